This design comes from an exercise in tuning for small area on the open sky130 flow, not from production work.
At most, simulation tests tie the RTL to the original design; equivalence was not proved.
Runs are listed by start time; runs that overlapped did not see each other's results, and the first one shown may already differ from the original design.
Not every run is shown, and edits may drop behaviour that the tests do not exercise.
No functional check of the RTL was part of run 2.
No driver is modelled on the clock port, so clocking that relies on it looks cheaper here than on a real chip.

==> flow/design.v <==
module PanelDisplay (
input logic clk,
input logic rst,
input logic button_up,
input logic button_dn,
input logic button_r,
input logic button_l,
input logic switch,
output logic [5:0] P1_Score,
output logic [5:0] P2_Score,
output logic hsync,
output logic vsync,
output logic move_enable,
output logic [3:0] red,
output logic [3:0] green,
output logic [3:0] blue);
reg [5:0]counter1;
reg [5:0]counter2;
assign P1_Score=counter1;
assign P2_Score=counter2;
parameter hpixels = 800;  
parameter vlines = 600;  
parameter hpulse = 120;  
parameter vpulse = 6;  
parameter hbp = 64; 	
parameter hfp = 56; 	
parameter vbp = 23;
parameter vfp = 37;
reg [10:0]hc;
reg [9:0]vc;
assign hsync = (hc < 920) ? 1:0; 
assign vsync = (vc < 660) ? 1:0;
wire valid_move_p1, valid_move_p2;
wire p1_up, p1_dn, p2_up, p2_dn;
assign valid_move_p1= button_up ^ button_l;
assign valid_move_p2= button_dn ^ button_r;
reg[10:0]p1h;
reg[9:0]p1v;
reg[10:0]p2h;
reg[9:0]p2v;
always_ff @(posedge clk) begin
if (rst) begin
p1h<=264;
p1v<=278;
end  if (valid_move_p1 && move_enable && switch) begin
     if(p1v>=189 && p1v<368) begin
	   if(p1_up==1) 
	     p1v<=p1v+10;
	  else if(p1_dn==1) 
	    p1v<=p1v-10;
      end else if(p1v<189 && p1_up==1) 
	   p1v<=219;
       else if(p1v>=368 && p1_dn==1)
		p1v<=367;
	end
end
always_ff @(posedge clk) begin
if (rst) begin
    p2h<=648;
    p2v<=278;
end  
else if (valid_move_p2 && move_enable==1 && switch ) begin
    if(p2v>=189 && p2v<368) begin
	   if(p2_up==1) 
	        p2v<=p2v+10;
	   else if(p2_dn==1) 
	        p2v<=p2v-10;	
	end
	else if(p2v<189 && p2_up==1) 
	   p2v<=190;
    else if(p2v>=368 && p2_dn==1)
	   p2v<=367;
	end
end
logic [1:0] p1_up_reg;
always_ff @(posedge clk) begin
 if (rst)
 p1_up_reg <= 2'b00;
 else begin
 p1_up_reg[1] <= p1_up_reg[0];
 p1_up_reg[0] <= button_up;
 end
 end
 assign p1_up= p1_up_reg[1];
logic [1:0] p1_dn_reg;
always_ff @(posedge clk) begin
 if (rst)
 p1_dn_reg <= 2'b00;
 else begin
 p1_dn_reg[1] <= p1_dn_reg[0];
 p1_dn_reg[0] <= button_l;
 end
 end
 assign p1_dn= p1_dn_reg[1];
logic [1:0] p2_up_reg;
always_ff @(posedge clk) begin
 if (rst)
 p2_up_reg <= 2'b00;
 else begin
 p2_up_reg[1] <= p2_up_reg[0];
 p2_up_reg[0] <= button_r;
 end
 end
 assign p2_up= p2_up_reg[1];
logic [1:0] p2_dn_reg;
always_ff @(posedge clk) begin
 if (rst)
 p2_dn_reg <= 2'b00;
 else begin
 p2_dn_reg[1] <= p2_dn_reg[0];
 p2_dn_reg[0] <= button_dn;
 end
 end
 assign p2_dn= p2_dn_reg[1];
logic pxlClk;
always_ff @(posedge clk) begin
 if (rst)
 pxlClk <= 1'b1;
 else
 pxlClk <= ~pxlClk;
end
logic [1:0] s_reg;
always_ff @(posedge clk) begin
 if (rst)
 s_reg <= 2'b11;
 else begin
 s_reg[1] <= s_reg[0];
 s_reg[0] <= vsync;
 end
 end
 assign move_enable = s_reg[1] & ~s_reg[0];
 always_ff @(posedge clk) begin
 if (rst) begin
 hc <=0;
 vc <=0;
 end
 else if (pxlClk) begin
	if (hc < 1040 )
	   hc <= hc + 1; 
	else begin
	hc<=0;
	if(vc<666)
		vc<=vc+1;
	else
		vc<=0;
	end
   end 
end
reg move_r;
reg move_u;
reg[10:0]hsq;
reg[9:0]vsq;
always_ff @(posedge clk) begin
 if (rst) begin
 hsq <=454;
 vsq <=313;
 move_r <= 0;
 move_u <= 1;
counter1<=0;
counter2<=0;
 end else if (vsync==0 && move_enable==1 && switch) begin
 	if (hsq < 628 && hsq > 264 && vsq < 458 && vsq >= 187) begin 
   		 if (move_r == 1) 
       			 hsq <= hsq + 5;
		 else 
			hsq<= hsq-5;
   		end
   		 if (move_u == 1) 
      			  vsq <= vsq - 5;
    		 else  
      			  vsq <= vsq + 5;
 	end
    else if (hsq+20>=p2h && move_r == 1) begin
      	if(vsq+20>=p2v && vsq<=p2v+90)begin
	hsq <= hsq - 5;
        move_r <= 0;
	end else begin
	 hsq <=454;
 	 vsq <=313;
	 counter1<=counter1+1;
end
    end else if (hsq<=p1h &&  move_r == 0) begin
       	if(vsq+20>=p1v && vsq<=p1v+90) begin
	 hsq <= hsq + 5;
         move_r <= 1;
	 end else begin
	  hsq <=454;
 	 vsq <=313;
	 counter2<=counter2+1;
	end
    end else if (vsq >= 438 && move_u == 0) begin
        vsq <= vsq - 5;    
        move_u <= 1;
    end else if (vsq < 188 && move_u == 1) begin
        vsq <= vsq + 5;
        move_u <= 0;
    end
end
always_ff @(posedge clk) begin
if (rst) begin
  	red = 4'b0000;
	green = 4'b0000;
    	blue = 4'b0000;
end
if (pxlClk ) begin 
	if (hc > (hpixels + hbp) || hc < hbp || vc > (vlines + vbp) || vc< vbp)begin
	    red = 4'b0000;
    	    green = 4'b0000;
            blue = 4'b0000;
  	end
	else if (vc <=149+vbp || vc >= 450+vbp ) begin
	    	red = 4'b0000;
    		green = 4'b0000;
		blue = 4'b0000;	
        end
	else if ((vc >= 150+vbp && vc <= 164+vbp)||(vc >= 435+vbp && vc <= 449+vbp)) begin
     		if ( hc <= 263 || (hc >= 664 && hc<= 1039)) begin
       			red = 4'b0000;
       			green = 4'b0000;
	   		blue = 4'b0000;       
	        end 
     		else begin
      	 		red = 4'b1111;
      	 		green = 4'b1111;
	  		blue = 4'b1111;                           
       		end
        end
 	else if (vc>= 165+vbp && vc<= 434+vbp) begin
		 if(hc>=hsq && hc<hsq+20 &&  vc>=vsq && vc<vsq+20 ) begin
      	 			red = 4'b1111;
      	 			green = 4'b1111;
	  		 	blue = 4'b1111;		
			end
			else if(hc>=p1h && hc<p1h+15 && vc>=p1v && vc<p1v+90) begin
				red = 4'b1111;
      	 			green = 4'b1111;
	  		 	blue = 4'b1111;		
				end
			else if(hc>=p2h && hc<p2h+15 && vc>=p2v && vc<p2v+90) begin
      	 			red = 4'b1111;
      	 			green = 4'b1111;
	  		 	blue = 4'b1111;
			end	
			else begin
      	 			red = 4'b0000;
      	 			green = 4'b0000;
	  		 	blue = 4'b0000;
			end	
end    
end
end
endmodule
==> flow/run.sh <==
#!/bin/bash
# synth_recipe.tcl (not shown) runs the flow's synth.tcl, then flattens the netlist and writes it again
# the make line also repeats each setting of config.mk as NAME=value (left out here)
make -C /OpenROAD-flow-scripts/flow DESIGN_CONFIG=/design/flow/config.mk WORK_HOME=/design/flow/orfs CLKGATE_MAP_FILE= SYNTH_SCRIPT=/design/flow/synth_recipe.tcl finish
==> flow/config.mk <==
export PLATFORM = sky130hd
export DESIGN_NAME = PanelDisplay
export DESIGN_NICKNAME = PanelDisplay
export VERILOG_FILES = /design/flow/design.v
export SDC_FILE = /design/flow/constraint.sdc
export NUM_CORES = 4
export LEC_CHECK = 0
export CAP_MARGIN = 20
export CORE_MARGIN = 2
export CORE_UTILIZATION = 40
export SLEW_MARGIN = 20
==> flow/constraint.sdc <==
create_clock -name core_clock -period 10.0 [get_ports {clk}]
set_input_delay 2.0000 -clock core_clock [delete_from_list [all_inputs] [get_ports {clk}]]
set_output_delay 2.0000 -clock core_clock [all_outputs]
set_load 0.01 [all_outputs]
==> flow_summary_export.csv, run 1 <==
group,metric,value,unit
status,run_status,"finished clean",
synthesis,post_synth_top_flop,"sky130_fd_sc_hd__dfxtp_1",
die,row_count,56,
die,die_width,158,um
worst_setup_path,crit_family,"buffers and inverters",
timing,fin_worst_skew,0.00986,ns
timing,setup_violations,0,
detailed_routing,drt_first_pass_iters,6,
grt,grt_remaining_overflow,0,
job,max_cap_viol_count,0,
worst_hold_path,hold-path-cell-count,1,
timing,tightest_slew,0.969,ns
detailed_routing,drt.antenna.violating_nets,0,
detailed_routing,drt_drc_violations_left,0,
timing,slew_violations,0,
grt,global_route_wire_length_before_repair,44.1,mm
timing,setup_total_negative_slack,0,ns
placement,port_buffers,33,
placement,dp_hpwl,19.6,mm
worst_setup_path,critical_path_cell_count,4,
worst_setup_path,critical_path.reg2reg.startpoint,"p2v[1]",
layout,layout-area-overhead-vs-synth,8.52,%
worst_setup_path,r2r_end,"vsq[3]",
timing,hold_viol,0,
die,floorplan.io_pins,34,
worst_setup_path,slowest_stage_cell_on_the_critical_path,"sky130_fd_sc_hd__dfxtp_1",
synthesis,async_reset_ff_share,0,%
worst_setup_path,critPathKind,"flip-flop to output port",
layout,number_of_antenna_cells_inserted,0,
layout,reg.largest.list,"hc: 11 flops, hsq: 11 flops",
clock_tree,clkSlewWorstSetupHoldPaths,0.08,ns
worst_setup_path,critical_path_peak_fanout,15,
synthesis,mappedNetlistNets,1368,
worst_hold_path,hold_class,"flip-flop to flip-flop",
clock_tree,clkSinkCount,99,
worst_setup_path,cp.required,8.00,ns
layout,layout-drive-gt1-share,4.53,%
layout,finalNetCount,1355,
detailed_routing,drt-initial-drc-count,1115,
synthesis,synth_cells,1223,
layout,highest_count_cells_in_the_layout_ignoring_fill_and_taps,"137 x sky130_fd_sc_hd__ha_1, 123 x sky130_fd_sc_hd__nor2_1, 98 x sky130_fd_sc_hd__dfxtp_1, 91 x sky130_fd_sc_hd__nand2_1, 89 x sky130_fd_sc_hd__a21oi_1",
grt,antenna_violations_before_repair,0,
clock_tree,worst_skew_pair.late_latency,0.37,ns
synthesis,yosysUniqueCellTypes,87,
clock_tree,post_cts.resized_instances,0,
clock_tree,clock_tree.root_cell,"sky130_fd_sc_hd__clkbuf_16",
grt,gr-usage-all-layers,22.2,%
detailed_routing,routed_via_density,5.84,
synthesis,number_of_synthesized_flops_with_an_enable_pin,1,
synthesis,sequential_fraction_of_the_synthesis_area,21.1,%
grt,grt_start_max_net_pins,39,
detailed_routing,vias,8965,
synthesis,yosys_register_bits,99,
die,core,0.0233,mm2
synthesis,syn_area_per_cell,7.73,um2
worst_hold_path,start_point_of_the_worst_min_delay_path,"p2_dn_reg[0]",
clock_tree,cts_htree_levels,3,
timing,max_slew_margin,35.4,%
detailed_routing,wire_per_inst,17.4,um
worst_setup_path,arrival,2.26,ns
worst_setup_path,timing.critical_path.buf_inv,2,
clock_tree,cts_inserted_buffers,9,
layout,layout.core_utilization,44.0,%
timing,rsz0062_at_grt,"false",
clock_tree,postCtsSetupBuffers,0,
clock_tree,clockBufferDepth,2,
placement,place.gp.congestion,0.889,
die,design.die.area,0.0249,mm2
die,floorplan.initialDensity,40.5,%
worst_setup_path,critPathMaxStageDelay,0.56,ns
clock_tree,cts_tree,"built",
worst_setup_path,critPathCaptureType,"output port",
timing,timing.final.crit_period,4.26,ns
synthesis,synthesis.area,0.00946,mm2
worst_setup_path,critical_path.startpoint_type,"flip-flop",
timing,finalCritPeriodShare,42.6,%
detailed_routing,routed_wirelength,26.7,mm
worst_setup_path,ff2ff_setup_slack,5.79,ns
grt,vias_in_the_first_global_route,8370,
worst_setup_path,worst-r2r-cell-count,14,
layout,fill_cells,2431,
timing,max_clock_freq,235,MHz
worst_hold_path,min_delay_worst_endpoint,"p2_dn_reg[1]",
layout,mostFrequentLayoutCell,"sky130_fd_sc_hd__ha_1",
synthesis,synth.yosys.warnings,1,
worst_setup_path,critical_path.cell_chain,"or3_1, o221a_2, inv_2, clkdlybuf4s50_1",
clock_tree,post_cts_hold_buffer_count,0,
die,floorplan.die.height,158,um
metrics by stage:
step / setup WS (ns) / std cells / hold WS, ns / area [um2]
2_1_floorplan: 6.42 / 1223 / 0.414 / 9460
3_3_place_gp: 5.50 / 1518 / 0.416 / 9960
3_5_place_dp: 5.48 / 1518 / 0.425 / 9960
4_1_cts: 5.74 / 1534 / 0.448 / 10300
5_1_grt: 5.41 / 1534 / 0.454 / 10300
6_report: 5.74 / 1534 / 0.442 / 10300
worst max-delay path by stage:
stage	from	endpoint	slack [ns]
2_1_floorplan	switch	vsq[6]	6.42
6_report	vc[6]	vsync	5.74
5_1_grt	p2v[1]	vsq[3]	5.41
3_3_place_gp	switch	hsq[7]	5.50
4_1_cts	vc[6]	vsync	5.74
3_5_place_dp	switch	hsq[7]	5.48
cells in the mapped netlist (10+ instances only):
library cell | count | area [um2]
sky130_fd_sc_hd__and2_1 | 10 | 62.6
sky130_fd_sc_hd__nor4_1 | 10 | 62.6
sky130_fd_sc_hd__nor2b_1 | 15 | 93.8
sky130_fd_sc_hd__inv_1 | 69 | 259
sky130_fd_sc_hd__nand4_1 | 20 | 125
sky130_fd_sc_hd__a21o_1 | 40 | 300
sky130_fd_sc_hd__a31oi_1 | 24 | 150
sky130_fd_sc_hd__nor3_1 | 21 | 105
sky130_fd_sc_hd__nand2_1 | 91 | 342
sky130_fd_sc_hd__xnor2_1 | 50 | 438
sky130_fd_sc_hd__dfxtp_1 | 98 | 1960
sky130_fd_sc_hd__nor2_1 | 123 | 462
sky130_fd_sc_hd__ha_1 | 137 | 1710
sky130_fd_sc_hd__a211oi_1 | 18 | 135
sky130_fd_sc_hd__o22ai_1 | 12 | 75.1
sky130_fd_sc_hd__o21a_1 | 13 | 97.6
sky130_fd_sc_hd__xor2_1 | 23 | 201
sky130_fd_sc_hd__and3_1 | 11 | 68.8
sky130_fd_sc_hd__clkbuf_1 | 47 | 176
sky130_fd_sc_hd__o211ai_1 | 14 | 105
sky130_fd_sc_hd__a21oi_1 | 89 | 445
sky130_fd_sc_hd__buf_2 | 13 | 65.1
sky130_fd_sc_hd__nand2b_1 | 15 | 93.8
sky130_fd_sc_hd__o21ai_0 | 67 | 335
sky130_fd_sc_hd__nand3_1 | 39 | 195
per-layer routing:
metal | global-route usage [%] | wire length (um) | up-vias
met5 | 0 | 0 | -
met4 | 6.71 | 596 | 0
met3 | 2.98 | 1400 | 40
met2 | 34.9 | 11800 | 265
met1 | 31.4 | 12900 | 4218
li1 | - | - | 4442
final cells by class:
class                   instances  area [um2]  share of cell area, %
inverters                      74         278                   2.71
multi-input cells             984        6900                   67.2
clock inverters                 7        78.8                  0.768
well taps                     319         399                   3.89
repair buffers                 42         393                   3.83
clock buffers                   9         225                   2.19
flip-flops and latches         99        1990                   19.4
logic make-up (layout without fill, tap and decap cells):
group                      after synthesis  count (layout)  synth area share (%)
buffers and inverters                  140             132                  6.01
DFF                                     99              99                  21.1
and+or+nand+nor                        389             389                  19.9
xor gates and xnor gates                73              73                  6.76
AOI/OAI and AO/OA                      376             376                  27.1
muxes                                    6               6                 0.648
adders and majority gates              140             140                  18.6
Power of run 1 is not shown: the default activity estimate is doubtful for this run.
==> run 2: changes to the inputs <==
==> flow/design.v (replaced) <==
module PanelDisplay (
input logic clk,
input logic rst,
input logic button_up,
input logic button_dn,
input logic button_r,
input logic button_l,
input logic switch,
output logic [5:0] P1_Score,
output logic [5:0] P2_Score,
output logic hsync,
output logic vsync,
output logic move_enable,
output logic [3:0] red,
output logic [3:0] green,
output logic [3:0] blue);
reg [5:0] counter1, counter2;
assign P1_Score = counter1;
assign P2_Score = counter2;
reg [10:0] hc;
reg [9:0]  vc;
reg        pxl;
assign hsync = (hc < 920);
assign vsync = (vc < 660);
reg [1:0] sup, sl, sr, sdn;
always_ff @(posedge clk) begin
  sup <= {sup[0], button_up};
  sl  <= {sl[0],  button_l};
  sr  <= {sr[0],  button_r};
  sdn <= {sdn[0], button_dn};
end
reg [1:0] s_reg;
always_ff @(posedge clk) begin
  if (rst) s_reg <= 2'b11;
  else     s_reg <= {s_reg[0], vsync};
end
assign move_enable = s_reg[1] & ~s_reg[0];
wire mv = move_enable & switch;
always_ff @(posedge clk) begin
  if (rst) begin
    pxl <= 1'b1; hc <= 0; vc <= 0;
  end else begin
    pxl <= ~pxl;
    if (pxl) begin
      if (hc != 1040) hc <= hc + 1;
      else begin
        hc <= 0;
        if (vc != 666) vc <= vc + 1; else vc <= 0;
      end
    end
  end
end
reg [8:0] p1v, p2v;
always_ff @(posedge clk) begin
  if (rst) p1v <= 278;
  else if ((button_up ^ button_l) && mv) begin
    if (p1v >= 189 && p1v < 368) begin
      if (sup[1]) p1v <= p1v + 10;
      else if (sl[1]) p1v <= p1v - 10;
    end else if (p1v < 189 && sup[1]) p1v <= 219;
    else if (p1v >= 368 && sl[1]) p1v <= 367;
  end
end
always_ff @(posedge clk) begin
  if (rst) p2v <= 278;
  else if ((button_dn ^ button_r) && mv) begin
    if (p2v >= 189 && p2v < 368) begin
      if (sr[1]) p2v <= p2v + 10;
      else if (sdn[1]) p2v <= p2v - 10;
    end else if (p2v < 189 && sr[1]) p2v <= 190;
    else if (p2v >= 368 && sdn[1]) p2v <= 367;
  end
end
reg [9:0] hsq;
reg [8:0] vsq;
reg move_r, move_u;
always_ff @(posedge clk) begin
  if (rst) begin
    hsq <= 454; vsq <= 313; move_r <= 0; move_u <= 1;
    counter1 <= 0; counter2 <= 0;
  end else if (mv) begin
    hsq <= move_r ? hsq + 5 : hsq - 5;
    vsq <= move_u ? vsq - 5 : vsq + 5;
  end else if (hsq >= 628 && move_r) begin
    if (vsq + 20 >= p2v && vsq <= p2v + 90) begin
      hsq <= hsq - 5; move_r <= 0;
    end else begin
      hsq <= 454; vsq <= 313; counter1 <= counter1 + 1;
    end
  end else if (hsq <= 264 && !move_r) begin
    if (vsq + 20 >= p1v && vsq <= p1v + 90) begin
      hsq <= hsq + 5; move_r <= 1;
    end else begin
      hsq <= 454; vsq <= 313; counter2 <= counter2 + 1;
    end
  end else if (vsq >= 438 && !move_u) begin
    vsq <= vsq - 5; move_u <= 1;
  end else if (vsq < 188 && move_u) begin
    vsq <= vsq + 5; move_u <= 0;
  end
end
reg pix;
always_ff @(posedge clk) begin
  if (pxl) begin
    if (hc > 864 || hc < 64 || vc <= 172 || vc >= 473) pix <= 1'b0;
    else if (vc <= 187 || vc >= 458) pix <= (hc >= 264 && hc <= 663);
    else pix <= (hc >= hsq && hc < hsq + 20 && vc >= vsq && vc < vsq + 20)
             || (hc >= 264 && hc < 279 && vc >= p1v && vc < p1v + 90)
             || (hc >= 648 && hc < 663 && vc >= p2v && vc < p2v + 90);
  end
end
assign red = {4{pix}};
assign green = {4{pix}};
assign blue = {4{pix}};
endmodule
==> flow_summary_export.csv, run 2 <==
group,metric,value,unit
clock_tree,clock_tree.root_cell,"sky130_fd_sc_hd__clkbuf_16",
grt,grt_start_max_net_pins,52,
synthesis,yosysTopAreaCell,"sky130_fd_sc_hd__ha_1",
layout,layout-drive-gt1-share,4.03,%
timing,timing.final.crit_period,4.31,ns
clock_tree,cts_htree_levels,3,
job,max_cap_viol_count,0,
grt,gr-usage-all-layers,20.6,%
grt,vias_in_the_first_global_route,7103,
status,run_status,"finished clean",
worst_setup_path,cp.required,10.24,ns
worst_setup_path,arrival,4.54,ns
clock_tree,post_cts_hold_buffer_count,0,
clock_tree,cts_tree,"built",
grt,grt_remaining_overflow,0,
timing,rsz0062_at_grt,"false",
clock_tree,cts_inserted_buffers,9,
synthesis,yosys_register_bits,84,
clock_tree,clkSinkCount,84,
synthesis,mappedNetlistNets,1192,
timing,finalCritPeriodShare,43.1,%
worst_setup_path,critPathCaptureType,"flip-flop",
synthesis,yosysUniqueCellTypes,77,
synthesis,syn_area_per_cell,7.90,um2
layout,layout-area-overhead-vs-synth,8.56,%
worst_setup_path,critical_path_peak_fanout,18,
die,floorplan.die.height,148,um
die,design.die.area,0.0219,mm2
layout,mostFrequentLayoutCell,"sky130_fd_sc_hd__ha_1",
grt,antenna_violations_before_repair,0,
synthesis,sequential_fraction_of_the_synthesis_area,20.4,%
timing,max_clock_freq,232,MHz
synthesis,post_synth_main_area_contributors,"sky130_fd_sc_hd__ha_1 20%, sky130_fd_sc_hd__dfxtp_1 20%, sky130_fd_sc_hd__xnor2_1 6.1%",
layout,largest_register_ffs,11,
worst_hold_path,hold_class,"flip-flop to flip-flop",
placement,dp_hpwl,16.5,mm
timing,fin_worst_skew,0.0149,ns
layout,highest_count_cells_in_the_layout_ignoring_fill_and_taps,"134 x sky130_fd_sc_hd__ha_1, 105 x sky130_fd_sc_hd__nor2_1, 83 x sky130_fd_sc_hd__dfxtp_1, 71 x sky130_fd_sc_hd__a21oi_1, 67 x sky130_fd_sc_hd__inv_1",
synthesis,post_synth_top_flop,"sky130_fd_sc_hd__dfxtp_1",
synthesis,synthesis.area,0.00829,mm2
synthesis,netlist.area_leader.share,20.2,%
timing,slew_violations,0,
timing,tightest_slew,1.02,ns
detailed_routing,drt-initial-drc-count,500,
clock_tree,clockBufferDepth,2,
worst_setup_path,critical_path.startpoint_type,"input pin",
worst_setup_path,critPathKind,"input pin to flip-flop",
placement,port_buffers,33,
grt,global_route_wire_length_before_repair,36.8,mm
layout,regMostFlops,"hc",
detailed_routing,routed_via_density,5.68,
layout,fill_cells,2067,
timing,hold_viol,0,
synthesis,async_reset_ff_share,0,%
timing,max_slew_margin,31.7,%
timing,setup_total_negative_slack,0,ns
detailed_routing,drt_drc_violations_left,0,
die,die_width,148,um
layout,number_of_antenna_cells_inserted,0,
clock_tree,worst_skew_pair.late_latency,0.36,ns
die,floorplan.initialDensity,40.8,%
synthesis,number_of_synthesized_flops_with_an_enable_pin,1,
die,floorplan.io_pins,34,
clock_tree,post_cts.resized_instances,0,
synthesis,synth.yosys.warnings,1,
clock_tree,postCtsSetupBuffers,0,
clock_tree,clkSlewWorstSetupHoldPaths,0.08,ns
detailed_routing,drt.antenna.violating_nets,0,
detailed_routing,wire_per_inst,16.9,um
die,row_count,52,
die,core,0.0203,mm2
detailed_routing,drt_first_pass_iters,4,
synthesis,yosysMostFrequentCell,"sky130_fd_sc_hd__ha_1",
detailed_routing,routed_wirelength,22.2,mm
detailed_routing,vias,7454,
timing,setup_violations,0,
placement,place.gp.congestion,0.924,
synthesis,post_synth_most_frequent_cells,"134 x sky130_fd_sc_hd__ha_1, 105 x sky130_fd_sc_hd__nor2_1, 83 x sky130_fd_sc_hd__dfxtp_1, 71 x sky130_fd_sc_hd__a21oi_1, 67 x sky130_fd_sc_hd__inv_1",
synthesis,synth_cells,1049,
layout,finalNetCount,1180,
layout,reg.largest.list,"hc: 11 flops, hsq: 10 flops, vc: 10 flops",
run 2: per-layer routing:
layer	part of all wire, %	track usage, %	wire length (um)
met2	46	33.4	10300
met1	48	28.5	10700
met5	0	0	0
met3	3.8	2.50	834
met4	1.7	6.57	387
run 2: cell type report:
class,instances,area (um2),area share (%)
timing repair buffer,36,348,3.86
sequential,84,1690,18.8
multi-input combinational,836,6050,67.3
tap,270,338,3.75
clock inverter,7,80.1,0.890
clock buffer,9,225,2.50
inverter,70,263,2.92
run 2: metrics by stage:
| step | setup WS (ns) | utilization [%] | cell area, um2 | hold slack, ns | std cells |
|---|---|---|---|---|---|
| 6_report | 5.69 | 44.3 | 9000 | 0.328 | 1312 |
| 5_1_grt | 5.36 | 44.3 | 9000 | 0.335 | 1312 |
| 4_1_cts | 5.63 | 44.3 | 9000 | 0.327 | 1312 |
| 3_5_place_dp | 5.27 | 42.8 | 8690 | 0.312 | 1296 |
| 3_3_place_gp | 5.35 | 42.8 | 8690 | 0.312 | 1296 |
| 2_1_floorplan | 6.45 | - | 8290 | 0.310 | 1049 |
run 2: worst paths after layout:
kind | from | to | slack [ns] | cells after the start
setup / recovery | switch | hsq[7] | 5.69 | 8
hold / removal | sup[0] | sup[1] | 0.33 | 0
setup reg to reg | vsq[3] | vsq[8] | 5.93 | 10
hold reg to reg | sup[0] | sup[1] | 0.33 | 0
run 2: worst max-delay path, cell delays in order:
cell and delay, ns:
sky130_fd_sc_hd__clkdlybuf4s50_1 0.47, sky130_fd_sc_hd__nand2_1 0.43, sky130_fd_sc_hd__nand4_1 0.52, sky130_fd_sc_hd__o21ai_0 0.30
sky130_fd_sc_hd__or3_1 0.41, sky130_fd_sc_hd__a21oi_1 0.18, sky130_fd_sc_hd__xnor2_1 0.14, sky130_fd_sc_hd__o21ai_0 0.09
run 2: kinds of logic after synthesis:
group / count (synthesis) / synth area share (%)
AND/OR/NAND/NOR: 315 / 18.6
AO/OA/AOI/OAI: 299 / 24.4
adder cells (fa/ha/maj): 139 / 21.1
buffers and inverters: 129 / 6.57
flip-flops: 84 / 20.4
XOR/XNOR: 74 / 7.82
multiplexers: 9 / 1.15
Power of run 2 is not shown: the default activity estimate is doubtful for this run.
==> run 3: changes to the inputs <==
==> flow/design.v (replaced) <==
module PanelDisplay (
input logic clk,
input logic rst,
input logic button_up,
input logic button_dn,
input logic button_r,
input logic button_l,
input logic switch,
output logic [5:0] P1_Score,
output logic [5:0] P2_Score,
output logic hsync,
output logic vsync,
output logic move_enable,
output logic [3:0] red,
output logic [3:0] green,
output logic [3:0] blue);
reg [4:0] L;    
reg [6:0] A;    
reg [3:0] U;    
reg [6:0] T;    
wire [3:0] B = L[4:1];
wire Lend = L[4] & L[1] & L[0];             
wire hend = A[6] & A[5] & A[3] & L[0];      
wire Uend = U[3] & U[0];                    
wire vend = T[6] & T[1] & U[2] & U[1];      
always_ff @(posedge clk) begin
  L <= rst ? 5'd1 : (Lend | hend) ? 5'd0 : L + 5'd1;
  A <= (rst | hend) ? 7'd0 : A + {6'd0, Lend};
  U <= (rst | (hend & (Uend | vend))) ? 4'd0 : U + {3'd0, hend};
  T <= (rst | (hend & vend)) ? 7'd0 : T + {6'd0, hend & Uend};
end
assign hsync = ~(A[6] & (A[5] | (A[4] & A[3] & A[2])));      
assign vsync = ~(T[6] & T[1]);                               
assign move_enable = T[6] & T[1] & (U[2:0] == 3'd0) & (A == 7'd0) & (L == 5'd1);
wire mv = move_enable & switch;
reg cu1, cd1, cu2, cd2;
always_ff @(posedge clk)
  if (hend) {cu1, cd1, cu2, cd2} <= {button_up, button_l, button_r, button_dn};
reg [5:0] a;  reg hb;      
reg [4:0] s;  reg hv;      
reg move_r, move_u;
reg [4:0] t1; reg u18, u19;    
reg [4:0] t2; reg v28, v27;    
reg [5:0] counter1, counter2;
assign P1_Score = counter1;
assign P2_Score = counter2;
wire sel = T[6];
wire [4:0] Tin = sel ? s : T[4:0];
wire [3:0] Uin = sel ? {hv, 1'b0, ~hv, ~hv} : U;
wire lt7 = ~Uin[3] & ~(Uin[2] & Uin[1] & Uin[0]);
wire lt8 = ~Uin[3];
wire lt9 = ~(Uin[3] & Uin[0]);
wire eq8 = Uin[3] & ~Uin[0];
wire c1 = u18 ? lt8 : u19 ? lt9 : lt7;
wire c2 = v28 ? lt8 : v27 ? lt7 : 1'b0;
wire [4:0] d1 = Tin - t1 - {4'd0, c1};
wire [4:0] d2 = Tin - t2 - {4'd0, c2};
wire in1 = d1 <= 5'd8;
wire in2 = d2 <= 5'd8;
wire hit1 = in1 | (d1 >= 5'd30) | (d1 == 5'd9 & eq8 & u18);
wire hit2 = in2 | (d2 >= 5'd30) | (d2 == 5'd9 & eq8 & v28);
wire coll = move_r ? (a == 6'd62 & hb) : (a == 6'd26 & ~hb);
wire hit  = move_r ? hit2 : hit1;
wire miss = coll & ~hit;
wire wall = ~coll & (move_u ? (s == 5'd18 & ~hv) : (s == 5'd11 & hv));
wire hstep = mv | (coll & hit);
wire hplus = move_r ^ coll;
wire vstep = mv | wall;
wire vplus = ~(move_u ^ wall);
always_ff @(posedge clk) begin
  if (rst | miss) begin
    a <= 6'd45; hb <= 1'b0; s <= 5'd31; hv <= 1'b0;
  end else begin
    if (hstep) begin
      hb <= ~hb;
      if (hb == hplus) a <= hplus ? a + 6'd1 : a - 6'd1;
    end
    if (vstep) begin
      hv <= ~hv;
      if (hv == vplus) s <= vplus ? s + 5'd1 : s - 5'd1;
    end
  end
  if (rst) begin
    move_r <= 1'b0; move_u <= 1'b1;
  end else begin
    if (coll & hit) move_r <= ~move_r;
    if (wall) move_u <= ~move_u;
  end
  if (rst) counter1 <= 6'd0;
  else if (miss & move_r) counter1 <= counter1 + 6'd1;
  if (rst) counter2 <= 6'd0;
  else if (miss & ~move_r) counter2 <= counter2 + 6'd1;
end
wire lo1 = (t1 == 5'd17) | (t1 == 5'd18 & ~u19);         
wire hi1 = (t1 == 5'd5) | (t1 == 5'd4 & (u18 | u19));    
always_ff @(posedge clk) begin
  if (rst) begin
    t1 <= 5'd27; u18 <= 1'b1; u19 <= 1'b0;            
  end else if ((button_up ^ button_l) & mv) begin
    if (~lo1 & ~hi1) begin
      if (cu1) t1 <= t1 + 5'd1;
      else if (cd1) t1 <= t1 - 5'd1;
    end else if (lo1 & cu1) begin
      t1 <= 5'd21; u18 <= 1'b0; u19 <= 1'b1;           
    end else if (hi1 & cd1) begin
      t1 <= 5'd4; u18 <= 1'b0; u19 <= 1'b0;            
    end
  end
end
wire lo2 = (t2 == 5'd18);                                
wire hi2 = (t2 == 5'd5) | (t2 == 5'd4 & v28);            
always_ff @(posedge clk) begin
  if (rst) begin
    t2 <= 5'd27; v28 <= 1'b1; v27 <= 1'b0;            
  end else if ((button_dn ^ button_r) & mv) begin
    if (~lo2 & ~hi2) begin
      if (cu2) t2 <= t2 + 5'd1;
      else if (cd2) t2 <= t2 - 5'd1;
    end else if (lo2 & cu2) begin
      t2 <= 5'd19; v28 <= 1'b0; v27 <= 1'b0;           
    end else if (hi2 & cd2) begin
      t2 <= 5'd4; v28 <= 1'b0; v27 <= 1'b1;            
    end
  end
end
wire rowm = ~T[6] & (T[5] ^ T[4]);                       
wire ch  = hb | (~B[3] & ~(B[2] & (B[1] | B[0])));       
wire [6:0] dh = A - {1'b0, a} - {6'd0, ch};
wire cv  = hv ? ~U[3] : (~U[3] & ~U[2] & ~(U[1] & U[0]));  
wire [4:0] dv = T[4:0] - s - {4'd0, cv};
wire ball = (dh[6:1] == 6'd0) & (dv[4:1] == 4'd0) & rowm;
wire a26 = (A == 7'd26) & (B >= 4'd5);
wire pc1 = a26 | (A == 7'd27);                                   
wire pc2 = ((A == 7'd64) & (B == 4'd9)) | (A == 7'd65) | ((A == 7'd66) & (B <= 4'd3));  
wire cb  = a26 | ((A >= 7'd27) & (A <= 7'd65)) | ((A == 7'd66) & (B <= 4'd4));          
wire rb  = ((T == 7'd17) & (U >= 4'd3)) | ((T == 7'd18) & (U <= 4'd7)) | ((T == 7'd45) & (U >= 4'd8))
         | (T == 7'd46) | ((T == 7'd47) & (U <= 4'd2));
wire pix = ball | (rb & cb) | (rowm & ((pc1 & in1) | (pc2 & in2)));
assign red = {4{pix}};
assign green = {4{pix}};
assign blue = {4{pix}};
endmodule
==> flow_summary_export.csv, run 3 <==
group,metric,value,unit
status,run_status,"finished clean",
worst_hold_path,hold-path-cell-count,1,
clock_tree,post_cts.resized_instances,0,
synthesis,yosys_register_bits,68,
clock_tree,cts_htree_levels,3,
timing,setup_total_negative_slack,0,ns
synthesis,synthesis.area,0.00536,mm2
grt,grt_start_max_net_pins,27,
layout,layout-area-overhead-vs-synth,12.5,%
worst_setup_path,critical_path_peak_fanout,16,
synthesis,synthMuxAreaShare,3.88,%
worst_setup_path,r2r_end,"counter2[4]",
worst_setup_path,critPathMaxStageDelay,0.69,ns
clock_tree,cts_inserted_buffers,9,
layout,highest_count_cells_in_the_layout_ignoring_fill_and_taps,"64 x sky130_fd_sc_hd__dfxtp_1, 56 x sky130_fd_sc_hd__nor2_1, 52 x sky130_fd_sc_hd__inv_1, 46 x sky130_fd_sc_hd__ha_1, 40 x sky130_fd_sc_hd__nand2_1",
timing,finalCritPeriodShare,66.1,%
worst_setup_path,critical_path.reg2reg.startpoint,"T[6]",
timing,timing.final.crit_period,6.61,ns
worst_setup_path,critPathKind,"flip-flop to output port",
job,max_cap_viol_count,0,
synthesis,number_of_synthesized_flops_with_an_enable_pin,4,
worst_setup_path,slowest_stage_cell_on_the_critical_path,"sky130_fd_sc_hd__dfxtp_1",
timing,slew_violations,0,
die,design.die.area,0.0143,mm2
synthesis,synth_compound_area_share,16.4,%
grt,vias_in_the_first_global_route,4111,
worst_setup_path,critPathCaptureType,"output port",
detailed_routing,drt.antenna.violating_nets,0,
clock_tree,clock_tree.root_cell,"sky130_fd_sc_hd__clkbuf_16",
synthesis,post_synth_most_frequent_cells,"64 x sky130_fd_sc_hd__dfxtp_1, 56 x sky130_fd_sc_hd__nor2_1, 52 x sky130_fd_sc_hd__inv_1, 46 x sky130_fd_sc_hd__ha_1, 40 x sky130_fd_sc_hd__nand2_1",
layout,layout-drive-gt1-share,6.13,%
timing,setup_violations,0,
worst_setup_path,critical_path.startpoint_type,"flip-flop",
die,floorplan.io_pins,34,
timing,fin_worst_skew,0.00655,ns
detailed_routing,drt_drc_violations_left,0,
synthesis,post_synth_main_area_contributors,"sky130_fd_sc_hd__dfxtp_1 24%, sky130_fd_sc_hd__ha_1 11%, sky130_fd_sc_hd__xnor2_1 6.4%",
timing,max_clock_freq,151,MHz
die,core,0.0131,mm2
clock_tree,post_cts_hold_buffer_count,0,
clock_tree,worst_skew_pair.late_latency,0.34,ns
grt,gr-usage-all-layers,17.6,%
detailed_routing,vias,4437,
worst_hold_path,min_delay_worst_endpoint,"L[0]",
detailed_routing,wire_per_inst,14.8,um
timing,tightest_slew,0.819,ns
layout,fill_cells,1292,
worst_setup_path,cp.required,8.00,ns
detailed_routing,drt_first_pass_iters,7,
layout,number_of_antenna_cells_inserted,0,
timing,rsz0062_at_grt,"false",
synthesis,async_reset_ff_share,0,%
worst_hold_path,start_point_of_the_worst_min_delay_path,"L[0]",
synthesis,yosys.area_share.simple,21.1,%
clock_tree,clkSinkCount,68,
layout,finish.instance_area,0.00602,mm2
detailed_routing,drt-initial-drc-count,212,
clock_tree,clkSlewWorstSetupHoldPaths,0.06,ns
grt,grt_remaining_overflow,0,
clock_tree,clockBufferDepth,2,
placement,placed_area,0.00573,mm2
die,floorplan.initialDensity,40.8,%
die,row_count,42,
die,die_width,120,um
clock_tree,cts_tree,"built",
synthesis,syn_area_per_cell,8.46,um2
timing,max_slew_margin,45.4,%
placement,dp_hpwl,9.37,mm
placement,port_buffers,33,
layout,mostFrequentLayoutCell,"sky130_fd_sc_hd__dfxtp_1",
synthesis,synthAdderAreaFrac,15.2,%
synthesis,synth_xor_area_share,9.72,%
worst_setup_path,worst-r2r-cell-count,14,
synthesis,synth.yosys.warnings,1,
synthesis,yosysTopAreaCell,"sky130_fd_sc_hd__dfxtp_1",
synthesis,sequential_fraction_of_the_synthesis_area,26.2,%
synthesis,netlist.area_leader.share,23.9,%
synthesis,mappedNetlistNets,698,
grt,antenna_violations_before_repair,0,
worst_setup_path,ff2ff_setup_slack,5.66,ns
layout,reg.largest.list,"A: 7 flops, T: 7 flops",
synthesis,synth_top_family_by_area,"simple AND/OR/NAND/NOR gates",
placement,place.gp.congestion,0.889,
synthesis,yosysUniqueCellTypes,74,
worst_setup_path,timing.critical_path.buf_inv,2,
synthesis,yosysMostFrequentCell,"sky130_fd_sc_hd__dfxtp_1",
die,floorplan.die.height,120,um
worst_setup_path,crit_family,"compound AO/OA/AOI/OAI gates",
worst_setup_path,critical_path.cell_chain,"inv_1, a21oi_1, nand2_1, fa_1, fa_1, nand2b_1, a21oi_1, xnor2_2, nand3_1, o2bb2ai_1, a31oi_1, o31ai_2, clkdlybuf4s50_1",
clock_tree,postCtsSetupBuffers,0,
synthesis,synth_cells,633,
worst_setup_path,arrival,4.61,ns
timing,hold_viol,0,
detailed_routing,routed_wirelength,12.2,mm
synthesis,post_synth_top_flop,"sky130_fd_sc_hd__dfxtp_1",
grt,global_route_wire_length_before_repair,20.2,mm
detailed_routing,routed_via_density,5.36,
worst_hold_path,hold_class,"flip-flop to flip-flop",
layout,finalNetCount,712,
==> run 3: changes by cell type in the layout (fill, tap and decap cells not counted), moves of 15 or more <==
cell / previous run / this run
sky130_fd_sc_hd__ha_1: 134 / 46
sky130_fd_sc_hd__nor2_1: 105 / 56
sky130_fd_sc_hd__a21oi_1: 71 / 31
sky130_fd_sc_hd__o21ai_0: 62 / 30
sky130_fd_sc_hd__dfxtp_1: 83 / 64
sky130_fd_sc_hd__xnor2_1: 58 / 39
sky130_fd_sc_hd__nand2_1: 56 / 40
sky130_fd_sc_hd__inv_1: 67 / 52
==> run 3: final cells by class <==
cell class / count / area (um2) / area share (%)
clock inverters: 7 / 67.6 / 1.12
well taps: 176 / 220 / 3.66
multi-input cells: 478 / 3560 / 59.1
repair buffers: 34 / 338 / 5.61
clock buffers: 9 / 225 / 3.74
flip-flops and latches: 68 / 1400 / 23.3
inverters: 56 / 211 / 3.51
==> run 3: how the worst max path moves through the flow <==
stage               from  endpoint  slack, ns  depth (start not counted)
floorplan           T[6]   blue[0]       4.44                         15
global placement    T[6]    red[2]       3.58                         13
detailed placement  T[6]    red[0]       3.37                         13
CTS                 T[6]    red[0]       2.99                         13
global route        T[6]    red[0]       2.96                         13
finish              T[6]    red[0]       3.39                         13
==> run 3: layer usage <==
metal  up-vias  global-route usage, %  share of wire [%]
met5         -                      0                  0
met4         0                   5.00                1.2
met3        12                   3.75                3.8
met2        89                   29.0                 47
met1      2111                   23.3                 48
li1       2225                      -                  -
==> run 3: worst register-to-register path, delay by kind of cell, from the launching register on <==
| family | cells | cell delay, ns |
|---|---|---|
| mux | 1 | 0.34 |
| xor+xnor | 1 | 0.16 |
| compound gates | 4 | 1.23 |
| simple gates | 4 | 0.91 |
| fa+ha+maj | 2 | 0.66 |
| flops | 1 | 0.69 |
| buf+inv | 2 | 0.23 |
==> run 3: stage by stage <==
| stage | cells | hold WS [ns] | utilization, % | setup WS (ns) |
|---|---|---|---|---|
| after CTS | 828 | 0.458 | 45.8 | 2.99 |
| final | 828 | 0.458 | 45.8 | 3.39 |
| after detailed placement | 812 | 0.444 | 43.6 | 3.37 |
| after global routing | 828 | 0.493 | 45.8 | 2.96 |
| after global placement | 812 | 0.451 | 43.6 | 3.58 |
| after floorplan | 633 | 0.407 | - | 4.44 |
==> run 3: kinds of logic after synthesis <==
| group | after synthesis |
|---|---|
| xor gates and xnor gates | 57 |
| adders and majority gates | 58 |
| muxes | 18 |
| buffers and inverters | 87 |
| AOI/OAI and AO/OA | 129 |
| and+or+nand+nor | 216 |
| DFF | 68 |
Power of run 3 is not shown: the default activity estimate is doubtful for this run.
==> run 4: changes to the inputs <==
--- a/flow/design.v
+++ b/flow/design.v
@@ -14,6 +14,26 @@
 output logic [3:0] red,
 output logic [3:0] green,
 output logic [3:0] blue);
+function automatic [7:0] radd(input [7:0] x, input [7:0] y, input ci);
+  reg c; integer i;
+  begin
+    c = ci;
+    for (i = 0; i < 8; i = i + 1) begin
+      radd[i] = x[i] ^ y[i] ^ c;
+      c = (x[i] & y[i]) | (c & (x[i] ^ y[i]));
+    end
+  end
+endfunction
+function automatic [7:0] incdec(input [7:0] x, input en, input dn);
+  reg c; integer i;
+  begin
+    c = en;
+    for (i = 0; i < 8; i = i + 1) begin
+      incdec[i] = x[i] ^ c;
+      c = c & (x[i] ^ dn);
+    end
+  end
+endfunction
 reg [4:0] L;    
 reg [6:0] A;    
 reg [3:0] U;    
@@ -24,10 +44,10 @@
 wire Uend = U[3] & U[0];                    
 wire vend = T[6] & T[1] & U[2] & U[1];      
 always_ff @(posedge clk) begin
-  L <= rst ? 5'd1 : (Lend | hend) ? 5'd0 : L + 5'd1;
-  A <= (rst | hend) ? 7'd0 : A + {6'd0, Lend};
-  U <= (rst | (hend & (Uend | vend))) ? 4'd0 : U + {3'd0, hend};
-  T <= (rst | (hend & vend)) ? 7'd0 : T + {6'd0, hend & Uend};
+  L <= rst ? 5'd1 : (Lend | hend) ? 5'd0 : incdec({3'd0, L}, 1'b1, 1'b0);
+  A <= (rst | hend) ? 7'd0 : incdec({1'b0, A}, Lend, 1'b0);
+  U <= (rst | (hend & (Uend | vend))) ? 4'd0 : incdec({4'd0, U}, hend, 1'b0);
+  T <= (rst | (hend & vend)) ? 7'd0 : incdec({1'b0, T}, hend & Uend, 1'b0);
 end
 assign hsync = ~(A[6] & (A[5] | (A[4] & A[3] & A[2])));      
 assign vsync = ~(T[6] & T[1]);                               
@@ -53,8 +73,10 @@
 wire eq8 = Uin[3] & ~Uin[0];
 wire c1 = u18 ? lt8 : u19 ? lt9 : lt7;
 wire c2 = v28 ? lt8 : v27 ? lt7 : 1'b0;
-wire [4:0] d1 = Tin - t1 - {4'd0, c1};
-wire [4:0] d2 = Tin - t2 - {4'd0, c2};
+wire [7:0] d1x = radd({3'd0, Tin}, {3'd0, ~t1}, ~c1);
+wire [4:0] d1 = d1x[4:0];
+wire [7:0] d2x = radd({3'd0, Tin}, {3'd0, ~t2}, ~c2);
+wire [4:0] d2 = d2x[4:0];
 wire in1 = d1 <= 5'd8;
 wire in2 = d2 <= 5'd8;
 wire hit1 = in1 | (d1 >= 5'd30) | (d1 == 5'd9 & eq8 & u18);
@@ -73,11 +95,11 @@
   end else begin
     if (hstep) begin
       hb <= ~hb;
-      if (hb == hplus) a <= hplus ? a + 6'd1 : a - 6'd1;
+      a <= incdec({2'd0, a}, hb == hplus, ~hplus);
     end
     if (vstep) begin
       hv <= ~hv;
-      if (hv == vplus) s <= vplus ? s + 5'd1 : s - 5'd1;
+      s <= incdec({3'd0, s}, hv == vplus, ~vplus);
     end
   end
   if (rst) begin
@@ -87,9 +109,9 @@
     if (wall) move_u <= ~move_u;
   end
   if (rst) counter1 <= 6'd0;
-  else if (miss & move_r) counter1 <= counter1 + 6'd1;
+  else counter1 <= incdec({2'd0, counter1}, miss & move_r, 1'b0);
   if (rst) counter2 <= 6'd0;
-  else if (miss & ~move_r) counter2 <= counter2 + 6'd1;
+  else counter2 <= incdec({2'd0, counter2}, miss & ~move_r, 1'b0);
 end
 wire lo1 = (t1 == 5'd17) | (t1 == 5'd18 & ~u19);         
 wire hi1 = (t1 == 5'd5) | (t1 == 5'd4 & (u18 | u19));    
@@ -98,8 +120,7 @@
     t1 <= 5'd27; u18 <= 1'b1; u19 <= 1'b0;            
   end else if ((button_up ^ button_l) & mv) begin
     if (~lo1 & ~hi1) begin
-      if (cu1) t1 <= t1 + 5'd1;
-      else if (cd1) t1 <= t1 - 5'd1;
+      t1 <= incdec({3'd0, t1}, cu1 | cd1, ~cu1);
     end else if (lo1 & cu1) begin
       t1 <= 5'd21; u18 <= 1'b0; u19 <= 1'b1;           
     end else if (hi1 & cd1) begin
@@ -114,8 +135,7 @@
     t2 <= 5'd27; v28 <= 1'b1; v27 <= 1'b0;            
   end else if ((button_dn ^ button_r) & mv) begin
     if (~lo2 & ~hi2) begin
-      if (cu2) t2 <= t2 + 5'd1;
-      else if (cd2) t2 <= t2 - 5'd1;
+      t2 <= incdec({3'd0, t2}, cu2 | cd2, ~cu2);
     end else if (lo2 & cu2) begin
       t2 <= 5'd19; v28 <= 1'b0; v27 <= 1'b0;           
     end else if (hi2 & cd2) begin
@@ -125,9 +145,11 @@
 end
 wire rowm = ~T[6] & (T[5] ^ T[4]);                       
 wire ch  = hb | (~B[3] & ~(B[2] & (B[1] | B[0])));       
-wire [6:0] dh = A - {1'b0, a} - {6'd0, ch};
+wire [7:0] dhx = radd({1'b0, A}, {2'b11, ~a}, ~ch);
+wire [6:0] dh = dhx[6:0];
 wire cv  = hv ? ~U[3] : (~U[3] & ~U[2] & ~(U[1] & U[0]));  
-wire [4:0] dv = T[4:0] - s - {4'd0, cv};
+wire [7:0] dvx = radd({3'd0, T[4:0]}, {3'd0, ~s}, ~cv);
+wire [4:0] dv = dvx[4:0];
 wire ball = (dh[6:1] == 6'd0) & (dv[4:1] == 4'd0) & rowm;
 wire a26 = (A == 7'd26) & (B >= 4'd5);
 wire pc1 = a26 | (A == 7'd27);                                   
--- a/flow/config.mk
+++ b/flow/config.mk
@@ -8,4 +8,6 @@
 export CAP_MARGIN = 20
 export CORE_MARGIN = 2
 export CORE_UTILIZATION = 40
+export CTS_BUF_LIST = sky130_fd_sc_hd__clkbuf_4
+export CTS_CLUSTER_SIZE = 40
 export SLEW_MARGIN = 20
==> flow_summary_export.csv, run 4 <==
group,metric,value,unit
placement,dp_hpwl,8.64,mm
worst_hold_path,hold_class,"flip-flop to flip-flop",
timing,finalCritPeriodShare,71.8,%
timing,timing.final.crit_period,7.18,ns
die,floorplan.die.height,113,um
placement,port_buffers,33,
timing,fin_worst_skew,0.0156,ns
grt,antenna_violations_before_repair,0,
worst_setup_path,critPathCaptureType,"output port",
timing,setup_violations,0,
clock_tree,worst_skew_pair.late_latency,0.47,ns
clock_tree,clock_tree.root_cell,"sky130_fd_sc_hd__clkbuf_4",
die,floorplan.io_pins,34,
worst_setup_path,critical_path_peak_fanout,20,
synthesis,yosys_register_bits,68,
grt,grt_start_max_net_pins,37,
worst_setup_path,worst-r2r-cell-count,19,
synthesis,yosysTopAreaCell,"sky130_fd_sc_hd__dfxtp_1",
die,floorplan.initialDensity,41.3,%
detailed_routing,drt_drc_violations_left,0,
clock_tree,cts_htree_levels,3,
worst_setup_path,critical_path.reg2reg.startpoint,"T[6]",
synthesis,yosysMostFrequentCell,"sky130_fd_sc_hd__dfxtp_1",
synthesis,yosysUniqueCellTypes,74,
timing,rsz0062_at_grt,"false",
job,max_cap_viol_count,0,
synthesis,number_of_synthesized_flops_with_an_enable_pin,4,
layout,fill_cells,1119,
timing,tightest_slew,0.966,ns
placement,dpl_worst_slack,3.34,ns
detailed_routing,routed_wirelength,11.5,mm
clock_tree,post_cts_hold_buffer_count,0,
die,design.die.area,0.0127,mm2
timing,setup_total_negative_slack,0,ns
detailed_routing,wire_per_inst,16.7,um
detailed_routing,drt-initial-drc-count,218,
clock_tree,clkSlewWorstSetupHoldPaths,0.12,ns
clock_tree,clkSinkCount,68,
worst_setup_path,cp.required,8.00,ns
worst_hold_path,start_point_of_the_worst_min_delay_path,"L[0]",
detailed_routing,drt.antenna.violating_nets,0,
synthesis,synth.yosys.warnings,1,
layout,mostFrequentLayoutCell,"sky130_fd_sc_hd__dfxtp_1",
layout,finalNetCount,598,
worst_setup_path,arrival,5.18,ns
timing,hold_viol,0,
worst_setup_path,critical_path.startpoint_type,"flip-flop",
grt,grt_remaining_overflow,0,
synthesis,post_synth_most_frequent_cells,"64 x sky130_fd_sc_hd__dfxtp_1, 33 x sky130_fd_sc_hd__ha_1, 32 x sky130_fd_sc_hd__nand2_1, 30 x sky130_fd_sc_hd__inv_1",
timing,slew_violations,0,
clock_tree,clockBufferDepth,2,
grt,gr-usage-all-layers,19.1,%
clock_tree,cts_inserted_buffers,9,
timing,timing.final.ws_setup,2.82,ns
die,core,0.0115,mm2
synthesis,mappedNetlistNets,592,
synthesis,synth_cells,536,
timing,max_clock_freq,139,MHz
clock_tree,post_cts.resized_instances,0,
worst_hold_path,hold-path-cell-count,1,
detailed_routing,routed_via_density,5.78,
detailed_routing,drt_first_pass_iters,5,
synthesis,post_synth_main_area_contributors,"sky130_fd_sc_hd__dfxtp_1 27%, sky130_fd_sc_hd__ha_1 8.7%, sky130_fd_sc_hd__fa_1 6.8%",
synthesis,post_synth_top_flop,"sky130_fd_sc_hd__dfxtp_1",
detailed_routing,vias,3984,
synthesis,netlist.area_leader.share,27.0,%
die,row_count,39,
worst_setup_path,critPathKind,"flip-flop to output port",
die,die_width,113,um
status,run_status,"finished clean",
placement,place.gp.congestion,0.893,
synthesis,syn_area_per_cell,8.84,um2
clock_tree,cts_tree,"built",
layout,layout-drive-gt1-share,4.40,%
grt,global_route_wire_length_before_repair,19.3,mm
synthesis,async_reset_ff_share,0,%
layout,number_of_antenna_cells_inserted,0,
clock_tree,postCtsSetupBuffers,0,
timing,max_slew_margin,34.7,%
grt,vias_in_the_first_global_route,3818,
layout,reg.largest.list,"A: 7 flops, T: 7 flops",
synthesis,sequential_fraction_of_the_synthesis_area,29.6,%
layout,layout-area-overhead-vs-synth,9.19,%
synthesis,synthesis.area,0.00474,mm2
layout,highest_count_cells_in_the_layout_ignoring_fill_and_taps,"64 x sky130_fd_sc_hd__dfxtp_1, 33 x sky130_fd_sc_hd__ha_1, 33 x sky130_fd_sc_hd__clkdlybuf4s50_1, 32 x sky130_fd_sc_hd__nand2_1, 30 x sky130_fd_sc_hd__inv_1",
worst_setup_path,critPathLaunch,"T[6]",
[run 4: changes by cell type after synthesis, moves of 8 or more]
| cell | before | now |
|---|---|---|
| sky130_fd_sc_hd__a21oi_1 | 31 | 18 |
| sky130_fd_sc_hd__and2_1 | 8 | 22 |
| sky130_fd_sc_hd__ha_1 | 46 | 33 |
| sky130_fd_sc_hd__inv_1 | 52 | 30 |
| sky130_fd_sc_hd__nand2_1 | 40 | 32 |
| sky130_fd_sc_hd__nor2_1 | 56 | 25 |
| sky130_fd_sc_hd__nor2b_1 | 6 | 14 |
| sky130_fd_sc_hd__nor3_1 | 27 | 13 |
| sky130_fd_sc_hd__xnor2_1 | 39 | 11 |
[run 4: worst paths after layout]
kind | to | slack (ns)
min | L[0] | 0.48
min reg2reg | L[0] | 0.48
max reg2reg | counter2[4] | 4.99
max | red[3] | 2.82
[run 4: cells by family (layout without fill, tap and decap cells)]
family          count (synthesis)  after routing  synth area share, %
fa+ha+maj                      49             49                 15.5
mux                             5              5                 1.06
simple gates                  206            206                 25.7
flops                          68             68                 29.6
compound gates                114            114                 17.1
buf+inv                        71             81                 6.89
xor+xnor                       23             23                 4.25
[run 4: per-layer routing]
layer	part of all wire (%)	vias up	track usage, %
li1	-	1955	-
met2	44	127	28.8
met4	2.4	0	8.13
met1	48	1881	26.4
met5	0	-	0
met3	5.9	21	4.39
[run 4: stage by stage]
step | hold WS, ns | area [um2] | std cells | util, %
floorplan | 0.395 | 4740 | 536 | -
global placement | 0.441 | 5050 | 674 | 44.0
detailed placement | 0.448 | 5050 | 674 | 44.0
CTS | 0.484 | 5170 | 689 | 45.1
global route | 0.499 | 5170 | 689 | 45.1
finish | 0.485 | 5170 | 689 | 45.1
[run 4: layout make-up]
class,instances,area (um2),share of cell area (%)
clock inverters,4,42.5,0.822
repair buffers,34,338,6.53
clock buffers,11,82.6,1.60
multi-input cells,397,3010,58.2
flip-flops and latches,68,1400,27.1
well taps,143,179,3.46
inverters,32,120,2.32
[run 4: critical path, stage by stage, from the launching register on]
cell	delay, ns
sky130_fd_sc_hd__dfxtp_1	0.76
sky130_fd_sc_hd__nand4b_1	0.23
sky130_fd_sc_hd__a21oi_1	0.08
sky130_fd_sc_hd__a211oi_1	0.24
sky130_fd_sc_hd__fa_1	0.22
sky130_fd_sc_hd__inv_1	0.05
sky130_fd_sc_hd__fa_1	0.38
sky130_fd_sc_hd__fa_1	0.39
sky130_fd_sc_hd__fa_1	0.38
sky130_fd_sc_hd__xnor2_1	0.15
sky130_fd_sc_hd__xnor2_1	0.18
sky130_fd_sc_hd__a221o_1	0.30
sky130_fd_sc_hd__a311o_1	0.27
sky130_fd_sc_hd__o21ai_1	0.39
sky130_fd_sc_hd__clkdlybuf4s50_1	0.68
Power of run 4 is not shown: the default activity estimate is doubtful for this run.
==> run 5: changes to the inputs <==
==> flow/flow/run.sh (new file) <==
#!/bin/bash
# Standard ORFS flow; only the port buffers use the smallest buffer cell.
cp standard.sh standard_sh_copy.log
export BUFFER_PORTS_ARGS="-buffer_cell sky130_fd_sc_hd__buf_1"
bash standard.sh > standard.log 2>&1
==> flow/standard.sh (new file) <==
#!/bin/bash
# synth_recipe.tcl (not shown) runs the flow's synth.tcl, then flattens the netlist and writes it again
# the make line also repeats each setting of config.mk as NAME=value (left out here)
make -C /OpenROAD-flow-scripts/flow DESIGN_CONFIG=/design/flow/config.mk WORK_HOME=/design/flow/orfs CLKGATE_MAP_FILE= SYNTH_SCRIPT=/design/flow/synth_recipe.tcl "${@:-finish}"
removed: flow/run.sh
==> flow_summary_export.csv, run 5 <==
group,metric,value,unit
timing,max_clock_freq,150,MHz
worst_hold_path,hold_class,"flip-flop to flip-flop",
timing,timing.final.crit_period,6.69,ns
timing,hold_viol,0,
detailed_routing,routed_wirelength,11.4,mm
synthesis,syn_area_per_cell,8.84,um2
worst_setup_path,timing.critical_path.buf_inv,2,
layout,layout-area-overhead-vs-synth,4.70,%
detailed_routing,routed_via_density,5.79,
detailed_routing,vias,3985,
synthesis,mappedNetlistNets,592,
grt,gr-usage-all-layers,18.7,%
clock_tree,cts_tree,"built",
clock_tree,clock_tree.root_cell,"sky130_fd_sc_hd__clkbuf_4",
placement,dpl_worst_slack,3.84,ns
synthesis,yosysMostFrequentCell,"sky130_fd_sc_hd__dfxtp_1",
placement,dp_hpwl,8.56,mm
timing,setup_total_negative_slack,0,ns
worst_setup_path,critical_path_peak_fanout,20,
worst_setup_path,critPathCaptureType,"output port",
timing,finalCritPeriodShare,66.9,%
layout,number_of_antenna_cells_inserted,0,
worst_setup_path,critical_path.startpoint_type,"flip-flop",
worst_hold_path,hold-path-cell-count,1,
worst_setup_path,cp.required,8.00,ns
worst_setup_path,critPathKind,"flip-flop to output port",
clock_tree,worst_skew_pair.late_latency,0.44,ns
grt,grt_remaining_overflow,0,
worst_setup_path,critPathLaunch,"T[6]",
status,run_status,"finished clean",
worst_setup_path,worst-r2r-cell-count,17,
worst_setup_path,critical_path.most_common_cell,"sky130_fd_sc_hd__fa_1",
synthesis,post_synth_top_flop,"sky130_fd_sc_hd__dfxtp_1",
clock_tree,clockBufferDepth,2,
layout,mostFrequentLayoutCell,"sky130_fd_sc_hd__dfxtp_1",
worst_setup_path,arrival,4.69,ns
grt,grt_start_max_net_pins,37,
layout,reg.largest.list,"A: 7 flops, T: 7 flops",
die,row_count,39,
worst_setup_path,critPathMaxStageDelay,0.75,ns
detailed_routing,wire_per_inst,16.5,um
synthesis,number_of_synthesized_flops_with_an_enable_pin,4,
timing,max_slew_margin,30.5,%
synthesis,post_synth_main_area_contributors,"sky130_fd_sc_hd__dfxtp_1 27%, sky130_fd_sc_hd__ha_1 8.7%, sky130_fd_sc_hd__fa_1 6.8%",
synthesis,synthesis.area,0.00474,mm2
clock_tree,postCtsSetupBuffers,0,
die,floorplan.initialDensity,41.3,%
worst_setup_path,slowest_stage_cell_on_the_critical_path,"sky130_fd_sc_hd__dfxtp_1",
clock_tree,post_cts_hold_buffer_count,0,
placement,port_buffers,33,
timing,slew_violations,0,
layout,fill_cells,1147,
layout,finalNetCount,597,
worst_hold_path,start_point_of_the_worst_min_delay_path,"L[0]",
synthesis,sequential_fraction_of_the_synthesis_area,29.6,%
worst_setup_path,critical_path.reg2reg.startpoint,"T[6]",
synthesis,netlist.area_leader.share,27.0,%
die,die_width,113,um
synthesis,post_synth_most_frequent_cells,"64 x sky130_fd_sc_hd__dfxtp_1, 33 x sky130_fd_sc_hd__ha_1, 32 x sky130_fd_sc_hd__nand2_1, 30 x sky130_fd_sc_hd__inv_1",
grt,antenna_violations_before_repair,0,
clock_tree,clkSinkCount,68,
timing,timing.final.ws_setup,3.31,ns
timing,fin_worst_skew,0.0127,ns
synthesis,yosys_register_bits,68,
grt,vias_in_the_first_global_route,3770,
layout,highest_count_cells_in_the_layout_ignoring_fill_and_taps,"64 x sky130_fd_sc_hd__dfxtp_1, 33 x sky130_fd_sc_hd__ha_1, 32 x sky130_fd_sc_hd__nand2_1, 32 x sky130_fd_sc_hd__buf_1, 30 x sky130_fd_sc_hd__inv_1",
clock_tree,cts_htree_levels,3,
detailed_routing,drt.antenna.violating_nets,0,
detailed_routing,drt_drc_violations_left,0,
detailed_routing,drt-initial-drc-count,298,
grt,global_route_wire_length_before_repair,18.9,mm
worst_setup_path,critical_path.cell_chain,"mux2i_1, fa_1, inv_1, fa_1, fa_1, fa_1, xor2_1, xnor2_1, nand4b_1, a311o_1, o21ai_1, buf_1",
worst_setup_path,crit_family,"adder cells",
synthesis,yosysTopAreaCell,"sky130_fd_sc_hd__dfxtp_1",
placement,place.gp.congestion,0.895,
clock_tree,post_cts.resized_instances,0,
layout,layout-drive-gt1-share,4.40,%
clock_tree,cts_inserted_buffers,9,
synthesis,synth.yosys.warnings,1,
timing,rsz0062_at_grt,"false",
clock_tree,clkSlewWorstSetupHoldPaths,0.11,ns
synthesis,async_reset_ff_share,0,%
synthesis,yosysUniqueCellTypes,74,
timing,setup_violations,0,
layout,area_taken_by_multi_input_logic_gates,0.00301,mm2
layout,layout.area.seq,0.00140,mm2
detailed_routing,drt_first_pass_iters,5,
synthesis,synth_cells,536,
worst_setup_path,critical_path_cell_count,12,
timing,tightest_slew,1.03,ns
die,floorplan.io_pins,34,
die,design.die.area,0.0127,mm2
job,max_cap_viol_count,0,
die,floorplan.die.height,113,um
die,core,0.0115,mm2
run 5: final timing paths:
kind | end | slack (ns)
max | red[2] | 3.31
min | L[0] | 0.49
max reg2reg | counter2[4] | 4.95
min reg2reg | L[0] | 0.49
run 5: kinds of logic after synthesis:
| kind of cell | Yosys count | share of synthesized area (%) |
|---|---|---|
| buffers and inverters | 71 | 6.89 |
| DFF | 68 | 29.6 |
| muxes | 5 | 1.06 |
| adders and majority gates | 49 | 15.5 |
| AOI/OAI and AO/OA | 114 | 17.1 |
| and+or+nand+nor | 206 | 25.7 |
| xor gates and xnor gates | 23 | 4.25 |
run 5: metal layers:
| layer | part of all wire, % | GRT usage, % |
|---|---|---|
| met4 | 3.0 | 8.78 |
| met1 | 48 | 25.0 |
| met5 | 0 | 0 |
| met3 | 5.0 | 4.23 |
| met2 | 44 | 28.6 |
run 5: layout make-up:
type	count	area share (%)
Clock buffer	11	1.66
Inverter	32	2.42
Multi-Input combinational cell	397	60.7
Clock inverter	4	0.858
Tap cell	143	3.61
Sequential cell	68	28.2
Timing Repair Buffer	33	2.52
run 5: stage by stage:
step,std cells,cell area [um2],hold slack [ns],util (%)
CTS,688,4960,0.494,43.3
detailed placement,673,4840,0.460,42.2
floorplan,536,4740,0.395,-
global placement,673,4840,0.447,42.2
global route,688,4960,0.522,43.3
finish,688,4960,0.486,43.3
run 5: worst register-to-register path, delay by kind of cell (launching register included):
family,cells,cell delay [ns]
muxes,1,0.47
DFF,1,0.75
buffers and inverters,2,0.23
adders and majority gates,9,2.22
and+or+nand+nor,3,0.76
xor gates and xnor gates,2,0.49
Power of run 5 is not shown: the default activity estimate is doubtful for this run.
==> run 6: changes to the inputs <==
--- a/flow/config.mk
+++ b/flow/config.mk
@@ -8,6 +8,7 @@
 export CAP_MARGIN = 20
 export CORE_MARGIN = 2
 export CORE_UTILIZATION = 40
-export CTS_BUF_LIST = sky130_fd_sc_hd__clkbuf_4
-export CTS_CLUSTER_SIZE = 40
+export CTS_BUF_LIST = sky130_fd_sc_hd__clkbuf_8
+export CTS_CLUSTER_DIAMETER = 500
+export CTS_CLUSTER_SIZE = 100
 export SLEW_MARGIN = 20
==> flow_summary_export.csv, run 6 <==
group,metric,value,unit
status,run_status,"finished clean",
timing,timing.final.ws_setup,3.41,ns
timing,finalCritPeriodShare,65.9,%
clock_tree,clockBufferDepth,2,
detailed_routing,drt.antenna.violating_nets,0,
worst_setup_path,cp.required,8.00,ns
layout,mostFrequentLayoutCell,"sky130_fd_sc_hd__dfxtp_1",
die,design.die.area,0.0127,mm2
job,max_cap_viol_count,0,
synthesis,yosys_register_bits,68,
worst_setup_path,slowest_stage_cell_on_the_critical_path,"sky130_fd_sc_hd__dfxtp_1",
die,floorplan.initialDensity,41.3,%
synthesis,post_synth_main_area_contributors,"sky130_fd_sc_hd__dfxtp_1 27%, sky130_fd_sc_hd__ha_1 8.7%, sky130_fd_sc_hd__fa_1 6.8%",
synthesis,sequential_fraction_of_the_synthesis_area,29.6,%
layout,fill_cells,1136,
detailed_routing,vias,3960,
synthesis,yosysTopAreaCell,"sky130_fd_sc_hd__dfxtp_1",
timing,timing.final.crit_period,6.59,ns
worst_setup_path,critical_path.cell_chain,"mux2i_1, fa_1, inv_1, fa_1, fa_1, fa_1, xor2_1, xnor2_1, nand4b_1, a311o_1, o21ai_1, buf_1",
timing,fin_worst_skew,0.00934,ns
clock_tree,post_cts_hold_buffer_count,0,
detailed_routing,drt_drc_violations_left,0,
detailed_routing,routed_wirelength,11.3,mm
clock_tree,postCtsSetupBuffers,0,
timing,slew_violations,0,
timing,max_slew_margin,32.4,%
clock_tree,clkSlewWorstSetupHoldPaths,0.08,ns
die,row_count,39,
synthesis,post_synth_most_frequent_cells,"64 x sky130_fd_sc_hd__dfxtp_1, 33 x sky130_fd_sc_hd__ha_1, 32 x sky130_fd_sc_hd__nand2_1, 30 x sky130_fd_sc_hd__inv_1",
layout,final_cells,688,
clock_tree,post_cts.resized_instances,0,
worst_setup_path,critPathMaxStageDelay,0.73,ns
layout,finalNetCount,597,
placement,dp.cells,673,
clock_tree,worst_skew_pair.late_latency,0.37,ns
synthesis,syn_area_per_cell,8.84,um2
grt,global_route_wire_length_before_repair,18.8,mm
clock_tree,cts_tree,"built",
worst_hold_path,hold_class,"flip-flop to flip-flop",
timing,tightest_slew,1.00,ns
grt,antenna_violations_before_repair,0,
grt,grt_start_max_net_pins,37,
die,die_width,113,um
placement,dp_hpwl,8.56,mm
placement,place.gp.congestion,0.895,
clock_tree,cts_inserted_buffers,9,
synthesis,number_of_synthesized_flops_with_an_enable_pin,4,
worst_setup_path,critical_path_peak_fanout,20,
synthesis,netlist.area_leader.share,27.0,%
clock_tree,clkSinkCount,68,
layout,layout.area.seq,0.00140,mm2
worst_setup_path,critical_path.most_common_cell,"sky130_fd_sc_hd__fa_1",
worst_setup_path,arrival,4.59,ns
timing,max_clock_freq,152,MHz
detailed_routing,routed_via_density,5.76,
grt,grt_remaining_overflow,0,
synthesis,async_reset_ff_share,0,%
layout,highest_count_cells_in_the_layout_ignoring_fill_and_taps,"64 x sky130_fd_sc_hd__dfxtp_1, 33 x sky130_fd_sc_hd__ha_1, 32 x sky130_fd_sc_hd__inv_1, 32 x sky130_fd_sc_hd__nand2_1, 32 x sky130_fd_sc_hd__buf_1",
timing,setup_violations,0,
layout,reg.largest.list,"A: 7 flops, T: 7 flops",
layout,layout-area-overhead-vs-synth,6.15,%
synthesis,synth_cells,536,
synthesis,mappedNetlistNets,592,
placement,dpl_worst_slack,3.84,ns
worst_setup_path,critPathKind,"flip-flop to output port",
layout,area_taken_by_multi_input_logic_gates,0.00301,mm2
worst_setup_path,critPathCaptureType,"output port",
timing,setup_total_negative_slack,0,ns
detailed_routing,drt-initial-drc-count,284,
die,core,0.0115,mm2
timing,hold_viol,0,
synthesis,synthesis.area,0.00474,mm2
synthesis,synth.yosys.warnings,1,
clock_tree,cts_htree_levels,3,
grt,vias_in_the_first_global_route,3769,
worst_setup_path,critical_path.startpoint_type,"flip-flop",
layout,number_of_antenna_cells_inserted,0,
detailed_routing,wire_per_inst,16.5,um
clock_tree,clock_tree.root_cell,"sky130_fd_sc_hd__clkbuf_8",
grt,gr-usage-all-layers,18.7,%
die,floorplan.io_pins,34,
synthesis,post_synth_top_flop,"sky130_fd_sc_hd__dfxtp_1",
detailed_routing,drt_first_pass_iters,4,
die,floorplan.die.height,113,um
synthesis,yosysMostFrequentCell,"sky130_fd_sc_hd__dfxtp_1",
timing,rsz0062_at_grt,"false",
placement,port_buffers,33,
layout,layout-drive-gt1-share,4.40,%
synthesis,yosysUniqueCellTypes,74,
run 6: cell counts after synthesis:
No cell type changed its count.
run 6: layout make-up:
cell class | instances | share of cell area (%)
Clock inverter | 4 | 0.846
Inverter | 32 | 2.39
Tap cell | 143 | 3.56
Timing Repair Buffer | 33 | 2.49
Multi-Input combinational cell | 397 | 59.9
Sequential cell | 68 | 27.9
Clock buffer | 11 | 3.01
run 6: worst paths after layout:
kind                            startpoint          end  slack, ns  cells after the start
worst max-delay path                  T[6]     green[3]       3.41                     12
worst min-delay path                  L[0]         L[0]       0.48                      1
worst max register to register        T[6]  counter2[4]       4.95                     17
worst min register to register        L[0]         L[0]       0.48                      1
run 6: critical path: cells and delay by family (launching register included):
family                   cells  cell delay, ns
adder cells (fa/ha/maj)      4            1.42
multiplexers                 1            0.46
AO/OA/AOI/OAI                2            0.69
buffers and inverters        2            0.26
flip-flops                   1            0.73
XOR/XNOR                     2            0.49
AND/OR/NAND/NOR              1            0.15
run 6: stage by stage:
step           instance area, um2  util, %  hold WS, ns
2_1_floorplan                4740        -        0.395
3_3_place_gp                 4840     42.2        0.447
3_5_place_dp                 4840     42.2        0.460
4_1_cts                      5030     43.9        0.485
5_1_grt                      5030     43.9        0.512
6_report                     5030     43.9        0.479
run 6: logic make-up (layout without fill, tap and decap cells):
logic type                 Yosys count  count (layout)  share of synthesized area (%)
adders and majority gates           49              49                           15.5
DFF                                 68              68                           29.6
muxes                                5               5                           1.06
and+or+nand+nor                    206             206                           25.7
buffers and inverters               71              80                           6.89
xor gates and xnor gates            23              23                           4.25
AOI/OAI and AO/OA                  114             114                           17.1
run 6: routing by layer:
layer | part of all wire, % | track usage [%] | wire length (um) | vias to the layer above
met1 | 47 | 24.9 | 5360 | 1879
li1 | - | - | - | 1944
met4 | 3.5 | 11.3 | 393 | 0
met2 | 44 | 28.6 | 4950 | 113
met5 | 0 | 0 | 0 | -
met3 | 5.6 | 3.05 | 637 | 24
Power of run 6 is not shown: the default activity estimate is doubtful for this run.
==> run 7: changes to the inputs <==
==> flow/flow/run.sh (replaced) <==
#!/bin/bash
# Layout flow: the standard synthesis, then an area-oriented re-mapping of
# the combinational logic between the unchanged registers (ABC &deepsyn + amap),
# proven equivalent with Yosys, then the standard ORFS flow from floorplan on,
# with the smallest buffer cell on the ports.
set -u
W=$(pwd)
RES=$W/orfs/results/$FLOW_PLATFORM/PanelDisplay/base
LIB=$FLOW_HOME/platforms/$FLOW_PLATFORM/lib/sky130_fd_sc_hd__tt_025C_1v80.lib
YOSYS=$(command -v yosys || echo "${YOSYS_EXE:-yosys}")
export BUFFER_PORTS_ARGS="-buffer_cell sky130_fd_sc_hd__buf_1"
# clock tree options (replace ORFS's default clock_tree_synthesis arguments)
if [ -s flow/cts.args ]; then export CTS_ARGS="$(cat flow/cts.args)"; fi

bash standard.sh synth > 1_standard_synth.log 2>&1 || exit 1
cp "$RES/1_2_yosys.v" std_synth.v

sed "s#@LIB@#$LIB#g" flow/resyn.ys > resyn_run.ys
sed "s#@LIB@#$LIB#g" flow/equiv.ys > equiv_run.ys
if "$YOSYS" -s resyn_run.ys > 1_resyn.log 2>&1 && [ -s resyn.v ] \
   && "$YOSYS" -s equiv_run.ys > 1_equiv.log 2>&1; then
  echo "re-mapped netlist proven equivalent; using it" > resyn_status.log
  cp resyn.v "$RES/1_2_yosys.v"
  rm -f "$RES/1_synth.odb" "$RES/1_synth.sdc"
else
  echo "re-mapping failed or not proven; keeping the standard netlist" > resyn_status.log
fi

bash standard.sh finish > 2_standard_finish.log 2>&1
==> flow/flow/cts.args (new file) <==
-sink_clustering_enable -repair_clock_nets -buf_list sky130_fd_sc_hd__clkbuf_4 -dont_use_dummy_load -sink_clustering_size 30 -sink_clustering_max_diameter 150
==> flow/flow/deep.abc (new file) <==
strash
&get -n
&deepsyn -T 60
&put
dch -f
amap
==> flow/flow/equiv.ys (new file) <==
read_liberty -ignore_miss_func @LIB@
read_verilog std_synth.v
rename PanelDisplay gold
read_verilog resyn.v
rename PanelDisplay gate
hierarchy -check
flatten gold gate
opt_clean
equiv_make gold gate equiv
hierarchy -top equiv
equiv_simple -seq 2
equiv_induct
equiv_status -assert
==> flow/flow/resyn.ys (new file) <==
read_liberty -ignore_miss_func @LIB@
blackbox sky130_fd_sc_hd__df* sky130_fd_sc_hd__edf* sky130_fd_sc_hd__sdf* sky130_fd_sc_hd__sedf* sky130_fd_sc_hd__dl*
read_verilog std_synth.v
hierarchy -top PanelDisplay
flatten
opt -purge
techmap
opt -fast -purge
abc -liberty @LIB@ -dont_use *lpflow* -script flow/deep.abc
opt_clean -purge
insbuf -buf sky130_fd_sc_hd__buf_4 A X
splitnets
opt_clean -purge
stat -liberty @LIB@
write_verilog -noattr -noexpr -nohex -nodec resyn.v
--- a/flow/config.mk
+++ b/flow/config.mk
@@ -8,7 +8,4 @@
 export CAP_MARGIN = 20
 export CORE_MARGIN = 2
 export CORE_UTILIZATION = 40
-export CTS_BUF_LIST = sky130_fd_sc_hd__clkbuf_8
-export CTS_CLUSTER_DIAMETER = 500
-export CTS_CLUSTER_SIZE = 100
 export SLEW_MARGIN = 20
==> flow_summary_export.csv, run 7 <==
group,metric,value,unit
worst_setup_path,cp.required,8.00,ns
grt,vias_in_the_first_global_route,3428,
clock_tree,postCtsSetupBuffers,0,
worst_setup_path,critPathCaptureType,"output port",
timing,finalCritPeriodShare,65.5,%
detailed_routing,drt.antenna.violating_nets,0,
worst_hold_path,start_point_of_the_worst_min_delay_path,"L[0]",
placement,dpl_worst_slack,3.97,ns
timing,setup_violations,0,
layout,final_cells,699,
timing,slew_violations,0,
clock_tree,post_cts_hold_buffer_count,0,
layout,layout-area-overhead-vs-synth,5.33,%
die,design.die.area,0.0105,mm2
layout,reg.largest.list,"A: 7 flops, T: 7 flops",
grt,antenna_violations_before_repair,0,
timing,rsz0062_at_grt,"false",
worst_setup_path,critical_path.reg2reg.startpoint,"T[6]",
detailed_routing,routed_via_density,5.54,
synthesis,syn_area_per_cell,7.16,um2
worst_setup_path,worst-r2r-cell-count,19,
placement,place.gp.congestion,0.936,
clock_tree,worst_skew_pair.late_latency,0.42,ns
worst_setup_path,critical_path.cell_chain,"clkinv_1, o22ai_1, clkinv_1, a22oi_1, nand2_1, o21ai_0, nand2_1, o211ai_1, o21ai_0, nand2_1, o21ai_0, nor2_1, a21oi_1, or4b_1, o41ai_1, o22a_1, a31oi_1, nor2_1, buf_1",
die,floorplan.die.height,103,um
detailed_routing,wire_per_inst,14.3,um
clock_tree,cts_inserted_buffers,9,
die,floorplan.initialDensity,40.6,%
layout,highest_count_cells_in_the_layout_ignoring_fill_and_taps,"108 x sky130_fd_sc_hd__nor2_1, 71 x sky130_fd_sc_hd__clkinv_1, 64 x sky130_fd_sc_hd__dfxtp_1, 38 x sky130_fd_sc_hd__o21ai_0, 35 x sky130_fd_sc_hd__nand2_1",
worst_setup_path,critical_path.startpoint_type,"flip-flop",
grt,gr-usage-all-layers,20.1,%
synthesis,synthesis.area,0.00389,mm2
detailed_routing,drt_first_pass_iters,5,
detailed_routing,routed_wirelength,9.99,mm
worst_hold_path,hold_class,"flip-flop to flip-flop",
die,floorplan.io_pins,34,
worst_setup_path,slowest_stage_cell_on_the_critical_path,"sky130_fd_sc_hd__dfxtp_1",
worst_setup_path,critPathMaxStageDelay,0.49,ns
grt,grt_start_max_net_pins,26,
detailed_routing,drt-initial-drc-count,161,
timing,setup_total_negative_slack,0,ns
worst_setup_path,ff2ff_setup_slack,5.43,ns
worst_hold_path,hold-path-cell-count,1,
worst_setup_path,critical_path_peak_fanout,12,
worst_hold_path,min_delay_worst_endpoint,"L[0]",
layout,finish.instance_area,0.00410,mm2
clock_tree,post_cts.resized_instances,0,
synthesis,mappedNetlistNets,551,
clock_tree,clkSlewWorstSetupHoldPaths,0.10,ns
placement,port_buffers,33,
die,die_width,103,um
job,max_cap_viol_count,0,
synthesis,synth_cells,544,
layout,mostFrequentLayoutCell,"sky130_fd_sc_hd__nor2_1",
worst_setup_path,critPathKind,"flip-flop to output port",
synthesis,synth.yosys.warnings,1,
clock_tree,clkSinkCount,68,
detailed_routing,vias,3873,
timing,hold_viol,0,
worst_setup_path,arrival,4.55,ns
grt,global_route_wire_length_before_repair,16.6,mm
placement,placed_area,0.00404,mm2
timing,timing.final.crit_period,6.55,ns
layout,layout-drive-gt1-share,2.12,%
timing,max_clock_freq,153,MHz
placement,dp_hpwl,7.55,mm
die,core,0.00959,mm2
status,run_status,"finished clean",
layout,finalNetCount,575,
placement,dp.cells,690,
clock_tree,cts_tree,"built",
die,row_count,36,
layout,number_of_antenna_cells_inserted,0,
timing,fin_worst_skew,0.0252,ns
timing,max_slew_margin,45.8,%
detailed_routing,drt_drc_violations_left,0,
worst_setup_path,r2r_end,"counter1[5]",
timing,timing.final.ws_setup,3.45,ns
timing,tightest_slew,0.810,ns
grt,grt_remaining_overflow,0,
run 7: metal layers:
metal | vias up | part of all wire [%] | routed length (um) | GRT usage, %
li1 | 1988 | - | - | -
met3 | 21 | 5.6 | 563 | 4.27
met1 | 1744 | 50 | 5040 | 29.0
met4 | 0 | 2.8 | 275 | 7.59
met5 | - | 0 | 0 | 0
met2 | 120 | 41 | 4110 | 29.3
run 7: worst max-delay path by stage:
stage               from       end  slack [ns]  depth (start not counted)
floorplan           T[6]   blue[1]        4.38                         19
global placement    T[6]   blue[1]        4.19                         19
detailed placement  T[6]  green[0]        3.97                         19
CTS                 T[6]  green[0]        3.53                         19
global route        T[6]    red[3]        2.70                         19
finish              T[6]  green[3]        3.45                         19
run 7: per-stage QoR:
step / hold slack (ns) / utilization [%]
finish: 0.450 / 42.8
global route: 0.475 / 42.8
CTS: 0.450 / 42.8
detailed placement: 0.426 / 42.1
global placement: 0.417 / 42.1
floorplan: 0.396 / -
run 7: layout make-up:
class / instances / area, um2
Fill cell: 1016 / 5490
Multi-Input combinational cell: 382 / 2050
Sequential cell: 68 / 1400
Inverter: 71 / 267
Tap cell: 133 / 166
Timing Repair Buffer: 36 / 146
Clock buffer: 9 / 67.6
run 7: worst max-delay path: cells and delay by family, from the launching register on:
kind,cells,cell delay (ns)
buf+inv,3,0.70
compound gates,10,1.59
simple gates,6,1.37
flops,1,0.49
Power of run 7 is not shown: the default activity estimate is doubtful for this run.
==> run 8: changes to the inputs <==
--- a/flow/design.v
+++ b/flow/design.v
@@ -65,24 +65,23 @@
 assign P1_Score = counter1;
 assign P2_Score = counter2;
 wire sel = T[6];
+wire psel = sel ? move_r : A[6];
 wire [4:0] Tin = sel ? s : T[4:0];
-wire [3:0] Uin = sel ? {hv, 1'b0, ~hv, ~hv} : U;
-wire lt7 = ~Uin[3] & ~(Uin[2] & Uin[1] & Uin[0]);
-wire lt8 = ~Uin[3];
-wire lt9 = ~(Uin[3] & Uin[0]);
-wire eq8 = Uin[3] & ~Uin[0];
-wire c1 = u18 ? lt8 : u19 ? lt9 : lt7;
-wire c2 = v28 ? lt8 : v27 ? lt7 : 1'b0;
-wire [7:0] d1x = radd({3'd0, Tin}, {3'd0, ~t1}, ~c1);
-wire [4:0] d1 = d1x[4:0];
-wire [7:0] d2x = radd({3'd0, Tin}, {3'd0, ~t2}, ~c2);
-wire [4:0] d2 = d2x[4:0];
-wire in1 = d1 <= 5'd8;
-wire in2 = d2 <= 5'd8;
-wire hit1 = in1 | (d1 >= 5'd30) | (d1 == 5'd9 & eq8 & u18);
-wire hit2 = in2 | (d2 >= 5'd30) | (d2 == 5'd9 & eq8 & v28);
+wire [4:0] tp = psel ? t2 : t1;
+wire pu8 = psel ? v28 : u18;           
+wire pu9 = ~psel & u19;                
+wire pu0 = psel & ~v28 & ~v27;         
+wire lt7 = ~U[3] & ~(U[2] & U[1] & U[0]);
+wire lt8 = ~U[3];
+wire lt9 = ~(U[3] & U[0]);
+wire cpr = pu8 ? lt8 : pu9 ? lt9 : (~pu0 & lt7);
+wire cpc = hv ? pu9 : ~pu0;
+wire cp = sel ? cpc : cpr;
+wire [7:0] dpx = radd({3'd0, Tin}, {3'd0, ~tp}, ~cp);
+wire [4:0] dp = dpx[4:0];
+wire inp = dp <= 5'd8;
+wire hit = inp | (dp >= 5'd30) | (dp == 5'd9 & hv & pu8);
 wire coll = move_r ? (a == 6'd62 & hb) : (a == 6'd26 & ~hb);
-wire hit  = move_r ? hit2 : hit1;
 wire miss = coll & ~hit;
 wire wall = ~coll & (move_u ? (s == 5'd18 & ~hv) : (s == 5'd11 & hv));
 wire hstep = mv | (coll & hit);
@@ -157,7 +156,7 @@
 wire cb  = a26 | ((A >= 7'd27) & (A <= 7'd65)) | ((A == 7'd66) & (B <= 4'd4));          
 wire rb  = ((T == 7'd17) & (U >= 4'd3)) | ((T == 7'd18) & (U <= 4'd7)) | ((T == 7'd45) & (U >= 4'd8))
          | (T == 7'd46) | ((T == 7'd47) & (U <= 4'd2));
-wire pix = ball | (rb & cb) | (rowm & ((pc1 & in1) | (pc2 & in2)));
+wire pix = ball | (rb & cb) | (rowm & (pc1 | pc2) & inp);
 assign red = {4{pix}};
 assign green = {4{pix}};
 assign blue = {4{pix}};
==> flow/flow/run.sh (replaced) <==
#!/bin/bash
# Layout flow: the standard synthesis, then an area-oriented re-mapping of
# the combinational logic between the unchanged registers (ABC &deepsyn + amap,
# a few random seeds, smallest kept), proven equivalent with Yosys, then the
# standard ORFS flow from floorplan on, with the smallest buffer cell on the
# ports and a clock tree of small buffers without dummy loads.
set -u
W=$(pwd)
RES=$W/orfs/results/$FLOW_PLATFORM/PanelDisplay/base
LIB=$FLOW_HOME/platforms/$FLOW_PLATFORM/lib/sky130_fd_sc_hd__tt_025C_1v80.lib
YOSYS=$(command -v yosys || echo "${YOSYS_EXE:-yosys}")
export BUFFER_PORTS_ARGS="-buffer_cell sky130_fd_sc_hd__buf_1"
# clock tree options (replace ORFS's default clock_tree_synthesis arguments)
if [ -s flow/cts.args ]; then export CTS_ARGS="$(cat flow/cts.args)"; fi

bash standard.sh synth > 1_standard_synth.log 2>&1 || exit 1
cp "$RES/1_2_yosys.v" std_synth.v

best=""; best_area=""
for S in 1 2 3 4; do
  sed "s#-T 60#-T 60 -S $S#" flow/deep.abc > deep_$S.abc
  sed "s#@LIB@#$LIB#g; s#flow/deep.abc#deep_$S.abc#; s#resyn.v#resyn_$S.v#" flow/resyn.ys > resyn_$S.ys
  "$YOSYS" -s resyn_$S.ys > 1_resyn_$S.log 2>&1 &
done
wait
for S in 1 2 3 4; do
  a=$(grep "Chip area" 1_resyn_$S.log | tail -1 | awk '{print $NF}')
  [ -s resyn_$S.v ] && [ -n "$a" ] || continue
  if [ -z "$best" ] || awk "BEGIN{exit !($a < $best_area)}"; then best=$S; best_area=$a; fi
done
echo "seed areas:" > resyn_status.log
grep -H "Chip area" 1_resyn_*.log >> resyn_status.log
sed "s#@LIB@#$LIB#g" flow/equiv.ys > equiv_run.ys
if [ -n "$best" ] && cp resyn_$best.v resyn.v && "$YOSYS" -s equiv_run.ys > 1_equiv.log 2>&1; then
  echo "seed $best ($best_area) proven equivalent; using it" >> resyn_status.log
  cp resyn.v "$RES/1_2_yosys.v"
  rm -f "$RES/1_synth.odb" "$RES/1_synth.sdc"
else
  echo "re-mapping failed or not proven; keeping the standard netlist" >> resyn_status.log
fi

bash standard.sh finish > 2_standard_finish.log 2>&1
==> flow/flow/cts.args (replaced) <==
-sink_clustering_enable -repair_clock_nets -buf_list sky130_fd_sc_hd__clkbuf_8 -dont_use_dummy_load -sink_clustering_size 30 -sink_clustering_max_diameter 150
==> flow/flow/deep.abc (replaced) <==
strash
&get -n
&deepsyn -T 60
&put
amap
==> flow/flow/equiv.ys (replaced) <==
read_liberty -ignore_miss_func @LIB@
read_verilog std_synth.v
rename PanelDisplay gold
read_verilog resyn.v
rename PanelDisplay gate
hierarchy -check
flatten gold gate
rename -hide w:* w:*.IQ x:* %u %d
opt_clean -purge
equiv_make gold gate equiv
hierarchy -top equiv
equiv_simple
equiv_induct
equiv_status -assert
==> flow_summary_export.csv, run 8 <==
group,metric,value,unit
detailed_routing,wire_per_inst,13.8,um
synthesis,synthesis.area,0.00371,mm2
timing,fin_worst_skew,0.0323,ns
clock_tree,post_cts.resized_instances,0,
clock_tree,clkSinkCount,68,
worst_setup_path,ff2ff_setup_slack,4.12,ns
timing,max_clock_freq,132,MHz
layout,finish.instance_area,0.00394,mm2
clock_tree,cts_tree,"built",
layout,highest_count_cells_in_the_layout_ignoring_fill_and_taps,"96 x sky130_fd_sc_hd__nor2_1, 72 x sky130_fd_sc_hd__clkinv_1, 64 x sky130_fd_sc_hd__dfxtp_1, 48 x sky130_fd_sc_hd__o21ai_0, 37 x sky130_fd_sc_hd__nand2_1",
worst_setup_path,worst-r2r-cell-count,33,
placement,placed_area,0.00382,mm2
worst_hold_path,hold_class,"flip-flop to flip-flop",
timing,rsz0062_at_grt,"false",
timing,setup_violations,0,
timing,slew_violations,0,
grt,grt_remaining_overflow,0,
clock_tree,worst_skew_pair.late_latency,0.35,ns
detailed_routing,drt.antenna.violating_nets,0,
worst_setup_path,critPathCaptureType,"output port",
job,max_cap_viol_count,0,
worst_setup_path,timing.critical_path.to,"green[1]",
timing,timing.final.crit_period,7.59,ns
clock_tree,clkSlewWorstSetupHoldPaths,0.07,ns
detailed_routing,routed_via_density,5.41,
grt,global_route_wire_length_before_repair,14.9,mm
worst_setup_path,cp.required,8.00,ns
timing,tightest_slew,0.766,ns
detailed_routing,drt_drc_violations_left,0,
timing,hold_viol,0,
clock_tree,post_cts_hold_buffer_count,0,
placement,dp_hpwl,6.83,mm
worst_setup_path,arrival,5.59,ns
die,core,0.00911,mm2
detailed_routing,drt_first_pass_iters,4,
worst_setup_path,critical_path.reg2reg.startpoint,"T[6]",
die,floorplan.initialDensity,40.8,%
placement,place.gp.congestion,0.953,
synthesis,syn_area_per_cell,7.17,um2
timing,setup_total_negative_slack,0,ns
die,design.die.area,0.0101,mm2
layout,mostFrequentLayoutCell,"sky130_fd_sc_hd__nor2_1",
worst_setup_path,critPathKind,"flip-flop to output port",
clock_tree,postCtsSetupBuffers,0,
synthesis,mappedNetlistNets,525,
worst_setup_path,r2r_end,"a[5]",
layout,layout-drive-gt1-share,2.04,%
layout,number_of_antenna_cells_inserted,0,
worst_setup_path,critical_path.startpoint_type,"flip-flop",
grt,antenna_violations_before_repair,0,
layout,layout-area-overhead-vs-synth,6.16,%
synthesis,synth.yosys.warnings,1,
layout,reg.largest.list,"A: 7 flops, T: 7 flops",
detailed_routing,drt-initial-drc-count,206,
detailed_routing,routed_wirelength,9.00,mm
die,floorplan.io_pins,34,
die,floorplan.die.height,100,um
die,die_width,100,um
status,run_status,"finished clean",
placement,port_buffers,33,
worst_setup_path,critPathLaunch,"T[6]",
die,row_count,35,
worst_setup_path,critical_path_peak_fanout,12,
clock_tree,cts_inserted_buffers,9,
layout,finalNetCount,548,
grt,vias_in_the_first_global_route,3139,
timing,max_slew_margin,48.8,%
grt,gr-usage-all-layers,18.7,%
synthesis,synth_cells,518,
layout,layout.core_utilization,43.3,%
timing,finalCritPeriodShare,75.9,%
grt,grt_start_max_net_pins,24,
detailed_routing,vias,3517,
-- run 8: routing by layer --
metal | track usage, % | routed length [um] | part of all wire (%) | vias to the layer above
li1 | - | - | - | 1866
met5 | 0 | 0 | 0 | -
met4 | 7.38 | 187 | 2.1 | 0
met2 | 30.8 | 4180 | 46 | 52
met1 | 23.9 | 4360 | 48 | 1589
met3 | 4.11 | 271 | 3.0 | 10
-- run 8: through the flow --
| stage | cells | hold slack [ns] | worst slack (ns) |
|---|---|---|---|
| final | 650 | 0.415 | 2.41 |
| after global routing | 650 | 0.446 | 1.72 |
| after CTS | 650 | 0.415 | 2.45 |
| after detailed placement | 641 | 0.397 | 2.82 |
| after global placement | 641 | 0.392 | 3.10 |
| after floorplan | 518 | 0.383 | 3.38 |
-- run 8: worst min path at each step --
stage / endpoint / startpoint / slack (ns) / cells after the start
2_1_floorplan: L[0] / L[0] / 0.38 / 1
3_3_place_gp: L[0] / L[0] / 0.39 / 1
3_5_place_dp: L[0] / L[0] / 0.40 / 1
4_1_cts: L[0] / L[0] / 0.42 / 1
5_1_grt: L[0] / L[0] / 0.45 / 1
6_report: L[0] / L[0] / 0.41 / 1
-- run 8: area by class of cell --
cell class	count	area, um2
clock buffers	9	124
fillers	946	5160
inverters	72	270
multi-input cells	355	1870
flip-flops and latches	68	1400
well taps	111	139
repair buffers	35	139
-- run 8: critical path: stages (launching register included) --
cell	delay, ns
sky130_fd_sc_hd__dfxtp_1	0.52
sky130_fd_sc_hd__clkinv_1	0.31
sky130_fd_sc_hd__o22ai_1	0.57
sky130_fd_sc_hd__nor2_1	0.16
sky130_fd_sc_hd__a21o_1	0.19
sky130_fd_sc_hd__nand3_1	0.07
sky130_fd_sc_hd__nand2_1	0.05
sky130_fd_sc_hd__a222oi_1	0.24
sky130_fd_sc_hd__o21bai_1	0.19
sky130_fd_sc_hd__o21ai_0	0.17
sky130_fd_sc_hd__o22ai_1	0.18
sky130_fd_sc_hd__and2_0	0.21
sky130_fd_sc_hd__nor2_1	0.08
sky130_fd_sc_hd__and3_1	0.19
sky130_fd_sc_hd__a21oi_1	0.16
sky130_fd_sc_hd__o21ai_0	0.16
sky130_fd_sc_hd__nor2_1	0.13
sky130_fd_sc_hd__a21oi_1	0.06
sky130_fd_sc_hd__nand2_1	0.10
sky130_fd_sc_hd__o21ai_0	0.11
sky130_fd_sc_hd__o21ai_0	0.22
sky130_fd_sc_hd__o21ai_0	0.17
sky130_fd_sc_hd__o22a_1	0.21
sky130_fd_sc_hd__o22ai_1	0.58
sky130_fd_sc_hd__buf_1	0.22
Power of run 8 is not shown: the default activity estimate is doubtful for this run.
==> run 9: changes to the inputs <==
==> flow/flow/cts.args (replaced) <==
-sink_clustering_enable -repair_clock_nets -root_buf sky130_fd_sc_hd__clkbuf_8 -buf_list sky130_fd_sc_hd__clkbuf_4 -dont_use_dummy_load -sink_clustering_size 30 -sink_clustering_max_diameter 150
==> flow_summary_export.csv, run 9 <==
group,metric,value,unit
timing,rsz0062_at_grt,"false",
clock_tree,post_cts_hold_buffer_count,0,
timing,setup_total_negative_slack,0,ns
layout,number_of_antenna_cells_inserted,0,
timing,timing.final.crit_period,7.59,ns
detailed_routing,routed_wirelength,9.00,mm
clock_tree,post_cts.resized_instances,0,
worst_setup_path,critPathKind,"flip-flop to output port",
layout,layout-area-overhead-vs-synth,6.16,%
layout,reg.largest.list,"A: 7 flops, T: 7 flops",
layout,mostFrequentLayoutCell,"sky130_fd_sc_hd__nor2_1",
timing,fin_worst_skew,0.0323,ns
die,die_width,100,um
timing,setup_violations,0,
timing,max_clock_freq,132,MHz
placement,dp_hpwl,6.83,mm
detailed_routing,routed_via_density,5.41,
clock_tree,cts_inserted_buffers,9,
timing,hold_viol,0,
grt,grt_start_max_net_pins,24,
layout,area_taken_by_multi_input_logic_gates,0.00187,mm2
placement,place.gp.congestion,0.953,
timing,tightest_slew,0.766,ns
worst_setup_path,critPathCaptureType,"output port",
clock_tree,cts_tree,"built",
worst_setup_path,worst-r2r-cell-count,33,
synthesis,synthesis.area,0.00371,mm2
layout,finalNetCount,548,
layout,layout.core_utilization,43.3,%
layout,highest_count_cells_in_the_layout_ignoring_fill_and_taps,"96 x sky130_fd_sc_hd__nor2_1, 72 x sky130_fd_sc_hd__clkinv_1, 64 x sky130_fd_sc_hd__dfxtp_1, 48 x sky130_fd_sc_hd__o21ai_0, 37 x sky130_fd_sc_hd__nand2_1",
detailed_routing,drt-initial-drc-count,206,
clock_tree,worst_skew_pair.late_latency,0.35,ns
worst_setup_path,critical_path.startpoint_type,"flip-flop",
die,floorplan.die.height,100,um
synthesis,mappedNetlistNets,525,
synthesis,synth.yosys.warnings,1,
grt,vias_in_the_first_global_route,3139,
clock_tree,postCtsSetupBuffers,0,
timing,max_slew_margin,48.8,%
die,row_count,35,
layout,layout.area.seq,0.00140,mm2
detailed_routing,drt.antenna.violating_nets,0,
grt,global_route_wire_length_before_repair,14.9,mm
worst_hold_path,hold_class,"flip-flop to flip-flop",
worst_hold_path,hold-path-cell-count,1,
die,core,0.00911,mm2
status,run_status,"finished clean",
detailed_routing,wire_per_inst,13.8,um
worst_setup_path,cp.required,8.00,ns
die,floorplan.initialDensity,40.8,%
placement,port_buffers,33,
clock_tree,clkSinkCount,68,
timing,slew_violations,0,
worst_setup_path,arrival,5.59,ns
detailed_routing,drt_drc_violations_left,0,
die,design.die.area,0.0101,mm2
clock_tree,clkSlewWorstSetupHoldPaths,0.07,ns
synthesis,syn_area_per_cell,7.17,um2
detailed_routing,drt_first_pass_iters,4,
detailed_routing,vias,3517,
synthesis,synth_cells,518,
die,floorplan.io_pins,34,
grt,gr-usage-all-layers,18.7,%
layout,layout-drive-gt1-share,2.04,%
layout,fill_cells,946,
timing,finalCritPeriodShare,75.9,%
grt,grt_remaining_overflow,0,
placement,dpl_worst_slack,2.82,ns
worst_setup_path,critical_path_peak_fanout,12,
job,max_cap_viol_count,0,
timing,timing.final.ws_setup,2.41,ns
grt,antenna_violations_before_repair,0,
-- run 9: worst paths after layout --
path,startpoint,endpoint,slack (ns)
max,T[6],green[1],2.41
min,L[0],L[0],0.41
max reg2reg,T[6],a[5],4.12
min reg2reg,L[0],L[0],0.41
-- run 9: metal layers --
metal / share of wire [%] / wire (um) / track usage, %
met1: 48 / 4360 / 23.9
met2: 46 / 4180 / 30.8
met3: 3.0 / 271 / 4.11
met4: 2.1 / 187 / 7.38
met5: 0 / 0 / 0
-- run 9: area by class of cell --
type / count / area share [%]
multi-input combinational: 355 / 47.4
timing repair buffer: 35 / 3.52
tap: 111 / 3.52
sequential: 68 / 35.5
clock buffer: 9 / 3.14
inverter: 72 / 6.85
-- run 9: critical path, cell delays in order, from the launching register on --
cell and delay, ns:
sky130_fd_sc_hd__dfxtp_1 0.52, sky130_fd_sc_hd__clkinv_1 0.31, sky130_fd_sc_hd__o22ai_1 0.57, sky130_fd_sc_hd__nor2_1 0.16, sky130_fd_sc_hd__a21o_1 0.19, sky130_fd_sc_hd__nand3_1 0.07, sky130_fd_sc_hd__nand2_1 0.05, sky130_fd_sc_hd__a222oi_1 0.24
sky130_fd_sc_hd__o21bai_1 0.19, sky130_fd_sc_hd__o21ai_0 0.17, sky130_fd_sc_hd__o22ai_1 0.18, sky130_fd_sc_hd__and2_0 0.21, sky130_fd_sc_hd__nor2_1 0.08, sky130_fd_sc_hd__and3_1 0.19, sky130_fd_sc_hd__a21oi_1 0.16, sky130_fd_sc_hd__o21ai_0 0.16
sky130_fd_sc_hd__nor2_1 0.13, sky130_fd_sc_hd__a21oi_1 0.06, sky130_fd_sc_hd__nand2_1 0.10, sky130_fd_sc_hd__o21ai_0 0.11, sky130_fd_sc_hd__o21ai_0 0.22, sky130_fd_sc_hd__o21ai_0 0.17, sky130_fd_sc_hd__o22a_1 0.21, sky130_fd_sc_hd__o22ai_1 0.58
sky130_fd_sc_hd__buf_1 0.22
-- run 9: per-stage QoR --
step | instance area (um2) | hold slack, ns | instances
2_1_floorplan | 3710 | 0.383 | 518
3_3_place_gp | 3820 | 0.392 | 641
3_5_place_dp | 3820 | 0.397 | 641
4_1_cts | 3940 | 0.415 | 650
5_1_grt | 3940 | 0.446 | 650
6_report | 3940 | 0.415 | 650
Power of run 9 is not shown: the default activity estimate is doubtful for this run.
==> run 10: changes to the inputs <==
--- a/flow/flow/run.sh
+++ b/flow/flow/run.sh
@@ -17,13 +17,15 @@
 cp "$RES/1_2_yosys.v" std_synth.v
 
 best=""; best_area=""
-for S in 1 2 3 4; do
-  sed "s#-T 60#-T 60 -S $S#" flow/deep.abc > deep_$S.abc
-  sed "s#@LIB@#$LIB#g; s#flow/deep.abc#deep_$S.abc#; s#resyn.v#resyn_$S.v#" flow/resyn.ys > resyn_$S.ys
-  "$YOSYS" -s resyn_$S.ys > 1_resyn_$S.log 2>&1 &
+for round in "1 2 3 4" "5 6 7 8"; do
+  for S in $round; do
+    sed "s#-T 60#-T 60 -S $S#" flow/deep.abc > deep_$S.abc
+    sed "s#@LIB@#$LIB#g; s#flow/deep.abc#deep_$S.abc#; s#resyn.v#resyn_$S.v#" flow/resyn.ys > resyn_$S.ys
+    "$YOSYS" -s resyn_$S.ys > 1_resyn_$S.log 2>&1 &
+  done
+  wait
 done
-wait
-for S in 1 2 3 4; do
+for S in 1 2 3 4 5 6 7 8; do
   a=$(grep "Chip area" 1_resyn_$S.log | tail -1 | awk '{print $NF}')
   [ -s resyn_$S.v ] && [ -n "$a" ] || continue
   if [ -z "$best" ] || awk "BEGIN{exit !($a < $best_area)}"; then best=$S; best_area=$a; fi
==> flow_summary_export.csv, run 10 <==
group,metric,value,unit
worst_setup_path,critical_path.most_common_cell,"sky130_fd_sc_hd__o21ai_0",
layout,number_of_antenna_cells_inserted,0,
detailed_routing,drt_drc_violations_left,0,
worst_hold_path,hold_class,"flip-flop to flip-flop",
layout,finalNetCount,548,
timing,setup_violations,0,
detailed_routing,drt.antenna.violating_nets,0,
die,row_count,35,
worst_setup_path,ff2ff_setup_slack,4.12,ns
placement,dp_hpwl,6.83,mm
layout,finish.instance_area,0.00394,mm2
worst_hold_path,min_delay_worst_endpoint,"L[0]",
timing,slew_violations,0,
timing,fin_worst_skew,0.0323,ns
synthesis,mappedNetlistNets,525,
clock_tree,clkSlewWorstSetupHoldPaths,0.07,ns
timing,timing.final.ws_setup,2.41,ns
layout,layout-area-overhead-vs-synth,6.16,%
worst_setup_path,worst-r2r-cell-count,33,
clock_tree,clkSinkCount,68,
placement,place.gp.congestion,0.953,
die,floorplan.initialDensity,40.8,%
timing,finalCritPeriodShare,75.9,%
die,floorplan.io_pins,34,
clock_tree,cts_inserted_buffers,9,
layout,layout-drive-gt1-share,2.04,%
worst_setup_path,critPathMaxStageDelay,0.58,ns
placement,dpl_worst_slack,2.82,ns
worst_setup_path,r2r_end,"a[5]",
layout,mostFrequentLayoutCell,"sky130_fd_sc_hd__nor2_1",
detailed_routing,drt-initial-drc-count,206,
timing,max_slew_margin,48.8,%
timing,rsz0062_at_grt,"false",
worst_setup_path,slowest_stage_cell_on_the_critical_path,"sky130_fd_sc_hd__o22ai_1",
grt,antenna_violations_before_repair,0,
synthesis,syn_area_per_cell,7.17,um2
layout,highest_count_cells_in_the_layout_ignoring_fill_and_taps,"96 x sky130_fd_sc_hd__nor2_1, 72 x sky130_fd_sc_hd__clkinv_1, 64 x sky130_fd_sc_hd__dfxtp_1, 48 x sky130_fd_sc_hd__o21ai_0, 37 x sky130_fd_sc_hd__nand2_1",
clock_tree,worst_skew_pair.late_latency,0.35,ns
detailed_routing,routed_via_density,5.41,
timing,hold_viol,0,
worst_setup_path,critPathKind,"flip-flop to output port",
clock_tree,postCtsSetupBuffers,0,
detailed_routing,drt_first_pass_iters,4,
worst_setup_path,cp.required,8.00,ns
grt,grt_remaining_overflow,0,
timing,tightest_slew,0.766,ns
timing,setup_total_negative_slack,0,ns
grt,gr-usage-all-layers,18.7,%
die,die_width,100,um
worst_setup_path,critPathCaptureType,"output port",
layout,reg.largest.list,"A: 7 flops, T: 7 flops",
grt,vias_in_the_first_global_route,3139,
synthesis,synth.yosys.warnings,1,
die,floorplan.die.height,100,um
worst_hold_path,hold-path-cell-count,1,
detailed_routing,wire_per_inst,13.8,um
synthesis,synth_cells,518,
worst_setup_path,critical_path_peak_fanout,12,
status,run_status,"finished clean",
worst_hold_path,start_point_of_the_worst_min_delay_path,"L[0]",
die,design.die.area,0.0101,mm2
clock_tree,post_cts_hold_buffer_count,0,
worst_setup_path,critical_path.cell_chain,"clkinv_1, o22ai_1, nor2_1, a21o_1, nand3_1, nand2_1, a222oi_1, o21bai_1, o21ai_0, o22ai_1, and2_0, nor2_1, and3_1, a21oi_1, o21ai_0, nor2_1, a21oi_1, nand2_1, o21ai_0, o21ai_0, o21ai_0, o22a_1, o22ai_1, buf_1",
placement,placed_area,0.00382,mm2
job,max_cap_viol_count,0,
clock_tree,post_cts.resized_instances,0,
synthesis,synthesis.area,0.00371,mm2
placement,port_buffers,33,
timing,max_clock_freq,132,MHz
timing,timing.final.crit_period,7.59,ns
die,core,0.00911,mm2
worst_setup_path,critical_path.reg2reg.startpoint,"T[6]",
detailed_routing,routed_wirelength,9.00,mm
worst_setup_path,arrival,5.59,ns
worst_setup_path,critical_path.startpoint_type,"flip-flop",
clock_tree,cts_tree,"built",
grt,grt_start_max_net_pins,24,
detailed_routing,vias,3517,
grt,global_route_wire_length_before_repair,14.9,mm
[run 10: worst max path at each step]
| stage | from | end | slack (ns) |
|---|---|---|---|
| after floorplan | T[6] | blue[1] | 3.38 |
| after global placement | T[6] | blue[1] | 3.10 |
| after detailed placement | T[6] | red[2] | 2.82 |
| after CTS | T[6] | red[2] | 2.45 |
| after global routing | T[6] | blue[1] | 1.72 |
| final | T[6] | green[1] | 2.41 |
[run 10: worst max-delay path, delay by kind of cell (launching register included)]
family	cells	cell delay, ns
compound gates	14	3.21
buf+inv	2	0.53
flops	1	0.52
simple gates	8	0.99
[run 10: cell type report]
class | instances | area [um2]
clock buffer | 9 | 124
timing repair buffer | 35 | 139
tap | 111 | 139
fill | 946 | 5160
multi-input combinational | 355 | 1870
inverter | 72 | 270
sequential | 68 | 1400
[run 10: routing by layer]
layer / global-route usage (%) / vias up / routed length, um
met4: 7.38 / 0 / 187
li1: - / 1866 / -
met3: 4.11 / 10 / 271
met1: 23.9 / 1589 / 4360
met5: 0 / - / 0
met2: 30.8 / 52 / 4180
[run 10: metrics by stage]
stage                     std cells  util [%]  hold slack (ns)
final                           650      43.3            0.415
after global routing            650      43.3            0.446
after CTS                       650      43.3            0.415
after detailed placement        641      41.9            0.397
after global placement          641      41.9            0.392
after floorplan                 518         -            0.383
Power of run 10 is not shown: the default activity estimate is doubtful for this run.
==> run 11: changes to the inputs <==
==> flow/flow/cts.args (replaced) <==
-sink_clustering_enable -repair_clock_nets -root_buf sky130_fd_sc_hd__clkbuf_4 -buf_list sky130_fd_sc_hd__clkbuf_4 -dont_use_dummy_load -sink_clustering_size 30 -sink_clustering_max_diameter 150
--- a/flow/config.mk
+++ b/flow/config.mk
@@ -7,5 +7,5 @@
 export LEC_CHECK = 0
 export CAP_MARGIN = 20
 export CORE_MARGIN = 2
-export CORE_UTILIZATION = 40
+export CORE_UTILIZATION = 70
 export SLEW_MARGIN = 20
==> flow_summary_export.csv, run 11 <==
group,metric,value,unit
worst_setup_path,critical_path.startpoint_type,"flip-flop",
synthesis,syn_area_per_cell,7.20,um2
synthesis,synth_cells,523,
clock_tree,cts_inserted_buffers,9,
synthesis,mappedNetlistNets,530,
clock_tree,cts_tree,"built",
detailed_routing,routed_wirelength,8.89,mm
timing,hold_viol,0,
layout,fill_cells,434,
worst_setup_path,critical_path_cell_count,14,
worst_setup_path,critPathMaxStageDelay,0.73,ns
die,core,0.00514,mm2
die,row_count,26,
layout,mostFrequentLayoutCell,"sky130_fd_sc_hd__nor2_1",
worst_hold_path,hold_class,"flip-flop to flip-flop",
placement,place.gp.congestion,0.940,
detailed_routing,drt_drc_violations_left,0,
grt,gr-usage-all-layers,30.9,%
synthesis,synth.yosys.warnings,1,
worst_setup_path,slowest_stage_cell_on_the_critical_path,"sky130_fd_sc_hd__o21ai_0",
die,design.die.area,0.00598,mm2
detailed_routing,routed_via_density,6.18,
die,floorplan.initialDensity,73.3,%
timing,max_clock_freq,147,MHz
worst_setup_path,critPathCaptureType,"output port",
placement,port_buffers,33,
detailed_routing,drt.antenna.violating_nets,0,
detailed_routing,drt_first_pass_iters,6,
layout,finalNetCount,553,
detailed_routing,drt-initial-drc-count,333,
grt,grt_remaining_overflow,0,
layout,layout-drive-gt1-share,2.21,%
worst_hold_path,hold-path-cell-count,1,
worst_setup_path,critPathKind,"flip-flop to output port",
timing,finalCritPeriodShare,68.2,%
clock_tree,clkSlewWorstSetupHoldPaths,0.10,ns
timing,fin_worst_skew,0.0350,ns
die,die_width,77.4,um
worst_setup_path,critical_path_peak_fanout,12,
clock_tree,postCtsSetupBuffers,0,
timing,setup_total_negative_slack,0,ns
layout,number_of_antenna_cells_inserted,0,
timing,slew_violations,0,
timing,setup_violations,0,
layout,reg.largest.list,"A: 7 flops, T: 7 flops",
grt,global_route_wire_length_before_repair,14.9,mm
clock_tree,clkSinkCount,68,
grt,vias_in_the_first_global_route,3334,
worst_setup_path,critical_path.cell_chain,"clkinv_1, o22ai_1, clkinv_1, o22ai_1, nand2_1, o21ai_0, o22ai_1, or2_0, nand2_1, o21ai_0, o221a_1, or4_1, o21ai_0, buf_1",
clock_tree,post_cts_hold_buffer_count,0,
grt,antenna_violations_before_repair,0,
job,max_cap_viol_count,0,
placement,dp_hpwl,6.67,mm
worst_setup_path,timing.critical_path.buf_inv,3,
synthesis,synthesis.area,0.00377,mm2
timing,rsz0062_at_grt,"false",
layout,layout-area-overhead-vs-synth,3.39,%
clock_tree,post_cts.resized_instances,0,
timing,max_slew_margin,29.8,%
die,floorplan.io_pins,34,
worst_setup_path,crit_family,"compound AO/OA/AOI/OAI gates",
layout,highest_count_cells_in_the_layout_ignoring_fill_and_taps,"95 x sky130_fd_sc_hd__nor2_1, 83 x sky130_fd_sc_hd__clkinv_1, 64 x sky130_fd_sc_hd__dfxtp_1, 47 x sky130_fd_sc_hd__o21ai_0, 34 x sky130_fd_sc_hd__nand2_1",
detailed_routing,vias,3794,
detailed_routing,wire_per_inst,14.5,um
status,run_status,"finished clean",
clock_tree,worst_skew_pair.late_latency,0.42,ns
timing,tightest_slew,1.05,ns
worst_setup_path,cp.required,8.00,ns
grt,grt_start_max_net_pins,21,
die,floorplan.die.height,77.4,um
worst_setup_path,worst-r2r-cell-count,26,
worst_setup_path,arrival,4.82,ns
timing,timing.final.crit_period,6.82,ns
==> run 11: final cells by class <==
| type | count | area, um2 | area share [%] |
|---|---|---|---|
| timing repair buffer | 35 | 139 | 3.57 |
| tap | 70 | 87.6 | 2.25 |
| inverter | 83 | 312 | 8.00 |
| clock buffer | 9 | 67.6 | 1.74 |
| multi-input combinational | 349 | 1890 | 48.5 |
| sequential | 68 | 1400 | 36.0 |
==> run 11: final timing paths <==
path                            startpoint  endpoint  slack (ns)
worst max-delay path                  T[6]    red[3]        3.18
worst min-delay path                  L[0]      L[0]        0.43
worst max register to register        T[6]      a[4]        4.71
worst min register to register        L[0]      L[0]        0.43
==> run 11: metal layers <==
metal,share of wire (%),track usage [%],vias to the layer above
met5,0,0,-
met4,1.7,12.3,0
met3,8.4,7.67,20
met2,47,51.3,198
met1,43,38.6,1698
li1,-,-,1878
==> run 11: metrics by stage <==
step                cell area (um2)  util [%]  instances  setup slack, ns  hold WS, ns
floorplan                      3770         -        523             3.97        0.370
global placement               3830      74.4        605             3.96        0.379
detailed placement             3830      74.4        605             3.64        0.403
CTS                            3890      75.8        614             3.19        0.427
global route                   3890      75.8        614             2.75        0.454
finish                         3890      75.8        614             3.18        0.427
==> run 11: worst reg2reg max path: cells and delay by family, from the launching register on <==
family                 cells  cell delay (ns)
AND/OR/NAND/NOR            9             1.37
flip-flops                 1             0.50
buffers and inverters      4             0.81
AO/OA/AOI/OAI             13             2.50
Power of run 11 is not shown: the default activity estimate is doubtful for this run.
==> run 12: changes to the inputs <==
--- a/flow/flow/run.sh
+++ b/flow/flow/run.sh
@@ -19,7 +19,7 @@
 best=""; best_area=""
 for round in "1 2 3 4" "5 6 7 8"; do
   for S in $round; do
-    sed "s#-T 60#-T 60 -S $S#" flow/deep.abc > deep_$S.abc
+    sed "s#-T 120#-T 120 -S $S#" flow/deep.abc > deep_$S.abc
     sed "s#@LIB@#$LIB#g; s#flow/deep.abc#deep_$S.abc#; s#resyn.v#resyn_$S.v#" flow/resyn.ys > resyn_$S.ys
     "$YOSYS" -s resyn_$S.ys > 1_resyn_$S.log 2>&1 &
   done
==> flow/flow/cts.args (replaced) <==
-sink_clustering_enable -repair_clock_nets -root_buf sky130_fd_sc_hd__clkbuf_8 -tree_buf sky130_fd_sc_hd__clkbuf_4 -buf_list sky130_fd_sc_hd__clkbuf_4 -dont_use_dummy_load -sink_clustering_size 30 -sink_clustering_max_diameter 150
==> flow/flow/deep.abc (replaced) <==
strash
&get -n
&deepsyn -T 120
&put
amap
==> flow_summary_export.csv, run 12 <==
group,metric,value,unit
synthesis,synthesis.area,0.00371,mm2
layout,mostFrequentLayoutCell,"sky130_fd_sc_hd__nor2_1",
clock_tree,clkSinkCount,68,
worst_setup_path,critical_path.most_common_cell,"sky130_fd_sc_hd__o21ai_0",
worst_hold_path,hold-path-cell-count,1,
timing,rsz0062_at_grt,"false",
timing,slew_violations,0,
detailed_routing,drt_first_pass_iters,8,
synthesis,syn_area_per_cell,7.17,um2
placement,port_buffers,33,
worst_setup_path,critical_path.startpoint_type,"flip-flop",
detailed_routing,drt-initial-drc-count,305,
layout,layout-drive-gt1-share,2.04,%
clock_tree,clkSlewWorstSetupHoldPaths,0.07,ns
grt,grt_start_max_net_pins,24,
worst_setup_path,cp.required,8.00,ns
worst_setup_path,critPathMaxStageDelay,0.57,ns
placement,dp_hpwl,6.80,mm
layout,number_of_antenna_cells_inserted,0,
layout,highest_count_cells_in_the_layout_ignoring_fill_and_taps,"96 x sky130_fd_sc_hd__nor2_1, 72 x sky130_fd_sc_hd__clkinv_1, 64 x sky130_fd_sc_hd__dfxtp_1, 48 x sky130_fd_sc_hd__o21ai_0, 37 x sky130_fd_sc_hd__nand2_1",
worst_setup_path,critical_path.cell_chain,"clkinv_1, o22ai_1, clkinv_1, nor2_1, a22oi_1, o21bai_1, o21ai_0, o22ai_1, and2_0, nor2_1, and3_1, a21oi_1, o21ai_0, nor2_1, a21oi_1, nand2_1, o21ai_0, o21ai_0, o21ai_0, o22a_1, o22ai_1, buf_1",
detailed_routing,drt_drc_violations_left,0,
timing,fin_worst_skew,0.0126,ns
timing,tightest_slew,0.860,ns
worst_setup_path,critical_path_cell_count,22,
grt,grt_remaining_overflow,0,
clock_tree,cts_inserted_buffers,9,
timing,max_clock_freq,131,MHz
detailed_routing,wire_per_inst,15.2,um
layout,reg.largest.list,"A: 7 flops, T: 7 flops",
worst_setup_path,critPathKind,"flip-flop to output port",
clock_tree,cts_tree,"built",
grt,gr-usage-all-layers,32.8,%
synthesis,synth_cells,518,
die,row_count,26,
synthesis,mappedNetlistNets,525,
worst_setup_path,arrival,5.66,ns
die,floorplan.die.height,76.9,um
worst_hold_path,hold_class,"flip-flop to flip-flop",
clock_tree,worst_skew_pair.late_latency,0.34,ns
timing,finalCritPeriodShare,76.6,%
worst_setup_path,critical_path_peak_fanout,12,
synthesis,synth.yosys.warnings,1,
clock_tree,post_cts.resized_instances,0,
placement,place.gp.congestion,0.972,
grt,vias_in_the_first_global_route,3509,
worst_setup_path,timing.critical_path.buf_inv,3,
timing,hold_viol,0,
die,die_width,76.9,um
layout,layout-area-overhead-vs-synth,4.78,%
detailed_routing,routed_wirelength,9.24,mm
grt,global_route_wire_length_before_repair,15.7,mm
status,run_status,"finished clean",
worst_setup_path,crit_family,"compound AO/OA/AOI/OAI gates",
worst_setup_path,worst-r2r-cell-count,31,
timing,max_slew_margin,42.4,%
clock_tree,postCtsSetupBuffers,0,
worst_setup_path,critPathCaptureType,"output port",
timing,setup_violations,0,
die,design.die.area,0.00591,mm2
clock_tree,post_cts_hold_buffer_count,0,
die,core,0.00511,mm2
layout,finalNetCount,548,
die,floorplan.initialDensity,72.7,%
job,max_cap_viol_count,0,
timing,setup_total_negative_slack,0,ns
detailed_routing,vias,3803,
worst_setup_path,slowest_stage_cell_on_the_critical_path,"sky130_fd_sc_hd__o22ai_1",
detailed_routing,routed_via_density,6.24,
grt,antenna_violations_before_repair,0,
timing,timing.final.crit_period,7.66,ns
die,floorplan.io_pins,34,
detailed_routing,drt.antenna.violating_nets,0,
run 12: final cells by class:
| class | count | area, um2 |
|---|---|---|
| Fill cell | 427 | 1210 |
| Clock buffer | 9 | 124 |
| Timing Repair Buffer | 35 | 139 |
| Multi-Input combinational cell | 355 | 1870 |
| Tap cell | 70 | 87.6 |
| Sequential cell | 68 | 1400 |
| Inverter | 72 | 270 |
run 12: worst paths after layout:
path / startpoint / endpoint / slack (ns)
hold reg to reg: L[0] / L[0] / 0.43
hold / removal: L[0] / L[0] / 0.43
setup reg to reg: T[6] / a[5] / 3.97
setup / recovery: T[6] / red[3] / 2.34
run 12: through the flow:
step / hold slack (ns) / setup slack (ns) / instances / util, % / cell area [um2]
detailed placement: 0.414 / 2.83 / 600 / 73.8 / 3770
global route: 0.444 / 1.64 / 609 / 76.2 / 3890
floorplan: 0.383 / 3.38 / 518 / - / 3710
CTS: 0.427 / 2.44 / 609 / 76.2 / 3890
global placement: 0.413 / 3.22 / 600 / 73.8 / 3770
finish: 0.426 / 2.34 / 609 / 76.2 / 3890
run 12: per-layer routing:
layer	vias up	GRT usage (%)	wire (um)
met1	1762	40.0	3940
met5	-	0	0
met2	159	55.4	4420
li1	1854	-	-
met3	28	6.24	623
met4	0	16.0	259
Power of run 12 is not shown: the default activity estimate is doubtful for this run.
==> run 13: changes to the inputs <==
==> flow/flow/cts.args (replaced) <==
-sink_clustering_enable -repair_clock_nets -root_buf sky130_fd_sc_hd__clkbuf_4 -buf_list sky130_fd_sc_hd__clkbuf_4 -dont_use_dummy_load -sink_clustering_size 30 -sink_clustering_max_diameter 150
==> flow_summary_export.csv, run 13 <==
group,metric,value,unit
layout,number_of_antenna_cells_inserted,0,
synthesis,synthesis.area,0.00371,mm2
layout,area_taken_by_multi_input_logic_gates,0.00187,mm2
worst_setup_path,critical_path.startpoint_type,"flip-flop",
grt,global_route_wire_length_before_repair,15.2,mm
detailed_routing,drt.antenna.violating_nets,0,
synthesis,syn_area_per_cell,7.17,um2
timing,slew_violations,0,
synthesis,synth.yosys.warnings,1,
timing,setup_violations,0,
clock_tree,worst_skew_pair.late_latency,0.42,ns
timing,fin_worst_skew,0.0255,ns
grt,grt_start_max_net_pins,24,
timing,max_clock_freq,129,MHz
timing,finalCritPeriodShare,77.6,%
detailed_routing,drt_first_pass_iters,5,
worst_hold_path,hold_class,"flip-flop to flip-flop",
clock_tree,clkSlewWorstSetupHoldPaths,0.10,ns
detailed_routing,routed_via_density,6.21,
job,max_cap_viol_count,0,
clock_tree,postCtsSetupBuffers,0,
clock_tree,cts_inserted_buffers,9,
timing,setup_total_negative_slack,0,ns
worst_setup_path,critical_path_peak_fanout,12,
die,floorplan.die.height,76.9,um
grt,antenna_violations_before_repair,0,
placement,dp_hpwl,6.80,mm
worst_setup_path,critPathKind,"flip-flop to output port",
placement,port_buffers,33,
detailed_routing,drt-initial-drc-count,372,
layout,layout.area.seq,0.00140,mm2
timing,timing.final.crit_period,7.76,ns
die,design.die.area,0.00591,mm2
detailed_routing,vias,3779,
layout,fill_cells,434,
placement,place.gp.congestion,0.972,
detailed_routing,routed_wirelength,9.00,mm
synthesis,synth_cells,518,
synthesis,mappedNetlistNets,525,
die,die_width,76.9,um
detailed_routing,wire_per_inst,14.8,um
worst_setup_path,arrival,5.76,ns
layout,mostFrequentLayoutCell,"sky130_fd_sc_hd__nor2_1",
worst_setup_path,cp.required,8.00,ns
layout,reg.largest.list,"A: 7 flops, T: 7 flops",
clock_tree,post_cts_hold_buffer_count,0,
worst_setup_path,critPathCaptureType,"output port",
layout,finalNetCount,548,
status,run_status,"finished clean",
clock_tree,cts_tree,"built",
grt,gr-usage-all-layers,31.9,%
layout,layout-area-overhead-vs-synth,3.27,%
grt,vias_in_the_first_global_route,3415,
grt,grt_remaining_overflow,0,
timing,max_slew_margin,43.2,%
clock_tree,post_cts.resized_instances,0,
clock_tree,clkSinkCount,68,
die,floorplan.io_pins,34,
timing,rsz0062_at_grt,"false",
die,floorplan.initialDensity,72.7,%
timing,hold_viol,0,
layout,layout-drive-gt1-share,2.04,%
die,core,0.00511,mm2
detailed_routing,drt_drc_violations_left,0,
timing,tightest_slew,0.850,ns
layout,highest_count_cells_in_the_layout_ignoring_fill_and_taps,"96 x sky130_fd_sc_hd__nor2_1, 72 x sky130_fd_sc_hd__clkinv_1, 64 x sky130_fd_sc_hd__dfxtp_1, 48 x sky130_fd_sc_hd__o21ai_0, 37 x sky130_fd_sc_hd__nand2_1",
die,row_count,26,
## run 13: critical path: stages (launching register included)
cell                       delay, ns
sky130_fd_sc_hd__dfxtp_1        0.55
sky130_fd_sc_hd__clkinv_1       0.35
sky130_fd_sc_hd__o22ai_1        0.57
sky130_fd_sc_hd__nor2_1         0.15
sky130_fd_sc_hd__a21o_1         0.19
sky130_fd_sc_hd__nand3_1        0.07
sky130_fd_sc_hd__nand2_1        0.05
sky130_fd_sc_hd__a222oi_1       0.23
sky130_fd_sc_hd__o21bai_1       0.20
sky130_fd_sc_hd__o21ai_0        0.18
sky130_fd_sc_hd__o22ai_1        0.20
sky130_fd_sc_hd__and2_0         0.22
sky130_fd_sc_hd__nor2_1         0.08
sky130_fd_sc_hd__and3_1         0.19
sky130_fd_sc_hd__a21oi_1        0.15
sky130_fd_sc_hd__o21ai_0        0.17
sky130_fd_sc_hd__nor2_1         0.14
sky130_fd_sc_hd__a21oi_1        0.06
sky130_fd_sc_hd__nand2_1        0.09
sky130_fd_sc_hd__o21ai_0        0.11
sky130_fd_sc_hd__o21ai_0        0.23
sky130_fd_sc_hd__o21ai_0        0.16
sky130_fd_sc_hd__o22a_1         0.21
sky130_fd_sc_hd__o22ai_1        0.56
sky130_fd_sc_hd__buf_1          0.22
## run 13: worst paths after layout
check / from / endpoint / slack, ns / cells past startpoint
max: T[6] / red[3] / 2.24 / 24
min reg2reg: L[0] / L[0] / 0.43 / 1
min: L[0] / L[0] / 0.43 / 1
max reg2reg: T[6] / a[5] / 3.96 / 33
## run 13: routing by layer
metal  global-route usage (%)  part of all wire [%]  wire, um  up-vias
li1                         -                     -         -     1863
met1                     39.7                    43      3890     1752
met2                     53.2                    48      4310      142
met3                     7.88                   6.8       610       22
met4                     12.4                   2.1       185        0
met5                        0                     0         0        -
## run 13: layout make-up
| type | count | share of cell area, % |
|---|---|---|
| repair buffers | 35 | 3.62 |
| flip-flops and latches | 68 | 36.5 |
| inverters | 72 | 7.05 |
| multi-input cells | 355 | 48.8 |
| clock buffers | 9 | 1.76 |
| well taps | 70 | 2.28 |
## run 13: metrics by stage
stage          hold slack, ns  instance area (um2)  worst slack, ns  cells  utilization [%]
2_1_floorplan           0.383                 3710             3.38    518                -
3_3_place_gp            0.413                 3770             3.22    600             73.8
3_5_place_dp            0.414                 3770             2.83    600             73.8
4_1_cts                 0.433                 3840             2.35    609             75.1
5_1_grt                 0.450                 3840             1.54    609             75.1
6_report                0.432                 3840             2.24    609             75.1
Power of run 13 is not shown: the default activity estimate is doubtful for this run.

[what the ideal ports hide]
The results above use ideal ports. As a check the final layouts listed here were re-extracted and re-timed, cells and wires unchanged. Step 1 (the two cells are an assumption about what drives the block):
set clk [get_ports {clk}]
set_driving_cell -lib_cell sky130_fd_sc_hd__clkbuf_16 $clk
set_driving_cell -lib_cell sky130_fd_sc_hd__buf_2 [delete_from_list [all_inputs] $clk]
Step 2 also shifts input and output timing later by t, the mid clock arrival at the registers, as if the neighbouring blocks saw the same clock. Slacks: ideal / step 1 / step 2; pairs: ideal / step 1.
run	t, ns	setup slack, ns	worst setup path after step 2	cell pins on the clock port's net
run 1	0.411	5.742 / 5.696 / 5.418	input to register	1
run 2	0.394	5.695 / 5.716 / 5.322	input to register	1
run 3	0.377	3.391 / 3.351 / 3.727	register to output	1
run 4	0.492	2.817 / 2.786 / 3.278	register to output	1
run 5	0.471	3.313 / 3.280 / 3.751	register to output	1
run 6	0.400	3.410 / 3.375 / 3.774	register to output	1
run 7	0.443	3.449 / 3.418 / 3.861	register to output	1
run 8	0.368	2.406 / 2.371 / 2.739	register to output	1
run 9	0.368	2.406 / 2.371 / 2.739	register to output	1
run 10	0.368	2.406 / 2.371 / 2.739	register to output	1
run 11	0.435	3.184 / 3.156 / 3.592	register to output	1
run 12	0.365	2.345 / 2.313 / 2.678	register to output	1
run 13	0.439	2.238 / 2.208 / 2.647	register to output	1
After both steps every run listed still meets setup and hold. The setup slack of run 2, which loses most, moves by +0.021 ns with the drivers and by -0.373 ns with both steps.
